From an optimization exercise on the open Yosys and OpenROAD flow, aimed at small area; shortcuts taken in it are not production practice.
The RTL was checked by simulation tests, not by an equivalence proof against the original design.
The runs stand in the order in which they began. Some may have run side by side, so a run need not build on the results above it, and the first need not be the original design.
Not every run is shown, and edits may drop behaviour that the tests do not exercise.
No driver is modelled on the clock port, so clock power and skew are understated where the tree is cut down; a real chip needs a root buffer or a tree.
Power and IR drop assume default switching activity.

==> flow/design.v <==
module screen_driver
#(
  parameter STARTUP_WAIT = 32'd10000000,     
  parameter FRAME_WAIT = 32'd450000  
)
(
  input clk,
  input rst,
  input wire [7:0] patternByte,
  output io_sclk,
  output io_sdin,
  output io_cs,
  output io_dc,
  output io_reset,
  output  wire [9:0] pixelIndex, 
  output  reg [7:0] frameNumber
);
  localparam STATE_INIT_POWER = 3'd0;
  localparam STATE_LOAD_INIT_CMD = 3'd1;
  localparam STATE_SEND = 3'd2;
  localparam STATE_CHECK_FINISHED_INIT = 3'd3;
  localparam STATE_LOAD_DATA = 3'd4;
  localparam STATE_WAIT_FRAME = 3'd5;
  reg [2:0] state;
  reg [31:0] counter;
  reg [31:0] frameWaitCounter;
  reg spiBitPhase;
  reg dc;
  reg sclk;
  reg sdin;
  reg reset;
  reg cs;
  reg [7:0] dataToSend;
  reg [3:0] bitNumber;
  reg [9:0] pixelCounter;
  localparam SETUP_INSTRUCTIONS = 23;
  localparam [(SETUP_INSTRUCTIONS*8)-1:0]
 startupCommands = {
    8'hAE, 8'h81, 8'h7F, 8'hA6, 8'h20, 8'h00, 8'hC8, 8'h40,
    8'hA1, 8'hA8, 8'h3F, 8'hD3, 8'h00, 8'hD5, 8'h80, 8'hD9,
    8'h22, 8'hDB, 8'h20, 8'h8D, 8'h14, 8'hA4, 8'hAF
  };
  reg [7:0] commandIndex;
  assign io_sclk = sclk;
  assign io_sdin = sdin;
  assign io_dc = dc;
  assign io_reset = reset;
  assign io_cs = cs;
  assign pixelIndex = pixelCounter;   
always @(posedge clk) begin
  if (rst) begin
    state <= STATE_INIT_POWER;
    counter <= 0;
    frameWaitCounter <= 0;
    spiBitPhase <= 0;
    dc <= 1;
    sclk <= 1;
    sdin <= 0;
    reset <= 1;
    cs <= 0;
    dataToSend <= 0;
    bitNumber <= 0;
    pixelCounter <= 0;
    frameNumber <= 0;
    commandIndex <= SETUP_INSTRUCTIONS * 8;
  end else begin
    case (state)
      STATE_INIT_POWER: begin
        counter <= counter + 1;
        if (counter < STARTUP_WAIT)
          reset <= 1;
        else if (counter < STARTUP_WAIT * 2)
          reset <= 0;
        else if (counter < STARTUP_WAIT * 3)
          reset <= 1;
        else begin
          state <= STATE_LOAD_INIT_CMD;
          counter <= 0;
        end
      end
      STATE_LOAD_INIT_CMD: begin
        dc <= 0;
        dataToSend <= startupCommands[(commandIndex-1)-:8];
        bitNumber <= 7;
        cs <= 0;
        commandIndex <= commandIndex - 8;
        state <= STATE_SEND;
      end
      STATE_SEND: begin
if (spiBitPhase == 0) begin
  sclk <= 0;
  sdin <= dataToSend[bitNumber];
  spiBitPhase <= 1;
end else begin
  sclk <= 1;
  spiBitPhase <= 0;
  if (bitNumber == 0)
    state <= STATE_CHECK_FINISHED_INIT;
  else
    bitNumber <= bitNumber - 1;
end
      end
      STATE_CHECK_FINISHED_INIT: begin
  cs <= 1;
  if (dc == 0) begin  
    if (commandIndex == 0) begin
      frameNumber <= frameNumber + 1;
      pixelCounter <= 0;
      state <= STATE_LOAD_DATA;
    end else begin
      state <= STATE_LOAD_INIT_CMD;
    end
  end else begin  
    pixelCounter <= pixelCounter + 1;
    if (pixelCounter < 1023) begin  
      state <= STATE_LOAD_DATA;
    end else begin
      state <= STATE_WAIT_FRAME;
    end
  end
end
     STATE_LOAD_DATA: begin
  if (pixelCounter < 1024) begin
    cs <= 0;
    dc <= 1;
    bitNumber <= 3'd7;
    dataToSend <= patternByte;
    state <= STATE_SEND;
  end else begin
    state <= STATE_WAIT_FRAME;
  end
end
STATE_WAIT_FRAME: begin
  frameWaitCounter <= frameWaitCounter + 1;
  if (frameWaitCounter >= FRAME_WAIT) begin
    frameWaitCounter <= 0;
    frameNumber <= frameNumber + 1;
    pixelCounter <= 0;
    state <= STATE_LOAD_DATA;
  end
end
    endcase
  end
  end
endmodule
module jump_controller (
  input wire clk,        
  input wire rst,        
  input wire btn1,       
  output reg jumpOffset  
);
  parameter JUMP_DURATION = 32'd19_500_000;
  reg [31:0] jumpCounter;
  reg jumping;
  always @(posedge clk) begin
    if (rst) begin
      jumpCounter <= 0;
      jumping <= 0;
      jumpOffset <= 0;
    end
    else if (!jumping && !btn1) begin
      jumping <= 1;            
      jumpCounter <= 0;        
      jumpOffset <= 1;         
    end
    else if (jumping) begin
      if (jumpCounter < JUMP_DURATION) begin
        jumpCounter <= jumpCounter + 1;  
        jumpOffset <= 1;                 
      end else begin
        jumping <= 0;        
        jumpOffset <= 0;     
      end
    end
    else begin
      jumpOffset <= 0;  
    end
  end
endmodule
module pattern_generator (
  input  wire       clk,            
  input  wire       rst,            
  input  wire [9:0] pixelIndex,     
  input  wire [7:0] frameNumber,    
  input        jumpOffset,          
  output reg  [7:0] patternByte     
);
  wire [6:0] col = pixelIndex % 128;
  wire [2:0] row = pixelIndex / 128;
  reg [7:0] catSprite [0:31];
  initial $readmemh("cat_sprite.hex", catSprite);
  localparam CAT_X        = 40;
  localparam CAT_WIDTH    = 16;
  localparam OBS_WIDTH    = 8;
  localparam SCREEN_WIDTH = 128;
  localparam WHITE_FRAMES = 30;   
  wire [6:0] obsX     = SCREEN_WIDTH - ((frameNumber * 1) % (SCREEN_WIDTH + OBS_WIDTH));
  wire [6:0] obsXEnd  = obsX + OBS_WIDTH;
  wire horizontalOverlap = (obsX < (CAT_X + CAT_WIDTH)) && (obsXEnd > CAT_X);
  wire catOnGround       = !jumpOffset;
  reg [7:0] whiteCounter;
  reg [7:0] prevFrame;
  reg       prevFrameBit0;
  always @(posedge clk) begin
    if (rst) begin
      whiteCounter  <= 0;
      prevFrame     <= 0;
      prevFrameBit0 <= 0;
    end else begin
      prevFrameBit0 <= frameNumber[0];
      if (frameNumber[0] && !prevFrameBit0 && frameNumber != prevFrame) begin
        prevFrame <= frameNumber;
        if (horizontalOverlap && catOnGround) begin
          whiteCounter <= WHITE_FRAMES;   
        end else if (whiteCounter > 0) begin
          whiteCounter <= whiteCounter - 1;
        end
      end
    end
  end
  wire showWhite = (whiteCounter > 0);
  always @(*) begin
    if (showWhite) begin
      patternByte = 8'hFF;   
    end else if (row == 6) begin
      patternByte = 8'hF0;   
    end
    else if ((row == (jumpOffset ? 1 : 4) || row == (jumpOffset ? 2 : 5)) &&
             (col >= CAT_X && col < CAT_X + CAT_WIDTH)) begin
      patternByte = catSprite[(row - (jumpOffset ? 1 : 4)) * 16 + (col - CAT_X)];
    end
    else if (row == 5 && (col >= obsX && col < obsXEnd)) begin
      patternByte = 8'hFF;   
    end else begin
      patternByte = 8'h00;   
    end
  end
endmodule
module top #(
  parameter STARTUP_WAIT = 32'd2000,
  parameter FRAME_WAIT = 32'd4500,
  parameter JUMP_DURATION = 32'd950000
)(
  input clk,
  input rst,
  input btn1,
  output io_sclk,
  output io_sdin,
  output io_cs,
  output io_dc,
  output io_reset
);
wire jumpOffset;
wire [9:0] pixelIndex;
wire [7:0] frameNumbers;
wire [7:0] patternByte;
  screen_driver #(
    .STARTUP_WAIT(STARTUP_WAIT),
    .FRAME_WAIT(FRAME_WAIT)
  ) driver (
    .clk(clk),
    .rst(rst),
    .io_sclk(io_sclk),
    .io_sdin(io_sdin),
    .io_cs(io_cs),
    .io_dc(io_dc),
    .io_reset(io_reset),
    .pixelIndex(pixelIndex),
    .frameNumber(frameNumbers),
    .patternByte(patternByte)
  );
jump_controller #(
  .JUMP_DURATION(JUMP_DURATION)
) jump_inst (
  .clk(clk),
  .rst(rst),
  .btn1(btn1),
  .jumpOffset(jumpOffset)
);
  pattern_generator patternGen (
    .clk(clk),
    .rst(rst),
    .pixelIndex(pixelIndex),
    .frameNumber(frameNumbers),
    .patternByte(patternByte),
    .jumpOffset(jumpOffset)
  );
endmodule
==> flow/cat_sprite.hex <==
00 e0 f0 f8 70 00 00 fc fe fe fc fc fc fe fe fe
00 0f 1f 1c 3c fc fe ff ff ff ff ff ff ff 01 00
==> flow/run.sh <==
#!/bin/bash
# synth_recipe.tcl (not shown) runs the flow's synth.tcl, then flattens the netlist and writes it again
# the make line also repeats each setting of config.mk as NAME=value (left out here)
make -C /OpenROAD-flow-scripts/flow DESIGN_CONFIG=/design/flow/config.mk WORK_HOME=/design/flow/orfs CLKGATE_MAP_FILE= SYNTH_SCRIPT=/design/flow/synth_recipe.tcl finish
==> flow/config.mk <==
export PLATFORM = sky130hd
export DESIGN_NAME = top
export DESIGN_NICKNAME = top
export VERILOG_FILES = /design/flow/design.v
export SDC_FILE = /design/flow/constraint.sdc
export NUM_CORES = 4
export LEC_CHECK = 0
export CAP_MARGIN = 20
export CORE_MARGIN = 2
export CORE_UTILIZATION = 40
export SLEW_MARGIN = 20
==> flow/constraint.sdc <==
create_clock -name core_clock -period 5.0 [get_ports {clk}]
set_input_delay 1.0000 -clock core_clock [delete_from_list [all_inputs] [get_ports {clk}]]
set_output_delay 1.0000 -clock core_clock [all_outputs]
set_load 0.01 [all_outputs]
==> results of run 1 <==
[flip-flops by register name (all words and copies together), names as in the netlist, 3 cells and up]
register / count
driver.counter: 32
driver.frameWaitCounter: 32
jump_inst.jumpCounter: 32
driver.pixelCounter: 10
driver.dataToSend: 8
driver.frameNumber: 8
patternGen.prevFrame: 8
patternGen.whiteCounter: 8
driver.commandIndex: 5
driver.bitNumber: 4
driver.state: 3
[worst max-delay path, stage by stage, from the launching register on]
cell and delay (ns):
dfxtp_1 0.51, inv_1 0.13, ha_1 0.30, nand2_1 0.08, o211ai_2 0.18, xor2_1 0.38
inv_1 0.08, ha_1 0.28, inv_1 0.04, ha_1 0.28, nand2_1 0.05, a21oi_1 0.14
o221ai_1 0.18, nand3b_1 0.22, a31oi_1 0.14, or3_1 0.38
[where the power goes]
| part | leakage [nW] | internal [W] | switching, W | total [W] |
|---|---|---|---|---|
| registers | 1.27 | 0.00126 | 0.00000498 | 0.00127 |
| clock network | 0.308 | 0.000847 | 0.000541 | 0.00139 |
| logic | 1.96 | 0.0000136 | 0.0000320 | 0.0000456 |
| total | 3.54 | 0.00212 | 0.000578 | 0.00270 |
[placed cells by master, fill, tap and decap left out, types with 11 or more instances in the layout]
| cell type | n |
|---|---|
| a21oi_1 | 62 |
| ha_1 | 32 |
| nand2b_1 | 13 |
| and2_1 | 36 |
| nand4_1 | 16 |
| a31oi_1 | 16 |
| xnor2_1 | 29 |
| xor2_1 | 54 |
| nor4_1 | 14 |
| o21ai_0 | 35 |
| inv_1 | 27 |
| nand3b_1 | 12 |
| dfxtp_1 | 158 |
| mux2i_1 | 13 |
| nand3_1 | 23 |
| clkbuf_16 | 17 |
| and3_1 | 29 |
| and4_1 | 11 |
| nor2_1 | 127 |
| nor3_1 | 25 |
| nand2_1 | 67 |
[metal layers]
layer	vias to the layer above	share of wire (%)	global-route usage [%]
li1	3494	-	-
met1	3125	52	22.3
met2	90	44	25.1
met3	15	2.7	3.33
met4	0	1.3	4.14
met5	-	0	0
[cells by family (layout without fill, tap and decap cells)]
family / Yosys count / count (layout) / share of synthesized area (%)
and+or+nand+nor: 430 / 430 / 27.3
AOI/OAI and AO/OA: 193 / 193 / 15.0
xor gates and xnor gates: 86 / 86 / 9.33
adders and majority gates: 32 / 32 / 4.77
DFF: 158 / 158 / 37.7
muxes: 15 / 15 / 2.09
buffers and inverters: 77 / 73 / 3.92
[per-stage QoR]
stage               hold WS [ns]  instance area [um2]
finish                     0.458                 9260
global route               0.467                 9260
CTS                        0.463                 9260
detailed placement         0.445                 8620
global placement           0.443                 8620
floorplan                  0.430                 8400
[path summary, 6_finish.rpt]
kind / cells after the start / start / end / slack (ns)
worst max register to register: 15 / driver.frameNumber[3] / driver.dataToSend[3] / 1.51
worst min-delay path: 1 / jump_inst.jumpCounter[24] / jump_inst.jumpCounter[24] / 0.46
worst max-delay path: 15 / driver.frameNumber[3] / driver.dataToSend[3] / 1.51
worst min register to register: 1 / jump_inst.jumpCounter[24] / jump_inst.jumpCounter[24] / 0.46
[final cells by class]
cell class / count / area, um2 / share of cell area, %
clock buffer: 18 / 429 / 4.64
clock inverter: 14 / 205 / 2.22
inverter: 29 / 109 / 1.18
multi-input combinational: 756 / 4900 / 53.0
sequential: 158 / 3160 / 34.2
tap: 275 / 344 / 3.72
timing repair buffer: 12 / 103 / 1.11
==> results.py, run 1 <==
metrics = {
    "run_status": {
        "outcome": "timing/DRC/antenna clean",
    },
    "placed_design": {
        "dp.cells": 1230,
        "dp_slack_ns": 1.53,
        "place_congestion": 0.824,
        "portBuffers": 7,
        "dp_hpwl_mm": 11.8,
    },
    "logic_synthesis": {
        "synth-seq-cells": 158,
        "syn_area_um2": 8400,
        "netlist_top_cells_count": "158 x dfxtp_1, 127 x nor2_1, 67 x nand2_1, 62 x a21oi_1, 54 x xor2_1",
        "ys_seq_area_share_pct": 37.7,
        "synth_top_area_cell": "dfxtp_1",
        "synth_edf_count": 0,
        "yosys_warnings": 3,
        "ys_async_sr_fraction_pct": 0,
        "synth_top_area_share_pct": 37.7,
        "synth-main-ff-cell": "dfxtp_1",
        "ys_types": 84,
        "syn-num-nets": 1026,
        "synth.most_common_cell": "dfxtp_1",
        "synth_area_leaders": "dfxtp_1 38%, nor2_1 5.7%, xor2_1 5.6%",
        "synth_area_per_cell_um2": 8.47,
        "syn_inst": 991,
    },
    "timing": {
        "rsz0062_at_grt": "false",
        "fin_setup_tns_ns": 0,
        "relSlewSlack_pct": 31.2,
        "worst_slack_ns": 1.51,
        "maxSlewViolCount": 0,
        "worstMarginPinSlew_ns": 1.03,
        "fin_crit_ns": 3.49,
        "setup_viol": 0,
        "hold_viol": 0,
        "skew_ns": 0.00776,
        "finalCritPeriodShare_pct": 69.9,
        "max_freq_mhz": 286,
    },
    "routing": {
        "drt-total-wl_mm": 17.2,
        "routed_via_density": 5.33,
        "routedWlPerCell_um": 13.6,
        "dr.pass1.iters": 5,
        "vias": 6724,
        "postRouteAntennaNets": 0,
        "drc": 0,
        "drt_iter0_markers": 295,
    },
    "finish": {
        "post-route-util_pct": 44.5,
        "area_growth_pct": 10.3,
        "fin_nets": 1009,
        "drive_above_1_share_pct": 6.48,
        "antenna_cells": 0,
        "final_cells": 1262,
        "num-fill-cells": 2071,
    },
    "clock_network": {
        "cts.sinks": 158,
        "clk_path_buf_depth": 2,
        "cts_tree": "yes",
        "hold_buffers": 0,
        "cts_setup_buffers": 0,
        "clk_pin_slew_ns": 0.06,
        "cts_buffers": 17,
        "insertion_delay_ns": 0.42,
        "cts_root_buf": "clkbuf_16",
        "htree_levels": 4,
        "cts_resized": 0,
    },
    "job": {
        "drv_cap": 0,
    },
    "setup_path": {
        "crit_arrival_ns": 3.80,
        "critPathKind": "reg2reg",
        "required_ns": 5.30,
        "crit_fanout": 9,
        "crit_path_end_kind": "flip-flop",
        "cp-start-kind": "flip-flop",
    },
    "die": {
        "dieArea_um2": 22200,
        "die_w_um": 149,
        "die_h_um": 149,
        "initial_core_util_pct": 40.3,
        "coreArea_um2": 20800,
        "io-pin-count": 8,
        "rows": 53,
    },
    "global_routing": {
        "grt_pass1_vias": 6169,
        "antenna_found_initial": 0,
        "overflow": 0,
        "grt_max_degree": 44,
        "grt_pass1_wl_mm": 29.8,
        "track_usage_pct": 16.0,
    },
    "power_and_ir_drop": {
        "p_total_w": 0.00270,
        "powerDensity_nw_per_um2": 292,
        "leakage_nw": 3.54,
        "vdd_ir_drop_max_mv": 0.135,
    },
    "worst_hold_path": {
        "min_path_type": "reg2reg",
    },
}
==> run 2, diff against run 1 <==
==> flow/design.v (replaced) <==
module screen_driver #(
  parameter STARTUP_WAIT = 32'd10000000,
  parameter FRAME_WAIT = 32'd450000
)(
  input  clk,
  input  rst,
  input  jumpOffset,
  output io_sclk,
  output io_sdin,
  output io_cs,
  output io_dc,
  output io_reset
);
  localparam [1:0] M_INIT = 2'd0, M_CMD = 2'd1, M_DATA = 2'd2, M_WAIT = 2'd3;
  localparam integer INIT_LEN   = 3 * STARTUP_WAIT + 1;
  localparam integer SLOT0      = (18 - INIT_LEN % 18) % 18;
  localparam integer INIT_BYTES = (INIT_LEN + SLOT0) / 18;
  localparam integer BYTE0      = 1024 - INIT_BYTES;
  localparam integer RLO = STARTUP_WAIT + 1 + SLOT0;
  localparam integer RHI = 2 * STARTUP_WAIT + SLOT0;
  localparam integer RLO_B = BYTE0 + RLO / 18, RLO_S = RLO % 18;
  localparam integer RHI_B = BYTE0 + RHI / 18, RHI_S = RHI % 18;
  localparam integer WAIT_B = FRAME_WAIT / 18, WAIT_S = FRAME_WAIT % 18;
  localparam SETUP_INSTRUCTIONS = 23;
  localparam [(SETUP_INSTRUCTIONS*8)-1:0] startupCommands = {
    8'hAE, 8'h81, 8'h7F, 8'hA6, 8'h20, 8'h00, 8'hC8, 8'h40,
    8'hA1, 8'hA8, 8'h3F, 8'hD3, 8'h00, 8'hD5, 8'h80, 8'hD9,
    8'h22, 8'hDB, 8'h20, 8'h8D, 8'h14, 8'hA4, 8'hAF
  };
  reg [1:0] mode;
  reg [4:0] slot;
  reg [9:0] index;
  reg [7:0] frameNumber;
  reg       jumpLatched;
  reg       sdin;
  wire inInit = (mode == M_INIT);
  wire inCmd  = (mode == M_CMD);
  wire inData = (mode == M_DATA);
  wire inWait = (mode == M_WAIT);
  wire sending = inCmd | inData;
  wire slotFirst = (slot == 5'd0);
  wire slotLast  = (slot == 5'd17);
  wire lastIndex = (index == 10'd1023);
  wire cmdEnd  = inCmd & (index == SETUP_INSTRUCTIONS) & slotFirst;
  wire waitEnd = inWait & (index == WAIT_B) & (slot == WAIT_S);
  wire [2:0] bitSel = ~slot[3:1];
  wire [7:0] cmdByte = startupCommands[(SETUP_INSTRUCTIONS*8-1) - index[4:0]*8 -: 8];
  wire whiteTrigger = inData & (index == 10'd0) & slotLast & frameNumber[0];
  wire patternBit;
  pattern_generator patternGen (
    .clk(clk),
    .rst(rst),
    .pixelIndex(index),
    .frameNumber(frameNumber),
    .jumpOffset(jumpLatched),
    .bitSel(bitSel),
    .update(whiteTrigger),
    .patternBit(patternBit)
  );
  always @(posedge clk) begin
    if (slotFirst)
      jumpLatched <= jumpOffset;
    if (rst) begin
      mode <= M_INIT;
      slot <= SLOT0;
      index <= BYTE0;
      frameNumber <= 0;
      sdin <= 0;
    end else begin
      slot <= (slotLast | waitEnd) ? 5'd0 : slot + 5'd1;
      if (cmdEnd | waitEnd)
        index <= 0;
      else if (slotLast)
        index <= index + 10'd1;
      if (cmdEnd | waitEnd)
        frameNumber <= frameNumber + 8'd1;
      if (lastIndex & slotLast & inInit)
        mode <= M_CMD;
      if (lastIndex & slotLast & inData)
        mode <= M_WAIT;
      if (cmdEnd | waitEnd)
        mode <= M_DATA;
      if (sending & slot[0] & ~slot[4])
        sdin <= inCmd ? cmdByte[bitSel] : patternBit;
    end
  end
  wire resetLow = inInit &
                  ((index > RLO_B) | ((index == RLO_B) & (slot >= RLO_S))) &
                  ((index < RHI_B) | ((index == RHI_B) & (slot <= RHI_S)));
  assign io_sclk  = ~(sending & ~slot[0] & ~slotFirst);
  assign io_sdin  = sdin;
  assign io_cs    = inWait | (slotFirst & (inData | (inCmd & (index != 0))));
  assign io_dc    = ~(inCmd & ~(slotFirst & (index == 0)));
  assign io_reset = ~resetLow;
endmodule
module jump_controller #(
  parameter JUMP_DURATION = 32'd19_500_000
)(
  input wire clk,
  input wire rst,
  input wire btn1,
  output reg jumpOffset
);
  function [19:0] lfsr_step(input [19:0] s);
    lfsr_step = {s[18:0], ~(s[19] ^ s[16])};
  endfunction
  function [419:0] map_compose(input [419:0] f, input [419:0] g);
    integer i, j;
    reg [19:0] v, r;
    begin
      for (j = 0; j <= 20; j = j + 1) begin
        v = g[20*j +: 20];
        r = (j == 20) ? f[400 +: 20] : 20'd0;
        for (i = 0; i < 20; i = i + 1)
          if (v[i]) r = r ^ f[20*i +: 20];
        map_compose[20*j +: 20] = r;
      end
    end
  endfunction
  function [19:0] lfsr_after(input integer n);
    integer j, k;
    reg [419:0] p, acc;
    begin
      for (j = 0; j < 20; j = j + 1) begin
        acc[20*j +: 20] = 20'd1 << j;
        p[20*j +: 20] = lfsr_step(20'd1 << j) ^ lfsr_step(20'd0);
      end
      acc[400 +: 20] = 20'd0;
      p[400 +: 20] = lfsr_step(20'd0);
      for (k = 0; k < 31; k = k + 1) begin
        if ((n >> k) & 1)
          acc = map_compose(p, acc);
        p = map_compose(p, p);
      end
      lfsr_after = acc[400 +: 20];
    end
  endfunction
  localparam [19:0] LFSR_END = lfsr_after(JUMP_DURATION);
  reg [19:0] lfsr;
  always @(posedge clk) begin
    lfsr <= jumpOffset ? lfsr_step(lfsr) : 20'd0;
    if (rst)
      jumpOffset <= 1'b0;
    else if (jumpOffset)
      jumpOffset <= (lfsr != LFSR_END);
    else
      jumpOffset <= !btn1;
  end
endmodule
module pattern_generator (
  input  wire       clk,
  input  wire       rst,
  input  wire [9:0] pixelIndex,
  input  wire [7:0] frameNumber,
  input  wire       jumpOffset,
  input  wire [2:0] bitSel,
  input  wire       update,
  output wire       patternBit
);
  wire [6:0] col = pixelIndex[6:0];
  wire [2:0] row = pixelIndex[9:7];
  reg [7:0] catSprite [0:31];
  initial $readmemh("cat_sprite.hex", catSprite);
  localparam CAT_X        = 40;
  localparam CAT_WIDTH    = 16;
  localparam OBS_WIDTH    = 8;
  localparam SCREEN_WIDTH = 128;
  localparam WHITE_FRAMES = 30;
  wire [7:0] frameMod = (frameNumber >= SCREEN_WIDTH + OBS_WIDTH) ?
                        frameNumber - (SCREEN_WIDTH + OBS_WIDTH) : frameNumber;
  wire [6:0] obsX    = SCREEN_WIDTH - frameMod;
  wire [6:0] obsXEnd = obsX + OBS_WIDTH;
  wire horizontalOverlap = (obsX < (CAT_X + CAT_WIDTH)) && (obsXEnd > CAT_X);
  reg [4:0] whiteCounter;
  always @(posedge clk) begin
    if (rst)
      whiteCounter <= 0;
    else if (update) begin
      if (horizontalOverlap && !jumpOffset)
        whiteCounter <= WHITE_FRAMES;
      else if (whiteCounter != 0)
        whiteCounter <= whiteCounter - 1;
    end
  end
  wire showWhite = (whiteCounter != 0);
  wire catRows = (row == (jumpOffset ? 1 : 4)) || (row == (jumpOffset ? 2 : 5));
  wire catCols = (col >= CAT_X) && (col < CAT_X + CAT_WIDTH);
  wire [4:0] spriteAddr = {row != (jumpOffset ? 3'd1 : 3'd4), col[3:0] - 4'd8};
  wire [7:0] spriteByte = catSprite[spriteAddr];
  reg [7:0] patternByte;
  always @(*) begin
    if (showWhite)
      patternByte = 8'hFF;
    else if (row == 6)
      patternByte = 8'hF0;
    else if (catRows && catCols)
      patternByte = spriteByte;
    else if (row == 5 && (col >= obsX && col < obsXEnd))
      patternByte = 8'hFF;
    else
      patternByte = 8'h00;
  end
  assign patternBit = patternByte[bitSel];
endmodule
module top #(
  parameter STARTUP_WAIT = 32'd2000,
  parameter FRAME_WAIT = 32'd4500,
  parameter JUMP_DURATION = 32'd950000
)(
  input clk,
  input rst,
  input btn1,
  output io_sclk,
  output io_sdin,
  output io_cs,
  output io_dc,
  output io_reset
);
  wire jumpOffset;
  jump_controller #(
    .JUMP_DURATION(JUMP_DURATION)
  ) jump_inst (
    .clk(clk),
    .rst(rst),
    .btn1(btn1),
    .jumpOffset(jumpOffset)
  );
  screen_driver #(
    .STARTUP_WAIT(STARTUP_WAIT),
    .FRAME_WAIT(FRAME_WAIT)
  ) driver (
    .clk(clk),
    .rst(rst),
    .jumpOffset(jumpOffset),
    .io_sclk(io_sclk),
    .io_sdin(io_sdin),
    .io_cs(io_cs),
    .io_dc(io_dc),
    .io_reset(io_reset)
  );
endmodule
==> results.py, run 2 <==
metrics = {
    "logic_synthesis": {
        "synth_area_leaders": "dfxtp_1 25%, ha_1 11%, and2_1 3.4%",
        "synth_edf_count": 1,
        "synth.most_common_cell": "dfxtp_1",
        "synth-simple-area-share_pct": 26.9,
        "synth-main-ff-cell": "dfxtp_1",
        "syn_inst": 518,
        "yosys_warnings": 3,
        "synth_top_area_share_pct": 24.7,
        "syn-num-nets": 557,
        "synth-xor-area-share_pct": 7.34,
        "netlist_top_cells_count": "52 x dfxtp_1, 36 x ha_1, 34 x nand2_1, 34 x nor2_1, 31 x inv_1",
        "syn_area_um2": 4210,
        "synth_top_area_cell": "dfxtp_1",
        "synth_area_per_cell_um2": 8.13,
        "synth.area.mux_share_pct": 0.505,
        "ys_types": 77,
        "ys_async_sr_fraction_pct": 0,
        "synth_top_family_by_area": "simple AND/OR/NAND/NOR gates",
        "ys_seq_area_share_pct": 25.4,
        "synth-seq-cells": 53,
        "synth_compound_gate_area_share_pct": 22.0,
        "synth_fa_ha_area_share_pct": 10.7,
    },
    "die": {
        "coreArea_um2": 10300,
        "dieArea_um2": 11400,
        "die_h_um": 107,
        "die_w_um": 107,
        "initial_core_util_pct": 41.0,
        "rows": 37,
        "io-pin-count": 8,
    },
    "finish": {
        "area_growth_pct": 4.90,
        "reg_top3": "jump_inst.lfsr: 20 flops, driver.index: 10 flops, driver.frameNumber: 8 flops",
        "antenna_cells": 0,
        "final_cell_area_um2": 4420,
        "final_common_cell": "dfxtp_1",
        "drive_above_1_share_pct": 6.97,
        "top_register": "jump_inst.lfsr",
        "fin_nets": 540,
        "final_cells": 638,
        "final_cell_mix": "52 x dfxtp_1, 36 x ha_1, 34 x nor2_1, 34 x nand2_1, 31 x inv_1",
        "largest_register_ffs": 20,
    },
    "clock_network": {
        "cts_tree": "yes",
        "hold_buffers": 0,
        "cts_root_buf": "clkbuf_8",
        "cts_buffers": 5,
        "insertion_delay_ns": 0.33,
        "cts_resized": 0,
        "cts_setup_buffers": 0,
        "htree_levels": 2,
        "clk_pin_slew_ns": 0.11,
        "clk_path_buf_depth": 2,
        "cts.sinks": 53,
    },
    "timing": {
        "maxSlewViolCount": 0,
        "finalCritPeriodShare_pct": 83.1,
        "max_freq_mhz": 241,
        "worst_slack_ns": 0.846,
        "setup_viol": 0,
        "fin_crit_ns": 4.15,
        "rsz0062_at_grt": "false",
        "relSlewSlack_pct": 43.9,
        "hold_viol": 0,
        "worstMarginPinSlew_ns": 0.841,
        "skew_ns": 0.0128,
        "fin_setup_tns_ns": 0,
    },
    "setup_path": {
        "critPathKind": "reg2out",
        "rrSetupSlack_ns": 1.24,
        "crit_arrival_ns": 3.15,
        "required_ns": 4.00,
        "crit_path_end_kind": "primary output",
        "cp-start-kind": "flip-flop",
        "crit_fanout": 22,
    },
    "placed_design": {
        "dp.cells": 630,
        "dp_slack_ns": 1.28,
        "dp_hpwl_mm": 7.42,
        "portBuffers": 7,
        "place_congestion": 0.924,
        "placed_cell_area_um2": 4310,
    },
    "routing": {
        "routedWlPerCell_um": 16.4,
        "postRouteAntennaNets": 0,
        "dr.pass1.iters": 5,
        "drc": 0,
        "wl_met3_um": 572,
        "vias": 3810,
        "drt_iter0_markers": 328,
        "drt-total-wl_mm": 10.4,
        "top_layer": "met4",
        "dr_wl_met2_mm": 4.87,
        "routed_via_density": 5.97,
        "wl_met1_mm": 4.82,
    },
    "global_routing": {
        "grt_pass1_vias": 3566,
        "grt_max_degree": 30,
        "antenna_found_initial": 0,
        "overflow": 0,
        "track_usage_pct": 18.9,
        "grt_pass1_wl_mm": 17.6,
    },
    "power_and_ir_drop": {
        "leakage_nw": 1.68,
        "powerDensity_nw_per_um2": 175,
        "p_total_w": 0.000775,
        "vdd_ir_drop_max_mv": 0.264,
    },
    "worst_hold_path": {
        "min_path_type": "reg2reg",
    },
    "job": {
        "drv_cap": 0,
    },
    "run_status": {
        "outcome": "timing/DRC/antenna clean",
    },
}
==> run 2: worst paths after layout <==
path | start | to | cells after the start
setup / recovery | driver.index[0] | io_reset | 8
hold / removal | jump_inst.lfsr[11] | jump_inst.lfsr[12] | 1
setup reg to reg | driver.index[0] | driver.sdin | 9
hold reg to reg | jump_inst.lfsr[11] | jump_inst.lfsr[12] | 1
==> run 2: stage by stage <==
step / util [%] / hold slack [ns]
3_3_place_gp: 42.0 / 0.433
2_1_floorplan: - / 0.420
6_report: 43.0 / 0.468
4_1_cts: 43.0 / 0.472
3_5_place_dp: 42.0 / 0.439
5_1_grt: 43.0 / 0.496
==> run 2: layer usage <==
layer,GRT usage [%],vias up
li1,-,1842
met3,2.74,20
met4,5.01,0
met5,0,-
met1,26.1,1803
met2,30.8,145
==> run 2: final cells by class <==
| type | count | area [um2] |
|---|---|---|
| Clock buffer | 5 | 68.8 |
| Clock inverter | 3 | 33.8 |
| Timing Repair Buffer | 13 | 115 |
| Sequential cell | 53 | 1070 |
| Multi-Input combinational cell | 396 | 2840 |
| Inverter | 32 | 120 |
| Fill cell | 1027 | 5860 |
| Tap cell | 136 | 170 |
==> run 2: where the power goes <==
part	switching [W]	internal, W
Clock	0.000166	0.000105
Sequential	0.0000190	0.000431
Combinational	0.0000287	0.0000256
==> run 2: cell families (layout without fill, tap and decap cells) <==
kind of cell	Yosys count	in the layout
xor gates and xnor gates	32	32
and+or+nand+nor	197	197
muxes	2	2
DFF	53	53
AOI/OAI and AO/OA	129	129
adders and majority gates	36	36
buffers and inverters	69	53
==> run 2: worst max-delay path, cell delays in order, from the launching register on <==
cell and delay, ns:
dfxtp_1 0.88, inv_1 0.36, ha_1 0.37, nor2b_1 0.16, a31oi_1 0.14, o41ai_1 0.08
a21oi_1 0.16, o2111ai_1 0.15, clkdlybuf4s50_1 0.53
==> run 3, diff against run 2 <==
--- a/flow/design.v
+++ b/flow/design.v
@@ -13,3 +13,4 @@
 );
-  localparam [1:0] M_INIT = 2'd0, M_CMD = 2'd1, M_DATA = 2'd2, M_WAIT = 2'd3;
+  localparam [1:0] M_INIT = 2'b00, M_CMD = 2'b01, M_DATA = 2'b11, M_WAIT = 2'b10;
+  localparam [1:0] SEG_X = 2'b01, SEG_Y = 2'b11, SEG_Z = 2'b00;
   localparam integer INIT_LEN   = 3 * STARTUP_WAIT + 1;
@@ -18,6 +19,6 @@
   localparam integer BYTE0      = 1024 - INIT_BYTES;
-  localparam integer RLO = STARTUP_WAIT + 1 + SLOT0;
-  localparam integer RHI = 2 * STARTUP_WAIT + SLOT0;
-  localparam integer RLO_B = BYTE0 + RLO / 18, RLO_S = RLO % 18;
-  localparam integer RHI_B = BYTE0 + RHI / 18, RHI_S = RHI % 18;
+  localparam integer RSET = STARTUP_WAIT + SLOT0;
+  localparam integer RCLR = 2 * STARTUP_WAIT + SLOT0;
+  localparam integer RSET_B = BYTE0 + RSET / 18, RSET_S = RSET % 18;
+  localparam integer RCLR_B = BYTE0 + RCLR / 18, RCLR_S = RCLR % 18;
   localparam integer WAIT_B = FRAME_WAIT / 18, WAIT_S = FRAME_WAIT % 18;
@@ -29,2 +30,24 @@
   };
+  function [9:0] inc10(input [9:0] a);
+    integer i;
+    reg c;
+    begin
+      c = 1'b1;
+      for (i = 0; i < 10; i = i + 1) begin
+        inc10[i] = a[i] ^ c;
+        c = c & a[i];
+      end
+    end
+  endfunction
+  function [6:0] dec7(input [6:0] a);
+    integer i;
+    reg b;
+    begin
+      b = 1'b1;
+      for (i = 0; i < 7; i = i + 1) begin
+        dec7[i] = a[i] ^ b;
+        b = b & ~a[i];
+      end
+    end
+  endfunction
   reg [1:0] mode;
@@ -32,5 +55,7 @@
   reg [9:0] index;
-  reg [7:0] frameNumber;
+  reg [6:0] obsX;
+  reg [1:0] seg;
   reg       jumpLatched;
   reg       sdin;
+  reg       resetLow;
   wire inInit = (mode == M_INIT);
@@ -39,11 +64,40 @@
   wire inWait = (mode == M_WAIT);
-  wire sending = inCmd | inData;
+  wire sending = mode[0];
   wire slotFirst = (slot == 5'd0);
   wire slotLast  = (slot == 5'd17);
-  wire lastIndex = (index == 10'd1023);
+  wire lastWrap  = (index == 10'd1023) & slotLast;
   wire cmdEnd  = inCmd & (index == SETUP_INSTRUCTIONS) & slotFirst;
   wire waitEnd = inWait & (index == WAIT_B) & (slot == WAIT_S);
+  wire newFrame = cmdEnd | waitEnd;
   wire [2:0] bitSel = ~slot[3:1];
-  wire [7:0] cmdByte = startupCommands[(SETUP_INSTRUCTIONS*8-1) - index[4:0]*8 -: 8];
-  wire whiteTrigger = inData & (index == 10'd0) & slotLast & frameNumber[0];
+  reg [7:0] cmdByte;
+  always @(*) begin
+    case (index[4:0])
+      5'd0: cmdByte = 8'hAE;
+      5'd1: cmdByte = 8'h81;
+      5'd2: cmdByte = 8'h7F;
+      5'd3: cmdByte = 8'hA6;
+      5'd4: cmdByte = 8'h20;
+      5'd5: cmdByte = 8'h00;
+      5'd6: cmdByte = 8'hC8;
+      5'd7: cmdByte = 8'h40;
+      5'd8: cmdByte = 8'hA1;
+      5'd9: cmdByte = 8'hA8;
+      5'd10: cmdByte = 8'h3F;
+      5'd11: cmdByte = 8'hD3;
+      5'd12: cmdByte = 8'h00;
+      5'd13: cmdByte = 8'hD5;
+      5'd14: cmdByte = 8'h80;
+      5'd15: cmdByte = 8'hD9;
+      5'd16: cmdByte = 8'h22;
+      5'd17: cmdByte = 8'hDB;
+      5'd18: cmdByte = 8'h20;
+      5'd19: cmdByte = 8'h8D;
+      5'd20: cmdByte = 8'h14;
+      5'd21: cmdByte = 8'hA4;
+      5'd22: cmdByte = 8'hAF;
+      default: cmdByte = 8'hxx;
+    endcase
+  end
+  wire whiteTrigger = inData & (index == 10'd0) & slotLast & obsX[0];
   wire patternBit;
@@ -53,3 +107,3 @@
     .pixelIndex(index),
-    .frameNumber(frameNumber),
+    .obsX(obsX),
     .jumpOffset(jumpLatched),
@@ -59,2 +113,3 @@
   );
+  wire [4:0] slotNext = (slot[0] ? {slot[4:1] + 4'd1, 1'b0} : {slot[4:1], 1'b1});
   always @(posedge clk) begin
@@ -66,28 +121,39 @@
       index <= BYTE0;
-      frameNumber <= 0;
+      obsX <= 0;
+      seg <= SEG_Z;
       sdin <= 0;
+      resetLow <= 0;
     end else begin
-      slot <= (slotLast | waitEnd) ? 5'd0 : slot + 5'd1;
-      if (cmdEnd | waitEnd)
+      slot <= (slotLast | waitEnd) ? 5'd0 : slotNext;
+      if (newFrame)
         index <= 0;
       else if (slotLast)
-        index <= index + 10'd1;
-      if (cmdEnd | waitEnd)
-        frameNumber <= frameNumber + 8'd1;
-      if (lastIndex & slotLast & inInit)
-        mode <= M_CMD;
-      if (lastIndex & slotLast & inData)
-        mode <= M_WAIT;
-      if (cmdEnd | waitEnd)
-        mode <= M_DATA;
+        index <= inc10(index);
+      if (newFrame) begin
+        if ((seg == SEG_Y && obsX == 7'd121) || (seg == SEG_Z && obsX == 7'd9))
+          obsX <= 0;
+        else
+          obsX <= dec7(obsX);
+        if (obsX == 0)
+          seg <= (seg == SEG_Z) ? SEG_X : (seg == SEG_X) ? SEG_Y : SEG_Z;
+      end
+      if (lastWrap & ~mode[1])
+        mode[0] <= 1'b1;
+      if (lastWrap & mode[1])
+        mode[0] <= 1'b0;
+      if (waitEnd)
+        mode[0] <= 1'b1;
+      if (cmdEnd)
+        mode[1] <= 1'b1;
       if (sending & slot[0] & ~slot[4])
         sdin <= inCmd ? cmdByte[bitSel] : patternBit;
-    end
-  end
-  wire resetLow = inInit &
-                  ((index > RLO_B) | ((index == RLO_B) & (slot >= RLO_S))) &
-                  ((index < RHI_B) | ((index == RHI_B) & (slot <= RHI_S)));
+      if (inInit & (index == RSET_B) & (slot == RSET_S))
+        resetLow <= 1'b1;
+      if ((index == RCLR_B) & (slot == RCLR_S))
+        resetLow <= 1'b0;
+    end
+  end
   assign io_sclk  = ~(sending & ~slot[0] & ~slotFirst);
   assign io_sdin  = sdin;
-  assign io_cs    = inWait | (slotFirst & (inData | (inCmd & (index != 0))));
+  assign io_cs    = inWait | (slotFirst & (mode[1] | (index != 0)) & sending);
   assign io_dc    = ~(inCmd & ~(slotFirst & (index == 0)));
@@ -103,2 +169,3 @@
 );
+  localparam [19:0] ODD = 20'haaaaa;
   function [19:0] lfsr_step(input [19:0] s);
@@ -138,5 +205,6 @@
   localparam [19:0] LFSR_END = lfsr_after(JUMP_DURATION);
-  reg [19:0] lfsr;
+  reg [19:0] lfsrQ;
+  wire [19:0] lfsr = lfsrQ ^ ODD;
   always @(posedge clk) begin
-    lfsr <= jumpOffset ? lfsr_step(lfsr) : 20'd0;
+    lfsrQ <= (jumpOffset ? lfsr_step(lfsr) : 20'd0) ^ ODD;
     if (rst)
@@ -153,3 +221,3 @@
   input  wire [9:0] pixelIndex,
-  input  wire [7:0] frameNumber,
+  input  wire [6:0] obsX,
   input  wire       jumpOffset,
@@ -165,10 +233,4 @@
   localparam CAT_WIDTH    = 16;
-  localparam OBS_WIDTH    = 8;
-  localparam SCREEN_WIDTH = 128;
   localparam WHITE_FRAMES = 30;
-  wire [7:0] frameMod = (frameNumber >= SCREEN_WIDTH + OBS_WIDTH) ?
-                        frameNumber - (SCREEN_WIDTH + OBS_WIDTH) : frameNumber;
-  wire [6:0] obsX    = SCREEN_WIDTH - frameMod;
-  wire [6:0] obsXEnd = obsX + OBS_WIDTH;
-  wire horizontalOverlap = (obsX < (CAT_X + CAT_WIDTH)) && (obsXEnd > CAT_X);
+  wire horizontalOverlap = ~obsX[6] & obsX[5] & ~(obsX[4] & obsX[3]);
   reg [4:0] whiteCounter;
@@ -181,9 +243,23 @@
       else if (whiteCounter != 0)
-        whiteCounter <= whiteCounter - 1;
-    end
-  end
+        whiteCounter <= whiteCounter - 5'd1;
+    end
+  end
+  reg [7:0] diff;
+  integer i;
+  reg b;
+  always @(*) begin
+    b = 1'b0;
+    for (i = 0; i < 7; i = i + 1) begin
+      diff[i] = col[i] ^ obsX[i] ^ b;
+      b = (~col[i] & (obsX[i] | b)) | (obsX[i] & b);
+    end
+    diff[7] = b;
+  end
+  wire obstacle = (diff[7:3] == 5'd0) & ~(obsX[6:3] == 4'b1111);
   wire showWhite = (whiteCounter != 0);
-  wire catRows = (row == (jumpOffset ? 1 : 4)) || (row == (jumpOffset ? 2 : 5));
+  wire [2:0] catRow0 = jumpOffset ? 3'd1 : 3'd4;
+  wire catRows = (row == catRow0) || (row == catRow0 + 3'd1);
   wire catCols = (col >= CAT_X) && (col < CAT_X + CAT_WIDTH);
-  wire [4:0] spriteAddr = {row != (jumpOffset ? 3'd1 : 3'd4), col[3:0] - 4'd8};
+  wire [6:0] catCol = col - CAT_X;
+  wire [4:0] spriteAddr = {row != catRow0, catCol[3:0]};
   wire [7:0] spriteByte = catSprite[spriteAddr];
@@ -197,3 +273,3 @@
       patternByte = spriteByte;
-    else if (row == 5 && (col >= obsX && col < obsXEnd))
+    else if (row == 5 && obstacle)
       patternByte = 8'hFF;
==> results.py, run 3 <==
metrics = {
    "timing": {
        "relSlewSlack_pct": 39.0,
        "maxSlewViolCount": 0,
        "worstMarginPinSlew_ns": 0.908,
        "fin_crit_ns": 4.47,
        "max_freq_mhz": 224,
        "skew_ns": 0.00674,
        "finalCritPeriodShare_pct": 89.4,
        "rsz0062_at_grt": "false",
        "fin_setup_tns_ns": 0,
        "setup_viol": 0,
        "hold_viol": 0,
    },
    "setup_path": {
        "critPathKind": "reg2reg",
        "reg2reg_from": "driver.index[1]",
        "rrSetupSlack_ns": 0.53,
        "cp-start-kind": "flip-flop",
        "required_ns": 5.22,
        "critPathLaunch": "driver.index[1]",
        "timing.rr.end": "driver.sdin",
        "reg2regPathDepth": 15,
        "crit_arrival_ns": 4.70,
        "crit_path_end_kind": "flip-flop",
        "crit_fanout": 12,
    },
    "die": {
        "io-pin-count": 8,
        "die_w_um": 95.0,
        "rows": 33,
        "die_h_um": 95.0,
        "dieArea_um2": 9030,
        "coreArea_um2": 8130,
        "initial_core_util_pct": 40.7,
    },
    "global_routing": {
        "use_met2_pct": 30.7,
        "overflow": 0,
        "grt.met3_usage_pct": 3.79,
        "grt_max_degree": 27,
        "grt_use_met1_pct": 24.9,
        "grt_busiest_layer": "met2",
        "track_usage_pct": 18.8,
        "grt_pass1_wl_mm": 13.4,
        "grt_pass1_vias": 2699,
        "antenna_found_initial": 0,
    },
    "logic_synthesis": {
        "syn_inst": 398,
        "syn_area_um2": 3310,
        "syn-num-nets": 432,
        "synth.most_common_cell": "dfxtp_1",
        "synth_top_area_share_pct": 32.6,
        "yosys_warnings": 3,
        "synth_compound_gate_area_share_pct": 17.9,
        "synth_top_family_by_area": "simple AND/OR/NAND/NOR gates",
        "synth_edf_count": 1,
        "synth-main-ff-cell": "dfxtp_1",
        "ys_seq_area_share_pct": 33.5,
        "synth_area_per_cell_um2": 8.32,
        "synth-simple-area-share_pct": 25.6,
        "synth_fa_ha_area_share_pct": 12.9,
        "synth-seq-cells": 55,
        "synth-xor-area-share_pct": 2.38,
        "ys_async_sr_fraction_pct": 0,
        "ys_types": 64,
        "synth_top_area_cell": "dfxtp_1",
        "synth.area.mux_share_pct": 2.42,
        "netlist_top_cells_count": "54 x dfxtp_1, 53 x nand2_1, 33 x nor2_1, 27 x ha_1, 22 x a21oi_1",
        "synth_area_leaders": "dfxtp_1 33%, ha_1 10%, nand2_1 6.0%",
    },
    "job": {
        "drv_cap": 0,
    },
    "routing": {
        "routed_via_density": 5.58,
        "vias": 2813,
        "dr.pass1.iters": 4,
        "drc": 0,
        "drt-total-wl_mm": 7.82,
        "drt_iter0_markers": 219,
        "routedWlPerCell_um": 15.5,
        "postRouteAntennaNets": 0,
    },
    "clock_network": {
        "cts_buffers": 5,
        "hold_buffers": 0,
        "cts_setup_buffers": 0,
        "insertion_delay_ns": 0.31,
        "clk_pin_slew_ns": 0.11,
        "cts.sinks": 55,
        "clk_path_buf_depth": 2,
        "cts_root_buf": "clkbuf_8",
        "cts_resized": 0,
        "htree_levels": 2,
        "cts_tree": "yes",
    },
    "placed_design": {
        "dp_hpwl_mm": 5.73,
        "place_congestion": 0.975,
        "portBuffers": 7,
    },
    "finish": {
        "num-fill-cells": 804,
        "antenna_cells": 0,
        "drive_above_1_share_pct": 6.27,
        "final_cell_mix": "54 x dfxtp_1, 53 x nand2_1, 33 x nor2_1",
        "final_common_cell": "dfxtp_1",
        "largest_register_ffs": 20,
        "reg_top3": "jump_inst.lfsrQ: 20 flops, driver.index: 10 flops, driver.obsX: 7 flops",
        "top_register": "jump_inst.lfsrQ",
        "fin_nets": 432,
        "area_growth_pct": 7.70,
    },
    "power_and_ir_drop": {
        "p_total_w": 0.000781,
        "leakage_nw": 1.34,
        "power_frac_comb_pct": 6.1,
        "power_frac_clock_pct": 34.6,
        "powerDensity_nw_per_um2": 219,
        "pwr-share-seq_pct": 59.3,
        "internal-power_w": 0.000573,
        "swShare_pct": 26.6,
        "p_sw_w": 0.000207,
        "vdd_ir_drop_max_mv": 0.171,
    },
    "worst_hold_path": {
        "worstHoldEndpoint": "jump_inst.lfsrQ[19]",
        "hold_start": "jump_inst.lfsrQ[18]",
        "min_path_type": "reg2reg",
        "min_path_cells": 1,
    },
    "run_status": {
        "outcome": "timing/DRC/antenna clean",
    },
}
run 3: cell type report:
class                      count  area (um2)  share of cell area (%)
tap                          105         131                    3.68
sequential                    55        1110                    31.1
clock buffer                   5        68.8                    1.93
clock inverter                 3        33.8                   0.947
timing repair buffer          12         108                    3.02
multi-input combinational    301        2030                    56.9
inverter                      23        86.3                    2.42
run 3: through the flow:
step | instances | area [um2] | hold WS, ns | utilization [%] | setup slack (ns)
after floorplan | 398 | 3310 | 0.361 | - | 0.970
after CTS | 504 | 3570 | 0.405 | 43.9 | 0.482
after global routing | 504 | 3570 | 0.417 | 43.9 | 0.0965
after global placement | 496 | 3470 | 0.369 | 42.6 | 0.703
final | 504 | 3570 | 0.402 | 43.9 | 0.528
after detailed placement | 496 | 3470 | 0.375 | 42.6 | 0.547
run 3: cells by family after synthesis:
logic type               after synthesis
XOR/XNOR                               9
AND/OR/NAND/NOR                      164
buffers and inverters                 42
AO/OA/AOI/OAI                         88
multiplexers                           8
adder cells (fa/ha/maj)               32
flip-flops                            55
run 3: worst max-delay path by stage:
stage	to	slack (ns)	depth (start not counted)
finish	driver.sdin	0.53	15
CTS	driver.sdin	0.48	15
floorplan	driver.sdin	0.97	15
global route	driver.sdin	0.1	15
global placement	driver.sdin	0.70	15
detailed placement	driver.sdin	0.55	15
run 3: power by group through the flow:
stage,logic [W],registers (W),clock network [W]
finish,0.0000472,0.000463,0.000270
global route,0.0000534,0.000466,0.000292
CTS,0.0000472,0.000463,0.000277
detailed placement,0.0000469,0.000473,0
global placement,0.0000467,0.000473,0
floorplan,0.0000472,0.000459,0
run 3: worst max-delay path, cell delays in order, from the launching register on:
cell	delay [ns]
dfxtp_1	0.56
inv_1	0.20
maj3_1	0.35
o21ai_0	0.07
o21ai_0	0.15
fa_1	0.48
fa_1	0.46
fa_1	0.43
inv_1	0.09
fa_1	0.38
nand4b_1	0.16
a2111oi_0	0.36
nand2_1	0.14
a21oi_1	0.17
a211oi_1	0.08
o41ai_2	0.30
run 3: routing by layer:
layer / vias up / wire length (um)
li1: 1414 / -
met1: 1288 / 3570
met2: 91 / 3530
met3: 20 / 493
met4: 0 / 235
met5: - / 0
==> run 4, diff against run 3 <==
==> flow/flow/run.sh (new file) <==
#!/bin/bash
# Own layout flow: the standard flow, except that after the standard
# synthesis the combinational logic is mapped again by ABC with an
# area-oriented script (the standard synthesis maps for speed). Registers,
# their names and cell types are left exactly as the standard synthesis made
# them. Each tool's output goes to a log file of its own in this folder.
set -euo pipefail

WORK=$(pwd)
FLOWDIR=$WORK/flow
RES=$WORK/orfs/results/$FLOW_PLATFORM/top/base
LIB=$FLOW_HOME/platforms/$FLOW_PLATFORM/lib/sky130_fd_sc_hd__tt_025C_1v80.lib
YOSYS=$(command -v yosys || echo "$FLOW_HOME/../tools/install/yosys/bin/yosys")

# 1. the standard synthesis, unchanged.
bash standard.sh synth > "$WORK/log_1_standard_synth.log" 2>&1
cp "$RES/1_2_yosys.v" "$WORK/standard_1_2_yosys.v"

# 2. Map the combinational logic again for area. Flip-flop cells are kept
#    as black boxes, so their instances stay as they are.
DONT_USE=""
for c in $(grep -o 'sky130_fd_sc_hd__\(lpflow\|probe\)[a-z0-9_]*' "$LIB" | sort -u); do
  DONT_USE="$DONT_USE -dont_use $c"
done
cat > "$WORK/remap.ys" <<EOS
read_liberty -ignore_miss_func $LIB
blackbox sky130_fd_sc_hd__df* sky130_fd_sc_hd__edf* sky130_fd_sc_hd__sdf* sky130_fd_sc_hd__sedf* sky130_fd_sc_hd__dl* sky130_fd_sc_hd__sdl*
read_verilog $WORK/standard_1_2_yosys.v
hierarchy -check -top $FLOW_TOP
flatten
opt -purge
abc -liberty $LIB $DONT_USE -script $FLOWDIR/area.abc
opt_clean -purge
hilomap -singleton -hicell sky130_fd_sc_hd__conb_1 HI -locell sky130_fd_sc_hd__conb_1 LO
splitnets
opt_clean -purge
tee -o $WORK/remap_stat.txt stat -liberty $LIB
write_verilog -noattr -nohex -nodec $WORK/remapped_1_2_yosys.v
EOS
"$YOSYS" -s "$WORK/remap.ys" > "$WORK/log_2_remap.log" 2>&1

# Use the remapped netlist only if it keeps every flip-flop instance.
n_std=$(grep -c 'sky130_fd_sc_hd__\(df\|edf\|sdf\|sedf\)' "$WORK/standard_1_2_yosys.v" || true)
n_new=$(grep -c 'sky130_fd_sc_hd__\(df\|edf\|sdf\|sedf\)' "$WORK/remapped_1_2_yosys.v" || true)
if [[ "$n_std" == "$n_new" ]]; then
  cp "$WORK/remapped_1_2_yosys.v" "$RES/1_2_yosys.v"
  touch "$RES/1_2_yosys.v"
else
  echo "remap changed the flip-flops ($n_std -> $n_new); keeping the standard netlist" >> "$WORK/log_2_remap.log"
fi

# 3. The rest of the standard flow, from the netlist on.
bash standard.sh > "$WORK/log_3_standard_layout.log" 2>&1
==> flow/flow/area.abc (new file) <==
strash; ifraig; dc2; dch -f; amap; strash; dch -f; amap; topo
==> flow/standard.sh (new file) <==
#!/bin/bash
# synth_recipe.tcl (not shown) runs the flow's synth.tcl, then flattens the netlist and writes it again
# the make line also repeats each setting of config.mk as NAME=value (left out here)
make -C /OpenROAD-flow-scripts/flow DESIGN_CONFIG=/design/flow/config.mk WORK_HOME=/design/flow/orfs CLKGATE_MAP_FILE= SYNTH_SCRIPT=/design/flow/synth_recipe.tcl "${@:-finish}"
removed: flow/run.sh
==> results.py, run 4 <==
metrics = {
    "run_status": {
        "outcome": "timing/DRC/antenna clean",
    },
    "die": {
        "io-pin-count": 8,
        "dieArea_um2": 7510,
        "die_w_um": 86.7,
        "die_h_um": 86.7,
        "initial_core_util_pct": 40.7,
        "rows": 30,
        "coreArea_um2": 6720,
    },
    "setup_path": {
        "reg2regPathDepth": 12,
        "crit_path_end_kind": "primary output",
        "cp-start-kind": "flip-flop",
        "critPathKind": "reg2out",
        "reg2reg_from": "driver.index[0]",
        "rrSetupSlack_ns": 2.05,
        "crit_arrival_ns": 2.57,
        "critPathLaunch": "driver.slot[1]",
        "timing.rr.end": "driver.sdin",
        "required_ns": 4.00,
        "crit_fanout": 9,
    },
    "routing": {
        "drt-total-wl_mm": 7.48,
        "vias": 2799,
        "routedWlPerCell_um": 15.5,
        "routed_via_density": 5.80,
        "dr.pass1.iters": 5,
        "drc": 0,
        "postRouteAntennaNets": 0,
        "drt_iter0_markers": 164,
    },
    "job": {
        "drv_cap": 0,
    },
    "logic_synthesis": {
        "yosys_warnings": 3,
        "syn-num-nets": 391,
        "syn_inst": 388,
        "syn_area_um2": 2730,
        "synth_area_per_cell_um2": 7.05,
    },
    "finish": {
        "final_common_cell": "nor2_1",
        "reg_top3": "jump_inst.lfsrQ: 20 flops, driver.index: 10 flops, driver.obsX: 7 flops",
        "final_cell_mix": "86 x nor2_1, 54 x dfxtp_1, 49 x clkinv_1",
        "area_growth_pct": 9.57,
        "final_cell_area_um2": 3000,
        "num-fill-cells": 687,
        "top_register": "jump_inst.lfsrQ",
        "antenna_cells": 0,
        "largest_register_ffs": 20,
        "drive_above_1_share_pct": 1.99,
        "fin_nets": 405,
    },
    "timing": {
        "max_freq_mhz": 280,
        "rsz0062_at_grt": "false",
        "fin_setup_tns_ns": 0,
        "hold_viol": 0,
        "skew_ns": 0.00807,
        "relSlewSlack_pct": 35.0,
        "setup_viol": 0,
        "fin_crit_ns": 3.57,
        "worstMarginPinSlew_ns": 0.966,
        "finalCritPeriodShare_pct": 71.5,
        "maxSlewViolCount": 0,
    },
    "clock_network": {
        "cts.sinks": 55,
        "hold_buffers": 0,
        "cts_root_buf": "clkbuf_8",
        "cts_resized": 0,
        "htree_levels": 2,
        "cts_tree": "yes",
        "insertion_delay_ns": 0.31,
        "clk_path_buf_depth": 2,
        "cts_buffers": 5,
        "cts_setup_buffers": 0,
        "clk_pin_slew_ns": 0.10,
    },
    "placed_design": {
        "portBuffers": 7,
        "placed_cell_area_um2": 2900,
        "place_congestion": 1.02,
        "dp_hpwl_mm": 5.65,
    },
    "power_and_ir_drop": {
        "leakage_nw": 0.981,
        "p_total_w": 0.000740,
        "vdd_ir_drop_max_mv": 0.160,
        "powerDensity_nw_per_um2": 247,
    },
    "worst_hold_path": {
        "hold_start": "jump_inst.lfsrQ[4]",
        "min_path_type": "reg2reg",
        "min_path_cells": 1,
        "worstHoldEndpoint": "jump_inst.lfsrQ[5]",
    },
    "global_routing": {
        "grt_pass1_wl_mm": 12.6,
        "antenna_found_initial": 0,
        "track_usage_pct": 21.1,
        "grt_pass1_vias": 2574,
        "grt_max_degree": 19,
        "overflow": 0,
    },
}
==> run 4: worst max-delay path by stage <==
stage	endpoint	slack, ns	cells after the start
CTS	io_dc	1.42	6
global route	io_dc	1.15	6
detailed placement	io_dc	1.77	6
global placement	io_dc	1.88	6
floorplan	io_dc	2.58	5
finish	io_dc	1.43	6
==> run 4: power breakdown <==
part           leakage [nW]   total, W  internal (W)  switching, W
combinational         0.485  0.0000380     0.0000124     0.0000256
sequential            0.447   0.000452      0.000445    0.00000718
clock                0.0485   0.000251      0.000101      0.000150
==> run 4: layout make-up <==
cell class                 count  area, um2  area share, %
clock buffer                   5       68.8           2.30
clock inverter                 3       22.5          0.752
inverter                      49        184           6.14
multi-input combinational    284       1440           48.0
sequential                    55       1110           37.1
tap                           80        100           3.34
timing repair buffer           7       70.1           2.34
==> run 4: per-layer routing <==
layer	vias up	share of wire [%]	global-route usage, %	routed length [um]
li1	1413	-	-	-
met5	-	0	0	0
met3	21	3.8	3.33	281
met1	1286	46	27.9	3450
met2	79	47	34.1	3530
met4	0	3.0	9.09	227
==> run 4: critical path, stage by stage, from the launching register on <==
cell and delay (ns):
dfxtp_1 0.40, nor2_1 0.31, nand2_1 0.12, nor3_1 0.45, clkinv_1 0.19, o21ai_0 0.22, clkdlybuf4s50_1 0.56
==> run 4: metrics by stage <==
step           setup WS [ns]  instances  hold slack [ns]  util, %
4_1_cts                 1.42        483            0.399     44.6
6_report                1.43        483            0.396     44.6
3_3_place_gp            1.88        475            0.364     43.2
3_5_place_dp            1.77        475            0.373     43.2
2_1_floorplan           2.58        388            0.358        -
5_1_grt                 1.15        483            0.412     44.6
==> run 5, diff against run 4 <==
--- a/flow/flow/run.sh
+++ b/flow/flow/run.sh
@@ -51,3 +51,8 @@
 
-# 3. The rest of the standard flow, from the netlist on.
-bash standard.sh > "$WORK/log_3_standard_layout.log" 2>&1
+# 3. The rest of the standard flow, from the netlist on. Every port still
+#    gets a buffer, but the smallest one; the clock tree uses small buffers
+#    and no dummy loads.
+bash standard.sh \
+  "BUFFER_PORTS_ARGS=-buffer_cell sky130_fd_sc_hd__buf_1" \
+  "CTS_ARGS=-sink_clustering_enable -repair_clock_nets -dont_use_dummy_load -buf_list {sky130_fd_sc_hd__clkbuf_2 sky130_fd_sc_hd__clkbuf_4 sky130_fd_sc_hd__clkbuf_8}" \
+  finish > "$WORK/log_3_standard_layout.log" 2>&1
--- a/flow/config.mk
+++ b/flow/config.mk
@@ -9,3 +9,3 @@
 export CORE_MARGIN = 2
-export CORE_UTILIZATION = 40
+export CORE_UTILIZATION = 70
 export SLEW_MARGIN = 20
==> results.py, run 5 <==
metrics = {
    "run_status": {
        "outcome": "timing/DRC/antenna clean",
    },
    "clock_network": {
        "cts_tree": "yes",
        "cts.sinks": 55,
        "clk_path_buf_depth": 2,
        "cts_buffers": 5,
        "cts_setup_buffers": 0,
        "cts_resized": 0,
        "insertion_delay_ns": 0.31,
        "hold_buffers": 0,
        "cts_root_buf": "clkbuf_8",
        "htree_levels": 2,
        "clk_pin_slew_ns": 0.09,
    },
    "power_and_ir_drop": {
        "powerDensity_nw_per_um2": 247,
        "vdd_ir_drop_max_mv": 0.212,
        "leakage_nw": 0.949,
    },
    "routing": {
        "routedWlPerCell_um": 16.5,
        "vias": 2925,
        "drt-total-wl_mm": 7.38,
        "drt_iter0_markers": 332,
        "wl_met3_um": 699,
        "drc": 0,
        "top_layer": "met4",
        "wl_met1_mm": 3.17,
        "postRouteAntennaNets": 0,
        "dr.pass1.iters": 9,
        "dr_wl_met2_mm": 3.31,
        "routed_via_density": 6.53,
    },
    "timing": {
        "setup_viol": 0,
        "relSlewSlack_pct": 25.6,
        "worst_slack_ns": 1.80,
        "max_freq_mhz": 313,
        "worstMarginPinSlew_ns": 1.11,
        "rsz0062_at_grt": "false",
        "finalCritPeriodShare_pct": 63.9,
        "maxSlewViolCount": 0,
        "skew_ns": 0.0207,
        "fin_crit_ns": 3.20,
        "fin_setup_tns_ns": 0,
        "hold_viol": 0,
    },
    "setup_path": {
        "crit_path_end_kind": "primary output",
        "cp-start-kind": "flip-flop",
        "required_ns": 4.00,
        "crit_fanout": 9,
        "crit_arrival_ns": 2.20,
        "critPathKind": "reg2out",
    },
    "logic_synthesis": {
        "syn_area_um2": 2730,
        "syn-num-nets": 391,
        "syn_inst": 388,
        "synth_area_per_cell_um2": 7.05,
        "yosys_warnings": 3,
    },
    "placed_design": {
        "portBuffers": 7,
        "dp_hpwl_mm": 5.44,
        "placed_cell_area_um2": 2820,
        "place_congestion": 1.03,
        "dp_slack_ns": 2.16,
    },
    "die": {
        "io-pin-count": 8,
        "rows": 22,
        "coreArea_um2": 3720,
        "die_w_um": 66.5,
        "die_h_um": 66.5,
        "dieArea_um2": 4420,
        "initial_core_util_pct": 73.6,
    },
    "finish": {
        "antenna_cells": 0,
        "final_cell_area_um2": 2890,
        "drive_above_1_share_pct": 1.25,
        "area_growth_pct": 5.68,
        "final_common_cell": "nor2_1",
        "reg_top3": "jump_inst.lfsrQ: 20 flops, driver.index: 10 flops, driver.obsX: 7 flops",
        "num-fill-cells": 278,
        "fin_nets": 405,
        "largest_register_ffs": 20,
        "final_cell_mix": "86 x nor2_1, 54 x dfxtp_1, 49 x clkinv_1",
        "top_register": "jump_inst.lfsrQ",
    },
    "global_routing": {
        "track_usage_pct": 36.0,
        "grt_pass1_vias": 2651,
        "grt_pass1_wl_mm": 12.3,
        "overflow": 0,
        "antenna_found_initial": 0,
        "grt_max_degree": 18,
    },
    "worst_hold_path": {
        "min_path_type": "reg2reg",
    },
    "job": {
        "drv_cap": 0,
    },
}
run 5: path summary, 6_finish.rpt:
| check | startpoint | end | slack [ns] | cells after the start |
|---|---|---|---|---|
| setup / recovery | driver.slot[1] | io_dc | 1.80 | 6 |
| hold / removal | jump_inst.lfsrQ[4] | jump_inst.lfsrQ[5] | 0.39 | 1 |
| hold reg to reg | jump_inst.lfsrQ[4] | jump_inst.lfsrQ[5] | 0.39 | 1 |
| setup reg to reg | driver.index[2] | driver.sdin | 2.08 | 10 |
run 5: layout make-up:
class / instances / area (um2) / area share [%]
flip-flops and latches: 55 / 1110 / 38.5
well taps: 48 / 60.1 / 2.08
clock buffers: 5 / 68.8 / 2.38
repair buffers: 7 / 26.3 / 0.909
inverters: 49 / 184 / 6.37
multi-input cells: 284 / 1440 / 49.8
run 5: layer usage:
metal  track usage (%)  vias to the layer above
li1                  -                     1397
met1              49.3                     1298
met2              57.0                      192
met4              12.0                        0
met5                 0                        -
met3              7.09                       38
run 5: critical path, stage by stage (launching register included):
cell      delay [ns]
dfxtp_1         0.40
nor2_1          0.33
nand2_1         0.14
nor3_1          0.43
clkinv_1        0.19
o21ai_0         0.24
buf_1           0.18
run 5: stage by stage:
stage          instances  util (%)  hold WS [ns]  power [W]
2_1_floorplan        388         -         0.358   0.000486
3_3_place_gp         443      75.9         0.363   0.000497
3_5_place_dp         443      75.9         0.368   0.000497
4_1_cts              448      77.7         0.388   0.000707
5_1_grt              448      77.7         0.403   0.000731
6_report             448      77.7         0.388   0.000713
run 5: power by group:
part           internal [W]  switching [W]
sequential         0.000444     0.00000763
clock             0.0000908       0.000133
combinational     0.0000114      0.0000254
==> run 6, diff against run 5 <==
--- a/flow/flow/run.sh
+++ b/flow/flow/run.sh
@@ -56,3 +56,3 @@
   "BUFFER_PORTS_ARGS=-buffer_cell sky130_fd_sc_hd__buf_1" \
-  "CTS_ARGS=-sink_clustering_enable -repair_clock_nets -dont_use_dummy_load -buf_list {sky130_fd_sc_hd__clkbuf_2 sky130_fd_sc_hd__clkbuf_4 sky130_fd_sc_hd__clkbuf_8}" \
+  "CTS_ARGS=-sink_clustering_enable -repair_clock_nets -dont_use_dummy_load -buf_list sky130_fd_sc_hd__clkbuf_8 -root_buf sky130_fd_sc_hd__clkbuf_8 -sink_clustering_size 30 -sink_clustering_max_diameter 300" \
   finish > "$WORK/log_3_standard_layout.log" 2>&1
==> results.py, run 6 <==
metrics = {
    "clock_network": {
        "insertion_delay_ns": 0.31,
        "cts_root_buf": "clkbuf_8",
        "clk_path_buf_depth": 2,
        "cts_tree": "yes",
        "hold_buffers": 0,
        "htree_levels": 2,
        "cts_buffers": 5,
        "clk_pin_slew_ns": 0.09,
        "cts_setup_buffers": 0,
        "cts.sinks": 55,
        "cts_resized": 0,
    },
    "finish": {
        "reg_top3": "jump_inst.lfsrQ: 20 flops, driver.index: 10 flops, driver.obsX: 7 flops",
        "final_cell_mix": "86 x nor2_1, 54 x dfxtp_1, 49 x clkinv_1",
        "largest_register_ffs": 20,
        "area_growth_pct": 5.68,
        "drive_above_1_share_pct": 1.25,
        "fin_nets": 405,
        "top_register": "jump_inst.lfsrQ",
        "antenna_cells": 0,
        "final_common_cell": "nor2_1",
        "num-fill-cells": 278,
    },
    "run_status": {
        "outcome": "timing/DRC/antenna clean",
    },
    "global_routing": {
        "grt_pass1_wl_mm": 12.3,
        "grt_pass1_vias": 2651,
        "track_usage_pct": 36.0,
        "grt_max_degree": 18,
        "antenna_found_initial": 0,
        "overflow": 0,
    },
    "power_and_ir_drop": {
        "internal-power_w": 0.000547,
        "power_frac_comb_pct": 5.2,
        "swShare_pct": 23.3,
        "leakage_nw": 0.949,
        "power_frac_clock_pct": 31.4,
        "powerDensity_nw_per_um2": 247,
        "vdd_ir_drop_max_mv": 0.212,
        "pwr-share-seq_pct": 63.4,
        "p_sw_w": 0.000166,
    },
    "worst_hold_path": {
        "worstHoldEndpoint": "jump_inst.lfsrQ[5]",
        "min_path_cells": 1,
        "min_path_type": "reg2reg",
        "hold_start": "jump_inst.lfsrQ[4]",
    },
    "routing": {
        "dr.pass1.iters": 9,
        "vias": 2925,
        "routed_via_density": 6.53,
        "drc": 0,
        "postRouteAntennaNets": 0,
        "drt_iter0_markers": 332,
        "routedWlPerCell_um": 16.5,
        "drt-total-wl_mm": 7.38,
    },
    "die": {
        "die_h_um": 66.5,
        "rows": 22,
        "initial_core_util_pct": 73.6,
        "io-pin-count": 8,
        "coreArea_um2": 3720,
        "die_w_um": 66.5,
        "dieArea_um2": 4420,
    },
    "setup_path": {
        "reg2reg_from": "driver.index[2]",
        "crit_path_end_kind": "primary output",
        "reg2regPathDepth": 10,
        "critPathLaunch": "driver.slot[1]",
        "cp_slowest_stage_delay_ns": 0.43,
        "critPathSlowestCell": "nor3_1",
        "rrSetupSlack_ns": 2.08,
        "crit_arrival_ns": 2.20,
        "cp-start-kind": "flip-flop",
        "required_ns": 4.00,
        "crit_fanout": 9,
        "crit_path_cell_trace": "nor2_1, nand2_1, nor3_1, clkinv_1, o21ai_0, buf_1",
        "critPathKind": "reg2out",
        "timing.rr.end": "driver.sdin",
    },
    "timing": {
        "maxSlewViolCount": 0,
        "setup_viol": 0,
        "max_freq_mhz": 313,
        "rsz0062_at_grt": "false",
        "hold_slack_ns": 0.388,
        "relSlewSlack_pct": 25.6,
        "worstMarginPinSlew_ns": 1.11,
        "hold_viol": 0,
        "skew_ns": 0.0207,
        "fin_crit_ns": 3.20,
        "fin_setup_tns_ns": 0,
        "finalCritPeriodShare_pct": 63.9,
    },
    "job": {
        "drv_cap": 0,
    },
    "placed_design": {
        "place_congestion": 1.03,
        "portBuffers": 7,
        "dp_hpwl_mm": 5.44,
    },
    "logic_synthesis": {
        "synth_area_per_cell_um2": 7.05,
        "syn-num-nets": 391,
        "syn_inst": 388,
        "syn_area_um2": 2730,
        "yosys_warnings": 3,
    },
}
## run 6: cell counts in the layout (fill, tap and decap cells not counted)
Identical to the previous run, type by type.
## run 6: final cells by class
type / count / area, um2 / area share [%]
multi-input cells: 284 / 1440 / 49.8
flip-flops and latches: 55 / 1110 / 38.5
inverters: 49 / 184 / 6.37
clock buffers: 5 / 68.8 / 2.38
well taps: 48 / 60.1 / 2.08
repair buffers: 7 / 26.3 / 0.909
## run 6: worst max-delay path: cells and delay by family (launching register included)
kind	cells	cell delay, ns
simple gates	3	0.90
flops	1	0.40
buf+inv	2	0.37
compound gates	1	0.24
## run 6: metal layers
| layer | wire [um] | vias to the layer above | GRT usage, % |
|---|---|---|---|
| met1 | 3170 | 1298 | 49.3 |
| met3 | 699 | 38 | 7.09 |
| li1 | - | 1397 | - |
| met2 | 3310 | 192 | 57.0 |
| met5 | 0 | - | 0 |
| met4 | 201 | 0 | 12.0 |
## run 6: per-stage QoR
step	worst slack [ns]	utilization (%)	cells	power, W	instance area [um2]
floorplan	2.58	-	388	0.000486	2730
global placement	2.13	75.9	443	0.000497	2820
detailed placement	2.16	75.9	443	0.000497	2820
CTS	1.87	77.7	448	0.000707	2890
global route	1.62	77.7	448	0.000731	2890
finish	1.80	77.7	448	0.000713	2890
## run 6: how the worst max path moves through the flow
stage	to	depth (start not counted)
finish	io_dc	6
global route	io_dc	6
CTS	io_dc	6
detailed placement	io_dc	6
global placement	driver.sdin	10
floorplan	io_dc	5
## run 6: power by group through the flow
stage / clock [W] / sequential (W) / combinational, W
after floorplan: 0 / 0.000460 / 0.0000259
after global placement: 0 / 0.000462 / 0.0000351
after detailed placement: 0 / 0.000462 / 0.0000355
after CTS: 0.000219 / 0.000452 / 0.0000357
after global routing: 0.000238 / 0.000453 / 0.0000408
final: 0.000224 / 0.000452 / 0.0000368
==> run 7, diff against run 6 <==
--- a/flow/flow/run.sh
+++ b/flow/flow/run.sh
@@ -56,3 +56,3 @@
   "BUFFER_PORTS_ARGS=-buffer_cell sky130_fd_sc_hd__buf_1" \
-  "CTS_ARGS=-sink_clustering_enable -repair_clock_nets -dont_use_dummy_load -buf_list sky130_fd_sc_hd__clkbuf_8 -root_buf sky130_fd_sc_hd__clkbuf_8 -sink_clustering_size 30 -sink_clustering_max_diameter 300" \
+  "CTS_ARGS=-sink_clustering_enable -repair_clock_nets -dont_use_dummy_load -buf_list sky130_fd_sc_hd__clkbuf_16 -root_buf sky130_fd_sc_hd__clkbuf_16 -sink_clustering_size 60 -sink_clustering_max_diameter 300" \
   finish > "$WORK/log_3_standard_layout.log" 2>&1
==> results.py, run 7 <==
metrics = {
    "run_status": {
        "outcome": "timing/DRC/antenna clean",
    },
    "timing": {
        "maxSlewViolCount": 0,
        "finalCritPeriodShare_pct": 63.6,
        "hold_viol": 0,
        "max_freq_mhz": 314,
        "setup_viol": 0,
        "relSlewSlack_pct": 24.5,
        "worstMarginPinSlew_ns": 1.12,
        "fin_crit_ns": 3.18,
        "fin_setup_tns_ns": 0,
        "skew_ns": 0.0130,
        "rsz0062_at_grt": "false",
        "hold_slack_ns": 0.382,
    },
    "setup_path": {
        "required_ns": 4.00,
        "critPathKind": "reg2out",
        "crit_path_end_kind": "primary output",
        "cp-start-kind": "flip-flop",
        "critPathSlowestCell": "nor3_1",
        "cp_slowest_stage_delay_ns": 0.44,
        "crit_arrival_ns": 2.18,
        "crit_fanout": 9,
        "crit_path_cell_trace": "nor2_1, nand2_1, nor3_1, clkinv_1, o21ai_0, buf_1",
    },
    "routing": {
        "postRouteAntennaNets": 0,
        "dr.pass1.iters": 5,
        "drt-total-wl_mm": 7.77,
        "drt_iter0_markers": 478,
        "routedWlPerCell_um": 17.3,
        "drc": 0,
        "routed_via_density": 6.64,
        "vias": 2974,
    },
    "power_and_ir_drop": {
        "power_frac_clock_pct": 39.7,
        "swShare_pct": 21.9,
        "internal-power_w": 0.000634,
        "power_frac_comb_pct": 4.6,
        "powerDensity_nw_per_um2": 276,
        "p_sw_w": 0.000178,
        "leakage_nw": 0.974,
        "pwr-share-seq_pct": 55.7,
        "vdd_ir_drop_max_mv": 0.335,
    },
    "finish": {
        "final_cells": 448,
        "final_cell_mix": "86 x nor2_1, 54 x dfxtp_1, 49 x clkinv_1",
        "num-fill-cells": 267,
        "antenna_cells": 0,
        "top_register": "jump_inst.lfsrQ",
        "drive_above_1_share_pct": 1.25,
        "largest_register_ffs": 20,
        "fin_nets": 405,
        "area_growth_pct": 7.73,
        "reg_top3": "jump_inst.lfsrQ: 20 flops, driver.index: 10 flops, driver.obsX: 7 flops",
        "final_common_cell": "nor2_1",
    },
    "clock_network": {
        "insertion_delay_ns": 0.29,
        "cts_root_buf": "clkbuf_16",
        "cts_resized": 0,
        "clk_pin_slew_ns": 0.06,
        "clk_path_buf_depth": 2,
        "htree_levels": 2,
        "cts_setup_buffers": 0,
        "cts_tree": "yes",
        "cts.sinks": 55,
        "hold_buffers": 0,
        "cts_buffers": 5,
    },
    "die": {
        "io-pin-count": 8,
        "initial_core_util_pct": 73.6,
        "die_w_um": 66.5,
        "rows": 22,
        "die_h_um": 66.5,
        "coreArea_um2": 3720,
        "dieArea_um2": 4420,
    },
    "job": {
        "drv_cap": 0,
    },
    "global_routing": {
        "grt_pass1_vias": 2739,
        "track_usage_pct": 37.7,
        "overflow": 0,
        "grt_pass1_wl_mm": 12.8,
        "antenna_found_initial": 0,
        "grt_max_degree": 18,
    },
    "placed_design": {
        "portBuffers": 7,
        "dp_hpwl_mm": 5.44,
        "dp.cells": 443,
        "place_congestion": 1.03,
    },
    "worst_hold_path": {
        "min_path_type": "reg2reg",
    },
    "logic_synthesis": {
        "syn_area_um2": 2730,
        "syn-num-nets": 391,
        "syn_inst": 388,
        "synth_area_per_cell_um2": 7.05,
        "yosys_warnings": 3,
    },
}
[run 7: routing by layer]
layer / part of all wire, % / routed length, um / track usage [%]
met4: 2.6 / 203 / 10.2
met2: 45 / 3490 / 60.6
met3: 9.7 / 756 / 7.43
met1: 43 / 3320 / 51.6
met5: 0 / 0 / 0
[run 7: path summary, 6_finish.rpt]
check                                        start                  to  slack [ns]  cells after the start
worst max-delay path                driver.slot[1]               io_dc        1.82                      6
worst min register to register  jump_inst.lfsrQ[4]  jump_inst.lfsrQ[5]        0.38                      1
worst max register to register     driver.index[2]         driver.sdin        2.01                     10
worst min-delay path            jump_inst.lfsrQ[4]  jump_inst.lfsrQ[5]        0.38                      1
[run 7: critical path, delay by kind of cell (launching register included)]
family | cells | cell delay, ns
buf+inv | 2 | 0.36
simple gates | 3 | 0.90
compound gates | 1 | 0.22
flops | 1 | 0.40
[run 7: cell type report]
type / count / area (um2) / share of cell area [%]
Clock buffer: 5 / 125 / 4.25
Inverter: 49 / 184 / 6.24
Multi-Input combinational cell: 284 / 1440 / 48.9
Sequential cell: 55 / 1110 / 37.7
Tap cell: 48 / 60.1 / 2.04
Timing Repair Buffer: 7 / 26.3 / 0.892
[run 7: power groups by stage]
stage / clock [W] / sequential (W) / combinational (W)
2_1_floorplan: 0 / 0.000460 / 0.0000259
4_1_cts: 0.000314 / 0.000452 / 0.0000359
3_3_place_gp: 0 / 0.000462 / 0.0000351
5_1_grt: 0.000335 / 0.000453 / 0.0000412
6_report: 0.000322 / 0.000452 / 0.0000370
3_5_place_dp: 0 / 0.000462 / 0.0000355
[run 7: metrics by stage]
step / setup slack (ns) / area, um2 / power, W / utilization, %
after floorplan: 2.58 / 2730 / 0.000486 / -
after global placement: 2.13 / 2820 / 0.000497 / 75.9
after detailed placement: 2.16 / 2820 / 0.000497 / 75.9
after CTS: 1.87 / 2950 / 0.000802 / 79.3
after global routing: 1.64 / 2950 / 0.000829 / 79.3
final: 1.82 / 2950 / 0.000812 / 79.3
==> run 8, diff against run 7 <==
--- a/flow/flow/run.sh
+++ b/flow/flow/run.sh
@@ -56,3 +56,3 @@
   "BUFFER_PORTS_ARGS=-buffer_cell sky130_fd_sc_hd__buf_1" \
-  "CTS_ARGS=-sink_clustering_enable -repair_clock_nets -dont_use_dummy_load -buf_list sky130_fd_sc_hd__clkbuf_16 -root_buf sky130_fd_sc_hd__clkbuf_16 -sink_clustering_size 60 -sink_clustering_max_diameter 300" \
+  "CTS_ARGS=-sink_clustering_enable -repair_clock_nets -dont_use_dummy_load -buf_list sky130_fd_sc_hd__clkbuf_16 -root_buf sky130_fd_sc_hd__clkbuf_16 -sink_clustering_size 60 -sink_clustering_max_diameter 500 -sink_buffer_max_cap_derate 1.0" \
   finish > "$WORK/log_3_standard_layout.log" 2>&1
==> results.py, run 8 <==
metrics = {
    "setup_path": {
        "cp-start-kind": "flip-flop",
        "crit_path_end_kind": "primary output",
        "timing.rr.end": "driver.sdin",
        "rrSetupSlack_ns": 2.01,
        "reg2reg_from": "driver.index[2]",
        "required_ns": 4.00,
        "reg2regPathDepth": 10,
        "critPathLaunch": "driver.slot[1]",
        "crit_fanout": 9,
        "crit_arrival_ns": 2.18,
        "critPathKind": "reg2out",
    },
    "die": {
        "die_h_um": 66.5,
        "coreArea_um2": 3720,
        "initial_core_util_pct": 73.6,
        "rows": 22,
        "die_w_um": 66.5,
        "io-pin-count": 8,
        "dieArea_um2": 4420,
    },
    "routing": {
        "routed_via_density": 6.64,
        "vias": 2974,
        "drt_iter0_markers": 478,
        "drc": 0,
        "postRouteAntennaNets": 0,
        "drt-total-wl_mm": 7.77,
        "routedWlPerCell_um": 17.3,
        "dr.pass1.iters": 5,
    },
    "timing": {
        "setup_viol": 0,
        "hold_viol": 0,
        "fin_crit_ns": 3.18,
        "fin_setup_tns_ns": 0,
        "hold_slack_ns": 0.382,
        "finalCritPeriodShare_pct": 63.6,
        "worstMarginPinSlew_ns": 1.12,
        "rsz0062_at_grt": "false",
        "relSlewSlack_pct": 24.5,
        "skew_ns": 0.0130,
        "max_freq_mhz": 314,
        "maxSlewViolCount": 0,
    },
    "global_routing": {
        "grt_pass1_wl_mm": 12.8,
        "grt_max_degree": 18,
        "track_usage_pct": 37.7,
        "antenna_found_initial": 0,
        "grt_pass1_vias": 2739,
        "overflow": 0,
    },
    "clock_network": {
        "cts_buffers": 5,
        "cts_resized": 0,
        "insertion_delay_ns": 0.29,
        "clk_pin_slew_ns": 0.06,
        "cts_setup_buffers": 0,
        "cts_tree": "yes",
        "clk_path_buf_depth": 2,
        "cts_root_buf": "clkbuf_16",
        "cts.sinks": 55,
        "hold_buffers": 0,
        "htree_levels": 2,
    },
    "logic_synthesis": {
        "yosys_warnings": 3,
        "syn-num-nets": 391,
        "syn_area_um2": 2730,
        "synth_area_per_cell_um2": 7.05,
        "syn_inst": 388,
    },
    "power_and_ir_drop": {
        "powerDensity_nw_per_um2": 276,
        "leakage_nw": 0.974,
        "vdd_ir_drop_max_mv": 0.335,
    },
    "finish": {
        "fin_nets": 405,
        "largest_register_ffs": 20,
        "reg_top3": "jump_inst.lfsrQ: 20 flops, driver.index: 10 flops, driver.obsX: 7 flops",
        "antenna_cells": 0,
        "multi_input_comb_area_um2": 1440,
        "final_common_cell": "nor2_1",
        "drive_above_1_share_pct": 1.25,
        "regArea_um2": 1110,
        "final_cell_area_um2": 2950,
        "area_growth_pct": 7.73,
        "top_register": "jump_inst.lfsrQ",
        "num-fill-cells": 267,
        "final_cells": 448,
        "final_cell_mix": "86 x nor2_1, 54 x dfxtp_1, 49 x clkinv_1",
    },
    "run_status": {
        "outcome": "timing/DRC/antenna clean",
    },
    "worst_hold_path": {
        "min_path_type": "reg2reg",
        "worstHoldEndpoint": "jump_inst.lfsrQ[5]",
        "hold_start": "jump_inst.lfsrQ[4]",
        "min_path_cells": 1,
    },
    "placed_design": {
        "placed_cell_area_um2": 2820,
        "dp.cells": 443,
        "place_congestion": 1.03,
        "portBuffers": 7,
        "dp_hpwl_mm": 5.44,
    },
    "job": {
        "drv_cap": 0,
    },
}
[run 8: layer usage]
metal	global-route usage [%]	routed length (um)
met1	51.6	3320
met2	60.6	3490
met3	7.43	756
met4	10.2	203
met5	0	0
[run 8: through the flow]
step,total power [W],util (%),setup slack (ns)
floorplan,0.000486,-,2.58
global placement,0.000497,75.9,2.13
detailed placement,0.000497,75.9,2.16
CTS,0.000802,79.3,1.87
global route,0.000829,79.3,1.64
finish,0.000812,79.3,1.82
[run 8: worst max-delay path by stage]
stage / depth (start not counted) / endpoint
2_1_floorplan: 5 / io_dc
3_3_place_gp: 10 / driver.sdin
5_1_grt: 6 / io_dc
3_5_place_dp: 6 / io_dc
4_1_cts: 6 / io_dc
6_report: 6 / io_dc
[run 8: critical path, cell delays in order, from the launching register on]
cell and delay, ns:
dfxtp_1 0.40, nor2_1 0.33, nand2_1 0.13, nor3_1 0.44, clkinv_1 0.19, o21ai_0 0.22, buf_1 0.17
[run 8: area by class of cell]
cell class                      count  area share, %
Timing Repair Buffer                7          0.892
Clock buffer                        5           4.25
Inverter                           49           6.24
Multi-Input combinational cell    284           48.9
Tap cell                           48           2.04
Sequential cell                    55           37.7
[run 8: power by group]
part | leakage [nW] | switching, W | internal, W | total, W
clock | 0.0616 | 0.000145 | 0.000177 | 0.000322
combinational | 0.466 | 0.0000256 | 0.0000114 | 0.0000370
sequential | 0.447 | 0.00000768 | 0.000445 | 0.000452
==> run 9, diff against run 8 <==
--- a/flow/flow/run.sh
+++ b/flow/flow/run.sh
@@ -56,3 +56,3 @@
   "BUFFER_PORTS_ARGS=-buffer_cell sky130_fd_sc_hd__buf_1" \
-  "CTS_ARGS=-sink_clustering_enable -repair_clock_nets -dont_use_dummy_load -buf_list sky130_fd_sc_hd__clkbuf_16 -root_buf sky130_fd_sc_hd__clkbuf_16 -sink_clustering_size 60 -sink_clustering_max_diameter 500 -sink_buffer_max_cap_derate 1.0" \
+  "CTS_ARGS=-sink_clustering_enable -repair_clock_nets -dont_use_dummy_load -buf_list sky130_fd_sc_hd__clkbuf_8 -root_buf sky130_fd_sc_hd__clkbuf_8 -sink_clustering_size 30 -sink_clustering_max_diameter 500 -sink_buffer_max_cap_derate 0.5" \
   finish > "$WORK/log_3_standard_layout.log" 2>&1
==> results.py, run 9 <==
metrics = {
    "run_status": {
        "outcome": "timing/DRC/antenna clean",
    },
    "finish": {
        "antenna_cells": 0,
        "drive_above_1_share_pct": 1.25,
        "fin_nets": 405,
        "final_cell_area_um2": 2890,
        "final_cell_mix": "86 x nor2_1, 54 x dfxtp_1, 49 x clkinv_1",
        "reg_top3": "jump_inst.lfsrQ: 20 flops, driver.index: 10 flops, driver.obsX: 7 flops",
        "final_common_cell": "nor2_1",
        "top_register": "jump_inst.lfsrQ",
        "area_growth_pct": 5.68,
        "largest_register_ffs": 20,
    },
    "timing": {
        "finalCritPeriodShare_pct": 63.9,
        "setup_viol": 0,
        "max_freq_mhz": 313,
        "fin_setup_tns_ns": 0,
        "skew_ns": 0.0207,
        "fin_crit_ns": 3.20,
        "rsz0062_at_grt": "false",
        "relSlewSlack_pct": 25.6,
        "worstMarginPinSlew_ns": 1.11,
        "maxSlewViolCount": 0,
        "hold_viol": 0,
    },
    "power_and_ir_drop": {
        "internal-power_w": 0.000547,
        "vdd_ir_drop_max_mv": 0.212,
        "powerDensity_nw_per_um2": 247,
        "pwr-share-seq_pct": 63.4,
        "p_sw_w": 0.000166,
        "power_frac_clock_pct": 31.4,
        "swShare_pct": 23.3,
        "leakage_nw": 0.949,
        "power_frac_comb_pct": 5.2,
    },
    "setup_path": {
        "crit_fanout": 9,
        "crit_path_end_kind": "primary output",
        "required_ns": 4.00,
        "crit_path_cell_trace": "nor2_1, nand2_1, nor3_1, clkinv_1, o21ai_0, buf_1",
        "critPathSlowestCell": "nor3_1",
        "crit_arrival_ns": 2.20,
        "cp-start-kind": "flip-flop",
        "critPathKind": "reg2out",
        "cp_slowest_stage_delay_ns": 0.43,
    },
    "die": {
        "die_w_um": 66.5,
        "dieArea_um2": 4420,
        "initial_core_util_pct": 73.6,
        "io-pin-count": 8,
        "die_h_um": 66.5,
        "coreArea_um2": 3720,
        "rows": 22,
    },
    "routing": {
        "drt-total-wl_mm": 7.38,
        "vias": 2925,
        "routedWlPerCell_um": 16.5,
        "postRouteAntennaNets": 0,
        "drt_iter0_markers": 332,
        "routed_via_density": 6.53,
        "dr.pass1.iters": 9,
        "drc": 0,
    },
    "global_routing": {
        "overflow": 0,
        "grt_use_met1_pct": 49.3,
        "grt_pass1_vias": 2651,
        "grt_max_degree": 18,
        "antenna_found_initial": 0,
        "grt_pass1_wl_mm": 12.3,
        "grt.met3_usage_pct": 7.09,
        "track_usage_pct": 36.0,
        "grt_busiest_layer": "met2",
        "use_met2_pct": 57.0,
    },
    "logic_synthesis": {
        "syn-num-nets": 391,
        "syn_area_um2": 2730,
        "synth_area_per_cell_um2": 7.05,
        "yosys_warnings": 3,
        "syn_inst": 388,
    },
    "clock_network": {
        "clk_pin_slew_ns": 0.09,
        "hold_buffers": 0,
        "clk_path_buf_depth": 2,
        "cts_setup_buffers": 0,
        "htree_levels": 2,
        "cts_resized": 0,
        "cts_buffers": 5,
        "cts_tree": "yes",
        "cts_root_buf": "clkbuf_8",
        "cts.sinks": 55,
        "insertion_delay_ns": 0.31,
    },
    "placed_design": {
        "dp_hpwl_mm": 5.44,
        "portBuffers": 7,
        "placed_cell_area_um2": 2820,
        "place_congestion": 1.03,
    },
    "job": {
        "drv_cap": 0,
    },
    "worst_hold_path": {
        "min_path_type": "reg2reg",
    },
}
## run 9: critical path: cells and delay by family (launching register included)
family,cells,cell delay (ns)
buffers and inverters,2,0.37
and+or+nand+nor,3,0.90
DFF,1,0.40
AOI/OAI and AO/OA,1,0.24
## run 9: power by group through the flow
stage               clock [W]  combinational [W]  sequential (W)
global placement            0          0.0000351        0.000462
finish               0.000224          0.0000368        0.000452
detailed placement          0          0.0000355        0.000462
floorplan                   0          0.0000259        0.000460
CTS                  0.000219          0.0000357        0.000452
global route         0.000238          0.0000408        0.000453
## run 9: per-layer routing
| metal | up-vias | share of wire, % |
|---|---|---|
| met1 | 1298 | 43 |
| li1 | 1397 | - |
| met4 | 0 | 2.7 |
| met3 | 38 | 9.5 |
| met2 | 192 | 45 |
| met5 | - | 0 |
## run 9: through the flow
stage | instances | setup WS [ns] | power (W) | util [%] | hold slack (ns)
finish | 448 | 1.80 | 0.000713 | 77.7 | 0.388
global placement | 443 | 2.13 | 0.000497 | 75.9 | 0.363
floorplan | 388 | 2.58 | 0.000486 | - | 0.358
global route | 448 | 1.62 | 0.000731 | 77.7 | 0.403
detailed placement | 443 | 2.16 | 0.000497 | 75.9 | 0.368
CTS | 448 | 1.87 | 0.000707 | 77.7 | 0.388
## run 9: final timing paths
check / start / to / slack, ns / cells after the start
worst max-delay path: driver.slot[1] / io_dc / 1.80 / 6
worst min-delay path: jump_inst.lfsrQ[4] / jump_inst.lfsrQ[5] / 0.39 / 1
worst max register to register: driver.index[2] / driver.sdin / 2.08 / 10
worst min register to register: jump_inst.lfsrQ[4] / jump_inst.lfsrQ[5] / 0.39 / 1
## run 9: cell type report
cell class	instances	area [um2]
clock buffer	5	68.8
fill	278	827
inverter	49	184
multi-input combinational	284	1440
sequential	55	1110
tap	48	60.1
timing repair buffer	7	26.3
==> run 10, diff against run 9 <==
--- a/flow/design.v
+++ b/flow/design.v
@@ -13,4 +13,3 @@
 );
-  localparam [1:0] M_INIT = 2'b00, M_CMD = 2'b01, M_DATA = 2'b11, M_WAIT = 2'b10;
-  localparam [1:0] SEG_X = 2'b01, SEG_Y = 2'b11, SEG_Z = 2'b00;
+  localparam [1:0] SEG_X = 2'b01, SEG_Y = 2'b11, SEG_Z = 2'b00, SEG_N = 2'b10;
   localparam integer INIT_LEN   = 3 * STARTUP_WAIT + 1;
@@ -52,3 +51,3 @@
   endfunction
-  reg [1:0] mode;
+  reg       sending;     
   reg [4:0] slot;
@@ -59,8 +58,7 @@
   reg       sdin;
-  reg       resetLow;
-  wire inInit = (mode == M_INIT);
-  wire inCmd  = (mode == M_CMD);
-  wire inData = (mode == M_DATA);
-  wire inWait = (mode == M_WAIT);
-  wire sending = mode[0];
+  wire started = (seg != SEG_N);
+  wire inInit = ~started & ~sending;
+  wire inCmd  = ~started & sending;
+  wire inData = started & sending;
+  wire inWait = started & ~sending;
   wire slotFirst = (slot == 5'd0);
@@ -118,3 +116,3 @@
     if (rst) begin
-      mode <= M_INIT;
+      sending <= 1'b0;
       slot <= SLOT0;
@@ -122,5 +120,4 @@
       obsX <= 0;
-      seg <= SEG_Z;
+      seg <= SEG_N;
       sdin <= 0;
-      resetLow <= 0;
     end else begin
@@ -137,18 +134,14 @@
         if (obsX == 0)
-          seg <= (seg == SEG_Z) ? SEG_X : (seg == SEG_X) ? SEG_Y : SEG_Z;
+          seg <= (seg == SEG_X) ? SEG_Y : (seg == SEG_Y) ? SEG_Z : SEG_X;
       end
-      if (lastWrap & ~mode[1])
-        mode[0] <= 1'b1;
-      if (lastWrap & mode[1])
-        mode[0] <= 1'b0;
+      if (inInit & (index == RSET_B) & (slot == RSET_S))
+        obsX[0] <= 1'b1;
+      if (inInit & (index == RCLR_B) & (slot == RCLR_S))
+        obsX[0] <= 1'b0;
+      if (lastWrap)
+        sending <= ~started;
       if (waitEnd)
-        mode[0] <= 1'b1;
-      if (cmdEnd)
-        mode[1] <= 1'b1;
+        sending <= 1'b1;
       if (sending & slot[0] & ~slot[4])
         sdin <= inCmd ? cmdByte[bitSel] : patternBit;
-      if (inInit & (index == RSET_B) & (slot == RSET_S))
-        resetLow <= 1'b1;
-      if ((index == RCLR_B) & (slot == RCLR_S))
-        resetLow <= 1'b0;
     end
@@ -157,5 +150,5 @@
   assign io_sdin  = sdin;
-  assign io_cs    = inWait | (slotFirst & (mode[1] | (index != 0)) & sending);
+  assign io_cs    = inWait | (slotFirst & (started | (index != 0)) & sending);
   assign io_dc    = ~(inCmd & ~(slotFirst & (index == 0)));
-  assign io_reset = ~resetLow;
+  assign io_reset = ~(~started & obsX[0]);
 endmodule
@@ -235,2 +228,15 @@
   wire horizontalOverlap = ~obsX[6] & obsX[5] & ~(obsX[4] & obsX[3]);
+  function [4:0] white_step(input [4:0] s);
+    white_step = {s[3:0], ~(s[4] ^ s[2])};
+  endfunction
+  function [4:0] white_load(input integer n);
+    integer k;
+    reg [4:0] s;
+    begin
+      s = 5'd0;
+      for (k = 0; k < 31 - n; k = k + 1)
+        s = white_step(s);
+      white_load = s;
+    end
+  endfunction
   reg [4:0] whiteCounter;
@@ -241,5 +247,5 @@
       if (horizontalOverlap && !jumpOffset)
-        whiteCounter <= WHITE_FRAMES;
+        whiteCounter <= white_load(WHITE_FRAMES);
       else if (whiteCounter != 0)
-        whiteCounter <= whiteCounter - 5'd1;
+        whiteCounter <= white_step(whiteCounter);
     end
==> flow/flow/run.sh (replaced) <==
#!/bin/bash
# Own layout flow: the standard flow, except that
#  - after the standard synthesis, the combinational logic is mapped again by
#    ABC for area (the standard synthesis maps for speed). A few area scripts
#    are tried and the smallest result is used. Registers, their names and
#    cell types are left exactly as the standard synthesis made them;
#  - every port still gets a buffer, but the smallest one (buf_1);
#  - the clock tree is built from clkbuf_8 cells, without dummy loads.
# Each tool's output goes to a log file of its own in this folder.
set -euo pipefail

WORK=$(pwd)
FLOWDIR=$WORK/flow
RES=$WORK/orfs/results/$FLOW_PLATFORM/top/base
LIB=$FLOW_HOME/platforms/$FLOW_PLATFORM/lib/sky130_fd_sc_hd__tt_025C_1v80.lib
YOSYS=$(command -v yosys || echo "$FLOW_HOME/../tools/install/yosys/bin/yosys")

# 1. the standard synthesis, unchanged.
bash standard.sh synth > "$WORK/log_1_standard_synth.log" 2>&1
cp "$RES/1_2_yosys.v" "$WORK/standard_1_2_yosys.v"

# 2. Map the combinational logic again for area. Flip-flop cells are kept
#    as black boxes, so their instances stay as they are.
DONT_USE=""
for c in $(grep -o 'sky130_fd_sc_hd__\(lpflow\|probe\)[a-z0-9_]*' "$LIB" | sort -u); do
  DONT_USE="$DONT_USE -dont_use $c"
done
n_std=$(grep -c 'sky130_fd_sc_hd__\(df\|edf\|sdf\|sedf\)' "$WORK/standard_1_2_yosys.v" || true)

remap() {  # remap NAME: maps with flow/NAME.abc into remap_NAME.v
  local name=$1
  cat > "$WORK/remap_$name.ys" <<EOS
read_liberty -ignore_miss_func $LIB
blackbox sky130_fd_sc_hd__df* sky130_fd_sc_hd__edf* sky130_fd_sc_hd__sdf* sky130_fd_sc_hd__sedf* sky130_fd_sc_hd__dl* sky130_fd_sc_hd__sdl*
read_verilog $WORK/standard_1_2_yosys.v
hierarchy -check -top $FLOW_TOP
flatten
opt -purge
abc -liberty $LIB $DONT_USE -script $FLOWDIR/$name.abc
opt_clean -purge
hilomap -singleton -hicell sky130_fd_sc_hd__conb_1 HI -locell sky130_fd_sc_hd__conb_1 LO
splitnets
opt_clean -purge
tee -o $WORK/remap_$name.stat stat -liberty $LIB
write_verilog -noattr -nohex -nodec $WORK/remap_$name.v
EOS
  "$YOSYS" -s "$WORK/remap_$name.ys" > "$WORK/log_2_remap_$name.log" 2>&1 || return 0
}

for s in area1 area2 area3; do remap $s & done
wait

best=""; best_area=""
for s in area1 area2 area3; do
  [[ -f "$WORK/remap_$s.v" && -f "$WORK/remap_$s.stat" ]] || continue
  n_new=$(grep -c 'sky130_fd_sc_hd__\(df\|edf\|sdf\|sedf\)' "$WORK/remap_$s.v" || true)
  [[ "$n_new" == "$n_std" ]] || continue
  a=$(awk '/Chip area for module/ {print $NF}' "$WORK/remap_$s.stat" | tail -1)
  echo "$s $a" >> "$WORK/remap_choice.txt"
  if [[ -z "$best" ]] || awk -v a="$a" -v b="$best_area" 'BEGIN{exit !(a<b)}'; then
    best=$s; best_area=$a
  fi
done
if [[ -n "$best" ]]; then
  echo "using $best ($best_area)" >> "$WORK/remap_choice.txt"
  cp "$WORK/remap_$best.v" "$RES/1_2_yosys.v"
  touch "$RES/1_2_yosys.v"
else
  echo "no remap kept the flip-flops; using the standard netlist" >> "$WORK/remap_choice.txt"
fi

# 3. The rest of the standard flow, from the netlist on.
bash standard.sh \
  "BUFFER_PORTS_ARGS=-buffer_cell sky130_fd_sc_hd__buf_1" \
  "CTS_ARGS=-sink_clustering_enable -repair_clock_nets -dont_use_dummy_load -buf_list sky130_fd_sc_hd__clkbuf_8 -root_buf sky130_fd_sc_hd__clkbuf_8" \
  finish > "$WORK/log_3_standard_layout.log" 2>&1
==> flow/flow/area1.abc (new file) <==
strash; ifraig; dc2; dch -f; amap; strash; dch -f; amap; topo
==> flow/flow/area2.abc (new file) <==
strash; &get -n; &deepsyn -J 300 -T 400; &put; dch -f; amap; strash; dch -f; amap; topo
==> flow/flow/area3.abc (new file) <==
strash; &get -n; &deepsyn -J 1000 -T 600; &put; dch -f; amap; topo
removed: flow/flow/area.abc
==> results.py, run 10 <==
metrics = {
    "clock_network": {
        "cts_tree": "yes",
        "clk_pin_slew_ns": 0.09,
        "htree_levels": 2,
        "cts_resized": 0,
        "cts_setup_buffers": 0,
        "cts_buffers": 5,
        "hold_buffers": 0,
        "clk_path_buf_depth": 2,
        "cts_root_buf": "clkbuf_8",
        "insertion_delay_ns": 0.31,
        "cts.sinks": 53,
    },
    "setup_path": {
        "critPathKind": "reg2reg",
        "cp-start-kind": "flip-flop",
        "required_ns": 5.18,
        "crit_arrival_ns": 4.26,
        "crit_fanout": 12,
        "crit_path_end_kind": "flip-flop",
    },
    "finish": {
        "antenna_cells": 0,
        "drive_above_1_share_pct": 1.36,
        "reg_top3": "jump_inst.lfsrQ: 20 flops, driver.index: 10 flops, driver.obsX: 7 flops",
        "num-fill-cells": 246,
        "largest_register_ffs": 20,
        "top_register": "jump_inst.lfsrQ",
        "area_growth_pct": 6.07,
        "fin_nets": 372,
        "post-route-util_pct": 78.7,
        "final_common_cell": "nor2_1",
        "final_cell_mix": "84 x nor2_1, 52 x dfxtp_1, 46 x clkinv_1",
    },
    "timing": {
        "maxSlewViolCount": 0,
        "setup_viol": 0,
        "relSlewSlack_pct": 56.9,
        "skew_ns": 0.0179,
        "fin_crit_ns": 4.08,
        "hold_viol": 0,
        "finalCritPeriodShare_pct": 81.5,
        "max_freq_mhz": 245,
        "worstMarginPinSlew_ns": 0.631,
        "fin_setup_tns_ns": 0,
        "rsz0062_at_grt": "false",
    },
    "die": {
        "dieArea_um2": 4090,
        "io-pin-count": 8,
        "coreArea_um2": 3390,
        "die_h_um": 63.9,
        "initial_core_util_pct": 74.2,
        "rows": 21,
        "die_w_um": 63.9,
    },
    "routing": {
        "drt-total-wl_mm": 6.40,
        "drc": 0,
        "routed_via_density": 6.35,
        "routedWlPerCell_um": 15.5,
        "drt_iter0_markers": 372,
        "vias": 2624,
        "postRouteAntennaNets": 0,
        "dr.pass1.iters": 5,
    },
    "logic_synthesis": {
        "syn_inst": 355,
        "synth_area_per_cell_um2": 7.08,
        "syn_area_um2": 2510,
        "yosys_warnings": 3,
        "syn-num-nets": 358,
    },
    "global_routing": {
        "grt_max_degree": 18,
        "antenna_found_initial": 0,
        "grt_pass1_wl_mm": 10.9,
        "track_usage_pct": 33.7,
        "grt_pass1_vias": 2396,
        "overflow": 0,
    },
    "job": {
        "drv_cap": 0,
    },
    "power_and_ir_drop": {
        "leakage_nw": 0.921,
        "vdd_ir_drop_max_mv": 0.239,
        "powerDensity_nw_per_um2": 259,
    },
    "placed_design": {
        "portBuffers": 7,
        "place_congestion": 1.04,
        "dp_hpwl_mm": 4.74,
    },
    "worst_hold_path": {
        "min_path_type": "reg2reg",
    },
    "run_status": {
        "outcome": "timing/DRC/antenna clean",
    },
}
[run 10: cell count changes in the layout (fill, tap and decap cells not counted), sizes merged, moves of 3 or more]
cell     change
a2111oi      -4
a21oi       -11
a221oi       -4
clkinv       -3
nor3         -3
nor4         +3
o21ai        -6
[run 10: final cells by class]
| type | instances | area (um2) | share of cell area, % |
|---|---|---|---|
| Clock buffer | 5 | 68.8 | 2.58 |
| Inverter | 46 | 173 | 6.47 |
| Multi-Input combinational cell | 256 | 1270 | 47.7 |
| Sequential cell | 53 | 1070 | 40.2 |
| Tap cell | 46 | 57.6 | 2.16 |
| Timing Repair Buffer | 7 | 26.3 | 0.985 |
[run 10: worst paths after layout]
path | startpoint | endpoint | slack [ns] | cells past startpoint
worst max-delay path | driver.index[3] | driver.seg[0] | 0.92 | 18
worst min-delay path | jump_inst.lfsrQ[12] | jump_inst.lfsrQ[13] | 0.38 | 1
worst max register to register | driver.index[3] | driver.seg[0] | 0.92 | 18
worst min register to register | jump_inst.lfsrQ[12] | jump_inst.lfsrQ[13] | 0.38 | 1
[run 10: critical path, cell delays in order, from the launching register on]
cell and delay, ns:
dfxtp_1 0.46, clkinv_1 0.34, nor4_1 0.37, nand4_1 0.12, a2111oi_0 0.46, clkinv_1 0.19, a21oi_1 0.26, clkinv_1 0.19
or2_0 0.27, nor2_1 0.14, clkinv_1 0.10, nor2_1 0.14, clkinv_1 0.10, nor2_1 0.13, clkinv_1 0.13, nor2_1 0.24
nand2_1 0.11, a22oi_1 0.16, nor2_1 0.05
[run 10: power breakdown]
part	total, W	internal [W]	switching, W	leakage (nW)
clock network	0.000217	0.0000906	0.000126	0.0359
logic	0.0000361	0.0000120	0.0000241	0.454
registers	0.000439	0.000429	0.0000101	0.431
total	0.000692	0.000531	0.000161	0.921
[run 10: per-stage QoR]
| step | instance area [um2] | power, W | std cells | worst slack, ns | hold slack [ns] |
|---|---|---|---|---|---|
| 6_report | 2670 | 0.000692 | 413 | 0.924 | 0.383 |
| 5_1_grt | 2670 | 0.000714 | 413 | 0.460 | 0.401 |
| 4_1_cts | 2670 | 0.000689 | 413 | 1.02 | 0.391 |
| 3_5_place_dp | 2600 | 0.000483 | 408 | 1.01 | 0.379 |
| 3_3_place_gp | 2600 | 0.000483 | 408 | 1.19 | 0.367 |
| 2_1_floorplan | 2510 | 0.000472 | 355 | 1.53 | 0.361 |
[run 10: per-layer routing]
layer	wire [um]	up-vias	track usage, %
met4	161	0	12.2
met1	2770	1173	45.0
li1	-	1273	-
met2	2870	158	52.2
met5	0	-	0
met3	595	20	9.33
==> run 11, diff against run 10 <==
--- a/flow/flow/run.sh
+++ b/flow/flow/run.sh
@@ -49,3 +49,3 @@
 
-for s in area1 area2 area3; do remap $s & done
+for s in area2; do remap $s & done
 wait
@@ -53,3 +53,3 @@
 best=""; best_area=""
-for s in area1 area2 area3; do
+for s in area2; do
   [[ -f "$WORK/remap_$s.v" && -f "$WORK/remap_$s.stat" ]] || continue
@@ -74,3 +74,3 @@
   "BUFFER_PORTS_ARGS=-buffer_cell sky130_fd_sc_hd__buf_1" \
-  "CTS_ARGS=-sink_clustering_enable -repair_clock_nets -dont_use_dummy_load -buf_list sky130_fd_sc_hd__clkbuf_8 -root_buf sky130_fd_sc_hd__clkbuf_8" \
+  "CTS_ARGS=-sink_clustering_enable -repair_clock_nets -dont_use_dummy_load -buf_list {sky130_fd_sc_hd__clkbuf_4 sky130_fd_sc_hd__clkbuf_8} -root_buf sky130_fd_sc_hd__clkbuf_8 -sink_clustering_size 10" \
   finish > "$WORK/log_3_standard_layout.log" 2>&1
--- a/flow/config.mk
+++ b/flow/config.mk
@@ -9,3 +9,3 @@
 export CORE_MARGIN = 2
-export CORE_UTILIZATION = 70
+export CORE_UTILIZATION = 80
 export SLEW_MARGIN = 20
==> results.py, run 11 <==
metrics = {
    "clock_network": {
        "htree_levels": 2,
        "cts.sinks": 53,
        "cts_resized": 0,
        "clk_path_buf_depth": 2,
        "cts_buffers": 5,
        "clk_pin_slew_ns": 0.09,
        "cts_setup_buffers": 0,
        "hold_buffers": 0,
        "cts_tree": "yes",
        "cts_root_buf": "clkbuf_8",
        "insertion_delay_ns": 0.31,
    },
    "global_routing": {
        "grt_pass1_wl_mm": 12.1,
        "grt_max_degree": 18,
        "overflow": 0,
        "antenna_found_initial": 0,
        "track_usage_pct": 45.5,
        "grt_pass1_vias": 2630,
    },
    "setup_path": {
        "rrSetupSlack_ns": 1.11,
        "cp_slowest_stage_delay_ns": 0.64,
        "crit_fanout": 6,
        "timing.rr.end": "driver.seg[0]",
        "critPathBufInv": 3,
        "critPathSlowestCell": "or4_1",
        "reg2regPathDepth": 10,
        "crit_family": "simple AND/OR/NAND/NOR gates",
        "required_ns": 5.21,
        "crit_arrival_ns": 4.10,
        "reg2reg_from": "driver.seg[1]",
        "crit_path_cell_trace": "clkinv_1, nor2_1, clkinv_1, or4_1, o21ai_0, clkinv_1, or4_1, nor2_1, nor2_1, a311oi_1",
        "cp-start-kind": "flip-flop",
        "critPathKind": "reg2reg",
        "crit_path_end_kind": "flip-flop",
    },
    "placed_design": {
        "placed_cell_area_um2": 2610,
        "dp_hpwl_mm": 5.23,
        "place_congestion": 1.15,
        "portBuffers": 7,
    },
    "timing": {
        "hold_slack_ns": 0.398,
        "skew_ns": 0.0187,
        "max_freq_mhz": 257,
        "fin_setup_tns_ns": 0,
        "finalCritPeriodShare_pct": 77.7,
        "setup_viol": 0,
        "rsz0062_at_grt": "false",
        "worstMarginPinSlew_ns": 0.825,
        "fin_crit_ns": 3.89,
        "maxSlewViolCount": 0,
        "relSlewSlack_pct": 44.3,
        "hold_viol": 0,
    },
    "finish": {
        "top_register": "jump_inst.lfsrQ",
        "post-route-util_pct": 88.4,
        "drive_above_1_share_pct": 1.39,
        "largest_register_ffs": 20,
        "num-fill-cells": 166,
        "reg_top3": "jump_inst.lfsrQ: 20 flops, driver.index: 10 flops, driver.obsX: 7 flops",
        "antenna_cells": 0,
        "fin_nets": 364,
        "final_common_cell": "nor2_1",
        "final_cell_area_um2": 2680,
        "area_growth_pct": 5.94,
        "final_cell_mix": "68 x nor2_1, 52 x dfxtp_1, 49 x clkinv_1",
    },
    "routing": {
        "drc": 0,
        "drt_iter0_markers": 656,
        "dr.pass1.iters": 10,
        "vias": 2894,
        "routed_via_density": 7.18,
        "drt-total-wl_mm": 7.64,
        "postRouteAntennaNets": 0,
        "routedWlPerCell_um": 19.0,
    },
    "die": {
        "die_w_um": 60.2,
        "io-pin-count": 8,
        "die_h_um": 60.2,
        "rows": 20,
        "coreArea_um2": 3030,
        "initial_core_util_pct": 83.4,
        "dieArea_um2": 3620,
    },
    "worst_hold_path": {
        "hold_start": "jump_inst.lfsrQ[13]",
        "min_path_cells": 1,
        "min_path_type": "reg2reg",
        "worstHoldEndpoint": "jump_inst.lfsrQ[14]",
    },
    "logic_synthesis": {
        "syn_area_um2": 2530,
        "yosys_warnings": 3,
        "syn-num-nets": 350,
        "synth_area_per_cell_um2": 7.28,
        "syn_inst": 347,
    },
    "power_and_ir_drop": {
        "powerDensity_nw_per_um2": 264,
        "leakage_nw": 0.899,
        "vdd_ir_drop_max_mv": 0.296,
    },
    "run_status": {
        "outcome": "timing/DRC/antenna clean",
    },
    "job": {
        "drv_cap": 0,
    },
}
-- run 11: metal layers --
| layer | routed length (um) | global-route usage (%) | share of wire [%] |
|---|---|---|---|
| met5 | 0 | 0 | 0 |
| met3 | 965 | 18.0 | 13 |
| met1 | 2710 | 52.1 | 35 |
| met2 | 3480 | 71.0 | 45 |
| met4 | 492 | 27.3 | 6.4 |
-- run 11: worst max path at each step --
| stage | cells past startpoint | slack, ns | from | end |
|---|---|---|---|---|
| after detailed placement | 11 | 1.34 | driver.slot[2] | driver.seg[0] |
| after floorplan | 13 | 1.90 | driver.slot[2] | driver.seg[0] |
| after global routing | 13 | 0.96 | driver.slot[2] | driver.seg[0] |
| after global placement | 13 | 1.60 | driver.slot[2] | driver.seg[0] |
| after CTS | 13 | 1.32 | driver.slot[2] | driver.seg[0] |
| final | 10 | 1.11 | driver.seg[1] | driver.seg[0] |
-- run 11: area by class of cell --
type	count	area (um2)	share of cell area [%]
clock buffers	5	68.8	2.57
flip-flops and latches	53	1070	40.0
inverters	49	184	6.87
repair buffers	7	26.3	0.982
multi-input cells	245	1270	47.5
well taps	44	55.1	2.06
-- run 11: per-stage QoR --
step | setup WS (ns) | total power (W) | std cells
floorplan | 1.90 | 0.000481 | 347
global placement | 1.60 | 0.000493 | 398
detailed placement | 1.34 | 0.000497 | 398
CTS | 1.32 | 0.000698 | 403
global route | 0.957 | 0.000721 | 403
finish | 1.11 | 0.000706 | 403
-- run 11: worst register-to-register path: cells and delay by family, from the launching register on --
kind | cells | cell delay [ns]
flops | 1 | 0.40
simple gates | 5 | 1.95
compound gates | 2 | 0.72
buf+inv | 3 | 0.71
-- run 11: report_power, final --
part           total [W]  internal, W  switching [W]
Clock           0.000215    0.0000905       0.000124
Sequential      0.000444     0.000431      0.0000133
Combinational  0.0000466    0.0000137      0.0000329
Total           0.000706     0.000535       0.000171
==> run 12, diff against run 11 <==
--- a/flow/flow/run.sh
+++ b/flow/flow/run.sh
@@ -49,3 +49,3 @@
 
-for s in area2; do remap $s & done
+for s in area1 ds0 ds1 ds2 ds3; do remap $s & done
 wait
@@ -53,3 +53,3 @@
 best=""; best_area=""
-for s in area2; do
+for s in area1 ds0 ds1 ds2 ds3; do
   [[ -f "$WORK/remap_$s.v" && -f "$WORK/remap_$s.stat" ]] || continue
@@ -74,3 +74,3 @@
   "BUFFER_PORTS_ARGS=-buffer_cell sky130_fd_sc_hd__buf_1" \
-  "CTS_ARGS=-sink_clustering_enable -repair_clock_nets -dont_use_dummy_load -buf_list {sky130_fd_sc_hd__clkbuf_4 sky130_fd_sc_hd__clkbuf_8} -root_buf sky130_fd_sc_hd__clkbuf_8 -sink_clustering_size 10" \
+  "CTS_ARGS=-sink_clustering_enable -repair_clock_nets -dont_use_dummy_load -buf_list sky130_fd_sc_hd__clkbuf_8 -root_buf sky130_fd_sc_hd__clkbuf_8" \
   finish > "$WORK/log_3_standard_layout.log" 2>&1
==> flow/flow/ds0.abc (new file) <==
strash; &get -n; &deepsyn -S 0 -J 1000 -T 900; &put; dch -f; amap; strash; dch -f; amap; strash; dch -f; amap; topo
==> flow/flow/ds1.abc (new file) <==
strash; &get -n; &deepsyn -S 1 -J 1000 -T 900; &put; dch -f; amap; strash; dch -f; amap; strash; dch -f; amap; topo
==> flow/flow/ds2.abc (new file) <==
strash; &get -n; &deepsyn -S 2 -J 1000 -T 900; &put; dch -f; amap; strash; dch -f; amap; strash; dch -f; amap; topo
==> flow/flow/ds3.abc (new file) <==
strash; &get -n; &deepsyn -S 3 -J 1000 -T 900; &put; dch -f; amap; strash; dch -f; amap; strash; dch -f; amap; topo
--- a/flow/config.mk
+++ b/flow/config.mk
@@ -9,3 +9,3 @@
 export CORE_MARGIN = 2
-export CORE_UTILIZATION = 80
+export CORE_UTILIZATION = 70
 export SLEW_MARGIN = 20
removed: flow/flow/area2.abc
removed: flow/flow/area3.abc
==> results.py, run 12 <==
metrics = {
    "global_routing": {
        "grt_pass1_wl_mm": 10.5,
        "track_usage_pct": 33.1,
        "overflow": 0,
        "antenna_found_initial": 0,
        "grt_max_degree": 18,
        "grt_pass1_vias": 2288,
    },
    "die": {
        "coreArea_um2": 3340,
        "die_h_um": 63.1,
        "initial_core_util_pct": 73.2,
        "die_w_um": 63.1,
        "io-pin-count": 8,
        "rows": 21,
        "dieArea_um2": 3980,
    },
    "finish": {
        "regArea_um2": 1070,
        "area_growth_pct": 6.25,
        "fin_nets": 352,
        "final_cells": 393,
        "multi_input_comb_area_um2": 1220,
        "final_common_cell": "nor2_1",
        "antenna_cells": 0,
        "largest_register_ffs": 20,
        "reg_top3": "jump_inst.lfsrQ: 20 flops, driver.index: 10 flops, driver.obsX: 7 flops",
        "final_cell_mix": "78 x nor2_1, 52 x dfxtp_1, 41 x clkinv_1",
        "num-fill-cells": 234,
        "drive_above_1_share_pct": 1.44,
        "top_register": "jump_inst.lfsrQ",
    },
    "power_and_ir_drop": {
        "power_frac_clock_pct": 31.5,
        "vdd_ir_drop_max_mv": 0.255,
        "power_frac_comb_pct": 5.2,
        "pwr-share-seq_pct": 63.3,
        "p_sw_w": 0.000161,
        "p_total_w": 0.000691,
        "swShare_pct": 23.3,
        "leakage_nw": 0.914,
        "powerDensity_nw_per_um2": 266,
        "internal-power_w": 0.000530,
    },
    "routing": {
        "drt_iter0_markers": 436,
        "postRouteAntennaNets": 0,
        "drc": 0,
        "drt-total-wl_mm": 6.32,
        "routedWlPerCell_um": 16.1,
        "vias": 2623,
        "routed_via_density": 6.67,
        "dr.pass1.iters": 6,
    },
    "placed_design": {
        "dp_hpwl_mm": 4.72,
        "dp.cells": 388,
        "portBuffers": 7,
        "place_congestion": 1.03,
    },
    "logic_synthesis": {
        "yosys_warnings": 3,
        "syn_inst": 335,
        "syn_area_um2": 2440,
        "syn-num-nets": 338,
        "synth_area_per_cell_um2": 7.29,
    },
    "timing": {
        "maxSlewViolCount": 0,
        "rsz0062_at_grt": "false",
        "finalCritPeriodShare_pct": 64.0,
        "fin_setup_tns_ns": 0,
        "worstMarginPinSlew_ns": 0.993,
        "fin_crit_ns": 3.20,
        "setup_viol": 0,
        "max_freq_mhz": 313,
        "relSlewSlack_pct": 33.1,
        "skew_ns": 0.0278,
        "hold_viol": 0,
    },
    "setup_path": {
        "crit_path_end_kind": "flip-flop",
        "crit_fanout": 10,
        "critPathKind": "reg2reg",
        "required_ns": 5.22,
        "cp-start-kind": "flip-flop",
        "crit_arrival_ns": 3.42,
    },
    "clock_network": {
        "cts_setup_buffers": 0,
        "cts_root_buf": "clkbuf_8",
        "cts_buffers": 5,
        "clk_path_buf_depth": 2,
        "clk_pin_slew_ns": 0.10,
        "hold_buffers": 0,
        "cts.sinks": 53,
        "cts_tree": "yes",
        "cts_resized": 0,
        "insertion_delay_ns": 0.32,
        "htree_levels": 2,
    },
    "job": {
        "drv_cap": 0,
    },
    "worst_hold_path": {
        "min_path_type": "reg2reg",
    },
    "run_status": {
        "outcome": "timing/DRC/antenna clean",
    },
}
[run 12: worst max-delay path: stages (launching register included)]
cell and delay, ns:
dfxtp_1 0.41, nor2_1 0.24, nand2_1 0.14, nor3_1 0.42
nand3_1 0.13, a21oi_1 0.13, o21ai_0 0.36, nor2_1 0.25
nand2_1 0.11, nor2_1 0.17, nand2_1 0.14, nor2_1 0.26
nand2_1 0.13, o221a_1 0.23
[run 12: cell type report]
| cell class | instances | share of cell area (%) |
|---|---|---|
| clock buffers | 5 | 2.65 |
| well taps | 46 | 2.22 |
| repair buffers | 7 | 1.01 |
| flip-flops and latches | 53 | 41.3 |
| multi-input cells | 241 | 46.9 |
| inverters | 41 | 5.93 |
[run 12: worst paths after layout]
path,from,to,slack (ns),cells past startpoint
worst max-delay path,driver.slot[1],driver.seg[0],1.80,13
worst min-delay path,jump_inst.lfsrQ[6],jump_inst.lfsrQ[7],0.40,1
worst max register to register,driver.slot[1],driver.seg[0],1.80,13
worst min register to register,jump_inst.lfsrQ[6],jump_inst.lfsrQ[7],0.40,1
[run 12: metrics by stage]
step	hold slack [ns]	util [%]	setup slack (ns)	instance area, um2
2_1_floorplan	0.362	-	2.54	2440
3_3_place_gp	0.367	75.7	2.05	2530
3_5_place_dp	0.378	75.7	1.88	2530
4_1_cts	0.399	77.8	1.89	2590
5_1_grt	0.414	77.8	1.37	2590
6_report	0.401	77.8	1.80	2590
[run 12: power by group through the flow]
stage	Combinational, W	Sequential [W]	Clock (W)
3_3_place_gp	0.0000353	0.000446	0
4_1_cts	0.0000347	0.000437	0.000216
3_5_place_dp	0.0000346	0.000447	0
6_report	0.0000357	0.000437	0.000218
5_1_grt	0.0000401	0.000438	0.000231
2_1_floorplan	0.0000252	0.000445	0
[run 12: layer usage]
layer  up-vias  wire length, um  global-route usage, %
li1       1210                -                      -
met1      1189             2500                   42.5
met2       180             2880                   54.8
met3        44              685                   6.25
met4         0              257                   13.6
met5         -                0                      0
==> run 13, diff against run 12 <==
--- a/flow/flow/run.sh
+++ b/flow/flow/run.sh
@@ -7,4 +7,2 @@
 #  - every port still gets a buffer, but the smallest one (buf_1);
-#  - the clock tree is built from clkbuf_8 cells, without dummy loads.
-# Each tool's output goes to a log file of its own in this folder.
 set -euo pipefail
@@ -49,3 +47,3 @@
 
-for s in area1 ds0 ds1 ds2 ds3; do remap $s & done
+for s in area1; do remap $s & done
 wait
@@ -53,3 +51,3 @@
 best=""; best_area=""
-for s in area1 ds0 ds1 ds2 ds3; do
+for s in area1; do
   [[ -f "$WORK/remap_$s.v" && -f "$WORK/remap_$s.stat" ]] || continue
@@ -72,3 +70,5 @@
 # 3. The rest of the standard flow, from the netlist on.
+export FLOW_CLOCK_PORT=clk
 bash standard.sh \
+  "POST_CTS_TCL=$FLOWDIR/post_cts.tcl" \
   "BUFFER_PORTS_ARGS=-buffer_cell sky130_fd_sc_hd__buf_1" \
==> flow/flow/ds4.abc (new file) <==
strash; &get -n; &deepsyn -S 4 -J 1000 -T 900; &put; dch -f; amap; strash; dch -f; amap; strash; dch -f; amap; topo
==> flow/flow/ds5.abc (new file) <==
strash; &get -n; &deepsyn -S 5 -J 1000 -T 900; &put; dch -f; amap; strash; dch -f; amap; strash; dch -f; amap; topo
==> flow/flow/ds6.abc (new file) <==
strash; &get -n; &deepsyn -S 6 -J 1000 -T 900; &put; dch -f; amap; strash; dch -f; amap; strash; dch -f; amap; topo
==> flow/flow/ds7.abc (new file) <==
strash; &get -n; &deepsyn -S 7 -J 1000 -T 900; &put; dch -f; amap; strash; dch -f; amap; strash; dch -f; amap; topo
==> flow/flow/post_cts.tcl (new file) <==
set block [ord::get_db_block]
set clk_port [expr {[info exists ::env(FLOW_CLOCK_PORT)] ? $::env(FLOW_CLOCK_PORT) : "clk"}]
set clk_net [[$block findBTerm $clk_port] getNet]
set loads [$clk_net getITerms]
if {[llength $loads] == 1} {
  set root [[lindex $loads 0] getInst]
  set root_master [[$root getMaster] getName]
  set out_net [[$root findITerm X] getNet]
  set root_loads {}
  if {[string match "sky130_fd_sc_hd__clkbuf_*" $root_master] && $out_net != "NULL"} {
    foreach it [$out_net getITerms] {
      if {[$it getInst] != $root} { lappend root_loads $it }
    }
  }
  set all_bufs 1
  foreach it $root_loads {
    if {![string match "sky130_fd_sc_hd__clkbuf_*" [[[$it getInst] getMaster] getName]]} { set all_bufs 0 }
  }
  if {[llength $root_loads] > 0 && [llength $root_loads] <= 4 && $all_bufs} {
    puts "post_cts: removing clock root buffer [$root getName] ($root_master), [llength $root_loads] loads"
    foreach it $root_loads { $it disconnect; $it connect $clk_net }
    odb::dbInst_destroy $root
    odb::dbNet_destroy $out_net
    estimate_parasitics -placement
  } else {
    puts "post_cts: clock root buffer kept"
  }
} else {
  puts "post_cts: clock port drives [llength $loads] cells; nothing changed"
}
==> results.py, run 13 <==
metrics = {
    "finish": {
        "final_cell_mix": "86 x nor2_1, 52 x dfxtp_1, 46 x clkinv_1",
        "multi_input_comb_area_um2": 1520,
        "area_growth_pct": 5.39,
        "top_register": "jump_inst.lfsrQ",
        "fin_nets": 412,
        "final_common_cell": "nor2_1",
        "largest_register_ffs": 20,
        "drive_above_1_share_pct": 1.23,
        "reg_top3": "jump_inst.lfsrQ: 20 flops, driver.index: 10 flops, driver.obsX: 7 flops",
        "regArea_um2": 1070,
        "num-fill-cells": 269,
        "antenna_cells": 0,
    },
    "setup_path": {
        "crit_arrival_ns": 3.53,
        "rrSetupSlack_ns": 1.49,
        "timing.rr.end": "driver.sdin",
        "reg2reg_from": "driver.index[2]",
        "critPathLaunch": "driver.index[2]",
        "critPathKind": "reg2reg",
        "reg2regPathDepth": 14,
        "cp-start-kind": "flip-flop",
        "required_ns": 5.01,
        "crit_path_end_kind": "flip-flop",
        "crit_fanout": 12,
        "endpoint": "driver.sdin",
    },
    "placed_design": {
        "place_congestion": 1.07,
        "dp_slack_ns": 1.65,
        "dp_hpwl_mm": 6.03,
        "portBuffers": 7,
    },
    "die": {
        "initial_core_util_pct": 74.3,
        "rows": 22,
        "io-pin-count": 8,
        "dieArea_um2": 4460,
        "coreArea_um2": 3720,
        "die_h_um": 66.8,
        "die_w_um": 66.8,
    },
    "power_and_ir_drop": {
        "vdd_ir_drop_max_mv": 0.292,
        "leakage_nw": 0.961,
        "powerDensity_nw_per_um2": 228,
    },
    "worst_hold_path": {
        "min_path_type": "reg2reg",
        "min_path_cells": 1,
    },
    "timing": {
        "skew_ns": 0.0210,
        "max_freq_mhz": 285,
        "fin_setup_tns_ns": 0,
        "maxSlewViolCount": 0,
        "finalCritPeriodShare_pct": 70.3,
        "fin_crit_ns": 3.51,
        "hold_viol": 0,
        "worst_slack_ns": 1.49,
        "rsz0062_at_grt": "false",
        "worstMarginPinSlew_ns": 0.744,
        "setup_viol": 0,
        "relSlewSlack_pct": 50.4,
    },
    "logic_synthesis": {
        "synth_area_per_cell_um2": 6.99,
        "syn-num-nets": 398,
        "syn_inst": 395,
        "yosys_warnings": 3,
        "syn_area_um2": 2760,
    },
    "clock_network": {
        "clk_pin_slew_ns": 0.10,
        "insertion_delay_ns": 0.16,
        "cts.sinks": 53,
    },
    "global_routing": {
        "track_usage_pct": 40.0,
        "grt_max_degree": 20,
        "grt_pass1_vias": 2934,
        "overflow": 0,
        "antenna_found_initial": 0,
        "grt_pass1_wl_mm": 13.6,
    },
    "routing": {
        "postRouteAntennaNets": 0,
        "drc": 0,
        "vias": 3159,
        "routedWlPerCell_um": 18.1,
        "dr.pass1.iters": 5,
        "drt-total-wl_mm": 8.23,
        "drt_iter0_markers": 506,
        "routed_via_density": 6.94,
    },
    "job": {
        "drv_cap": 0,
    },
    "run_status": {
        "outcome": "timing/DRC/antenna clean",
    },
}
## run 13: changes by cell type in the layout (fill, tap and decap cells not counted), sizes merged, moves of 5 or more
cell	previous run	this run
nand2	39	45
a31oi	3	9
nor3	18	23
a211oi	8	3
nand3	5	11
clkinv	41	46
o21ai	18	24
nor2	78	86
a2111oi	2	8
## run 13: stage by stage
step                power (W)  instance area (um2)  hold slack [ns]  utilization, %  instances
floorplan            0.000469                 2760            0.362               -        395
finish               0.000663                 2910            0.401            78.4        455
global placement     0.000481                 2860            0.369            76.9        451
detailed placement   0.000482                 2860            0.377            76.9        451
global route         0.000676                 2910            0.413            78.4        455
## run 13: worst max-delay path, cell delays in order (launching register included)
cell       delay (ns)
dfxtp_1          0.54
clkinv_1         0.40
nor2_1           0.30
clkinv_1         0.17
nor2_1           0.21
clkinv_1         0.14
nor2_1           0.16
nor3_1           0.07
o311ai_0         0.30
o31ai_1          0.13
o21a_1           0.13
a2111oi_0        0.48
a21oi_1          0.07
nor2b_1          0.15
nor2b_1          0.12
## run 13: worst min-delay path by stage
| stage | to | startpoint | slack [ns] |
|---|---|---|---|
| 2_1_floorplan | jump_inst.lfsrQ[3] | jump_inst.lfsrQ[2] | 0.36 |
| 3_3_place_gp | jump_inst.lfsrQ[3] | jump_inst.lfsrQ[2] | 0.37 |
| 3_5_place_dp | jump_inst.lfsrQ[11] | jump_inst.lfsrQ[10] | 0.38 |
| 5_1_grt | jump_inst.lfsrQ[19] | jump_inst.lfsrQ[18] | 0.41 |
| 6_report | jump_inst.lfsrQ[11] | jump_inst.lfsrQ[10] | 0.40 |
## run 13: cell type report
class / instances / share of cell area [%]
clock buffer: 4 / 1.89
inverter: 46 / 5.93
multi-input combinational: 296 / 52.2
sequential: 53 / 36.8
tap: 48 / 2.06
timing repair buffer: 8 / 1.16
## run 13: where the power goes
group          switching [W]  internal (W)  total [W]
clock network       0.000115     0.0000738   0.000188
registers         0.00000933      0.000429   0.000438
logic              0.0000259    0.00000988  0.0000358
## run 13: per-layer routing
| metal | part of all wire (%) | global-route usage (%) | up-vias | wire, um |
|---|---|---|---|---|
| met5 | 0 | 0 | - | 0 |
| met4 | 4.3 | 18.6 | 0 | 355 |
| met3 | 10 | 10.3 | 46 | 839 |
| met2 | 46 | 66.3 | 238 | 3760 |
| met1 | 40 | 48.4 | 1434 | 3280 |
| li1 | - | - | 1441 | - |
==> run 14, diff against run 13 <==
--- a/flow/flow/run.sh
+++ b/flow/flow/run.sh
@@ -47,3 +47,3 @@
 
-for s in area1; do remap $s & done
+for s in area1 ds0 ds1 ds2 ds3 ds4 ds5 ds6 ds7; do remap $s & done
 wait
@@ -51,3 +51,3 @@
 best=""; best_area=""
-for s in area1; do
+for s in area1 ds0 ds1 ds2 ds3 ds4 ds5 ds6 ds7; do
   [[ -f "$WORK/remap_$s.v" && -f "$WORK/remap_$s.stat" ]] || continue
==> results.py, run 14 <==
metrics = {
    "placed_design": {
        "portBuffers": 7,
        "dp_hpwl_mm": 4.72,
        "place_congestion": 1.03,
        "dp_slack_ns": 1.88,
        "dp.cells": 388,
    },
    "global_routing": {
        "overflow": 0,
        "antenna_found_initial": 0,
        "grt_pass1_wl_mm": 10.4,
        "track_usage_pct": 32.7,
        "grt_pass1_vias": 2299,
        "grt_max_degree": 18,
    },
    "power_and_ir_drop": {
        "vdd_ir_drop_max_mv": 0.259,
        "powerDensity_nw_per_um2": 253,
        "leakage_nw": 0.907,
    },
    "routing": {
        "drc": 0,
        "dr.pass1.iters": 6,
        "drt-total-wl_mm": 6.34,
        "routed_via_density": 6.55,
        "vias": 2568,
        "postRouteAntennaNets": 0,
        "drt_iter0_markers": 403,
        "routedWlPerCell_um": 16.2,
    },
    "setup_path": {
        "crit_path_end_kind": "flip-flop",
        "crit_arrival_ns": 3.31,
        "cp-start-kind": "flip-flop",
        "reg2reg_from": "driver.slot[1]",
        "critPathLaunch": "driver.slot[1]",
        "crit_fanout": 10,
        "critPathKind": "reg2reg",
        "required_ns": 5.06,
        "reg2regPathDepth": 13,
    },
    "clock_network": {
        "insertion_delay_ns": 0.16,
        "cts.sinks": 53,
        "clk_pin_slew_ns": 0.10,
    },
    "timing": {
        "worstMarginPinSlew_ns": 0.979,
        "worst_slack_ns": 1.75,
        "hold_viol": 0,
        "fin_setup_tns_ns": 0,
        "setup_viol": 0,
        "maxSlewViolCount": 0,
        "fin_crit_ns": 3.25,
        "relSlewSlack_pct": 34.0,
        "rsz0062_at_grt": "false",
        "skew_ns": 0.0300,
        "max_freq_mhz": 307,
        "finalCritPeriodShare_pct": 65.1,
    },
    "finish": {
        "final_common_cell": "nor2_1",
        "post-route-util_pct": 77.4,
        "antenna_cells": 0,
        "reg_top3": "jump_inst.lfsrQ: 20 flops, driver.index: 10 flops, driver.obsX: 7 flops",
        "largest_register_ffs": 20,
        "final_cells": 392,
        "fin_nets": 351,
        "final_cell_mix": "78 x nor2_1, 52 x dfxtp_1, 41 x clkinv_1",
        "drive_above_1_share_pct": 1.16,
        "area_growth_pct": 5.69,
        "top_register": "jump_inst.lfsrQ",
    },
    "logic_synthesis": {
        "yosys_warnings": 3,
        "synth_area_per_cell_um2": 7.29,
        "syn-num-nets": 338,
        "syn_inst": 335,
        "syn_area_um2": 2440,
    },
    "die": {
        "dieArea_um2": 3980,
        "die_w_um": 63.1,
        "io-pin-count": 8,
        "rows": 21,
        "die_h_um": 63.1,
        "initial_core_util_pct": 73.2,
        "coreArea_um2": 3340,
    },
    "job": {
        "drv_cap": 0,
    },
    "run_status": {
        "outcome": "timing/DRC/antenna clean",
    },
    "worst_hold_path": {
        "hold_start": "jump_inst.lfsrQ[6]",
        "min_path_type": "reg2reg",
        "min_path_cells": 1,
    },
}
run 14: metal layers:
metal	GRT usage (%)	part of all wire, %	wire length (um)
met5	0	0	0
met4	10.8	2.6	163
met3	6.43	11	691
met2	54.1	45	2880
met1	42.8	41	2600
run 14: worst paths after layout:
kind / endpoint / slack, ns
worst max-delay path: driver.seg[0] / 1.75
worst min register to register: jump_inst.lfsrQ[7] / 0.40
worst max register to register: driver.seg[0] / 1.75
worst min-delay path: jump_inst.lfsrQ[7] / 0.40
run 14: critical path, cell delays in order (launching register included):
cell and delay [ns]:
dfxtp_1 0.40, nor2_1 0.24, nand2_1 0.15, nor3_1 0.45, nand3_1 0.13, a21oi_1 0.12, o21ai_0 0.36, nor2_1 0.27
nand2_1 0.11, nor2_1 0.17, nand2_1 0.14, nor2_1 0.26, nand2_1 0.13, o221a_1 0.23
run 14: area by class of cell:
class | instances | area [um2]
clock buffer | 4 | 55.1
timing repair buffer | 7 | 26.3
tap | 46 | 57.6
sequential | 53 | 1070
inverter | 41 | 154
multi-input combinational | 241 | 1220
fill | 235 | 756
run 14: power breakdown:
part | switching [W] | internal [W] | leakage, nW | total (W)
clock | 0.000106 | 0.0000736 | 0.0288 | 0.000179
combinational | 0.0000252 | 0.0000104 | 0.448 | 0.0000357
sequential | 0.00000829 | 0.000429 | 0.431 | 0.000437
total | 0.000139 | 0.000513 | 0.907 | 0.000652
run 14: through the flow:
stage | total power (W) | hold slack, ns | instance area, um2
2_1_floorplan | 0.000470 | 0.362 | 2440
3_3_place_gp | 0.000482 | 0.367 | 2530
3_5_place_dp | 0.000481 | 0.378 | 2530
5_1_grt | 0.000671 | 0.414 | 2580
6_report | 0.000652 | 0.395 | 2580

[static timing again, ports no longer ideal]
No port has a modelled driver above. Below, the same layouts with a new extraction and two added sets of constraints.
Step 1 assumes that a clkbuf_16 drives the clock port and a buf_2 every other input.
Step 2, shift: input delay + t, output delay - t, t = (earliest + latest rising clock arrival at the registers) / 2. This alone moves slack from input paths to output paths.
Three values: ideal ports, drivers, drivers and shift; two values: the first two.
run | t (ns) | setup slack, ns | hold WS [ns] | latest minus earliest clock arrival (ns) | worst slew at a driven data input, ns
run 1 | 0.453 | 1.506 / 1.506 / 1.506 | 0.458 / 0.458 / 0.458 | 0.011 / 0.011 | 0.03
run 2 | 0.350 | 0.846 / 0.817 / 1.167 | 0.468 / 0.468 / 0.468 | 0.013 / 0.013 | 0.04
run 3 | 0.341 | 0.528 / 0.528 / 0.528 | 0.402 / 0.402 / 0.402 | 0.007 / 0.007 | 0.03
run 4 | 0.336 | 1.426 / 1.397 / 1.733 | 0.396 / 0.396 / 0.396 | 0.008 / 0.008 | 0.03
run 5 | 0.333 | 1.805 / 1.775 / 2.081 | 0.388 / 0.388 / 0.388 | 0.021 / 0.021 | 0.03
run 6 | 0.333 | 1.805 / 1.775 / 2.081 | 0.388 / 0.388 / 0.388 | 0.021 / 0.021 | 0.03
run 7 | 0.317 | 1.819 / 1.788 / 2.008 | 0.382 / 0.382 / 0.382 | 0.013 / 0.013 | 0.03
run 8 | 0.317 | 1.819 / 1.788 / 2.008 | 0.382 / 0.382 / 0.382 | 0.013 / 0.013 | 0.03
run 9 | 0.333 | 1.805 / 1.775 / 2.081 | 0.388 / 0.388 / 0.388 | 0.021 / 0.021 | 0.03
run 10 | 0.329 | 0.924 / 0.924 / 0.924 | 0.383 / 0.383 / 0.383 | 0.018 / 0.018 | 0.03
run 11 | 0.325 | 1.113 / 1.113 / 1.113 | 0.398 / 0.398 / 0.398 | 0.020 / 0.020 | 0.03
run 12 | 0.331 | 1.801 / 1.801 / 1.801 | 0.401 / 0.401 / 0.401 | 0.028 / 0.027 | 0.03
run 13 | 0.202 | 1.486 / 1.486 / 1.486 | 0.401 / 0.401 / 0.401 | 0.021 / 0.022 | 0.03
run 14 | 0.201 | 1.747 / 1.747 / 1.747 | 0.395 / 0.395 / 0.395 | 0.030 / 0.030 | 0.03
After both steps setup and hold are still met in every run listed.
